From an optimization exercise on the open Yosys and OpenROAD flow, aimed at small area; shortcuts taken in it are not production practice.
At most, simulation tests tie the RTL to the original design; equivalence was not proved.
Runs are listed by start time; runs that overlapped did not see each other's results, and the first one shown may already differ from the original design.
The series may have gaps, and a smaller design here may also do less where the tests do not look.
Only the layout flow was run in run 7; the RTL was not checked for function there.
Power figures rest on the tool's default switching activity, not on a simulated workload.

==> design/flow/config.mk <==
export PLATFORM = sky130hd
export DESIGN_NAME = Lab5
export DESIGN_NICKNAME = Lab5
export VERILOG_FILES = /design/flow/design.v
export SDC_FILE = /design/flow/constraint.sdc
export NUM_CORES = 4
export LEC_CHECK = 0
export CAP_MARGIN = 20
export CORE_MARGIN = 2
export CORE_UTILIZATION = 40
export SLEW_MARGIN = 20
==> design/flow/constraint.sdc <==
create_clock -name core_clock -period 6.0 [get_ports {sys_clk}]
set_input_delay 1.2000 -clock core_clock [delete_from_list [all_inputs] [get_ports {sys_clk}]]
set_output_delay 1.2000 -clock core_clock [all_outputs]
set_load 0.01 [all_outputs]
==> design/flow/design.v <==
module Lab5(input sys_clk, input [5:0] num, input [1:0] op, input do_op, input reset, output [6:0] HEX1, output [6:0] HEX0);
int top;
reg [5:0] stack[0:15];
reg [5:0] current;
reg stale;
reg [22:0] count;
parameter D = 1000;
assign HEX1[0] = ((current >= 6'd10 && current < 6'd20) || (current >= 6'd40 && current < 6'd50));
assign HEX1[1] = (current >= 6'd50);
assign HEX1[2] = (current >= 6'd20 && current < 6'd30);
assign HEX1[3] = ((current >= 6'd10 && current < 6'd20) || (current >= 6'd40 && current < 6'd50));
assign HEX1[4] = ((current >= 6'd10 && current < 6'd20) || (current >= 6'd30 && current < 6'd60));
assign HEX1[5] = (current >= 6'd10 && current < 6'd40);
assign HEX1[6] = (current >= 6'd0 && current < 6'd20);
assign HEX0[0] = (current % 6'd10 == 1 || current % 6'd10 == 4);
assign HEX0[1] = (current % 6'd10 == 5 || current % 6'd10 == 6);
assign HEX0[2] = (current % 6'd10 == 2);
assign HEX0[3] = (current % 6'd10 == 1 || current % 6'd10 == 4 || current % 6'd10 == 7);
assign HEX0[4] = ~(current % 6'd10 == 0 || current % 6'd10 == 2 || current % 6'd10 == 6 || current % 6'd10 == 8);
assign HEX0[5] = (current % 6'd10 == 1 || current % 6'd10 == 2 || current % 6'd10 == 3 || current % 6'd10 == 7);
assign HEX0[6] = (current % 6'd10 == 0 || current % 6'd10 == 1 || current % 6'd10 == 7);
always @ (posedge sys_clk) begin
	if (!reset) begin
		for (int j = 0; j < 16; j++) begin
			stack[j] <= 6'b0;
		end
		current <= 0;
		top <= 0;
		stale <= 0;
		count <= 0;
	end
	else if (stale) begin
		if (count == D) begin
			stale <= 0;
			count <= 0;
		end
		else begin
			count <= count + 1;
		end
	end
	else if (!do_op && !stale) begin
		stale <= 1;
		if (op[1] == 1'b1 && op[0] == 1'b0 && top < 15) begin
			stack[top] <= num;
			current <= num;
			top <= top + 1;
		end
		else if (op[1] == 1'b0 && op[0] == 1'b1) begin
			if (top > 0) begin
				top <= top - 1;
				stack[top - 1] <= 6'b0;
				current <= stack[top - 1];
			end
			else begin
				stack[0] <= 6'b0;
				current <= stack[0];
			end
		end
	end
end
endmodule
==> design/flow/run.sh <==
#!/bin/bash
# synth_recipe.tcl (not shown) runs the flow's synth.tcl, then flattens the netlist and writes it again
# the make line also repeats each setting of config.mk as NAME=value (left out here)
make -C /OpenROAD-flow-scripts/flow DESIGN_CONFIG=/design/flow/config.mk WORK_HOME=/design/flow/orfs CLKGATE_MAP_FILE= SYNTH_SCRIPT=/design/flow/synth_recipe.tcl finish
==> impl_metrics.sql, run 1 <==
INSERT INTO impl_metrics (metric_group, metric, value, unit) VALUES
('synthesis', 'synth_enable_flop_cells', '96', ''),
('clocking', 'h-tree-depth', '4', ''),
('synthesis', 'yosys.area.top_type', 'sky130_fd_sc_hd__edfxtp_1', ''),
('timing', 'timing.max_slew.rel_slack', '27.7', '%'),
('synthesis', 'synth.yosys.seq_area_share', '46.1', '%'),
('global_routing', 'antenna_found_initial', '0', ''),
('synthesis', 'netlist_top_cells_area', 'sky130_fd_sc_hd__edfxtp_1, sky130_fd_sc_hd__dfxtp_1, sky130_fd_sc_hd__nor2_1', ''),
('timing', 'final-hold-violation-count', '0', ''),
('setup_path', 'start_kind', 'flop', ''),
('die', 'initial_utilization', '40.8', '%'),
('timing', 'finalSetupViolations', '0', ''),
('die', 'core.rowCount', '54', ''),
('die', 'floorplan.die.width', '153', 'microns'),
('timing', 'highest_clock_frequency_the_design_can_meet', '176', 'MHz'),
('finish', 'most-common-layout-cells', 'sky130_fd_sc_hd__nor2_1, sky130_fd_sc_hd__edfxtp_1, sky130_fd_sc_hd__nand2_1, sky130_fd_sc_hd__dfxtp_1, sky130_fd_sc_hd__a21oi_1', ''),
('run_status', 'run_status', 'timing/DRC/antenna clean', ''),
('timing', 'period_share', '94.5', '%'),
('clocking', 'cts_tree', 'done', ''),
('synthesis', 'synthArstFlopShare', '0', '%'),
('clocking', 'number_of_sinks_handled_by_clock_tree_synthesis', '158', ''),
('power_and_ir_drop', 'power_density', '606', 'mW/mm^2'),
('route', 'ant_nets', '0', ''),
('route', 'drt_pre_antenna_iters', '5', ''),
('finish', 'post_route_cells_drive_above_1_share', '10.7', '%'),
('die', 'boundaryPins', '25', ''),
('synthesis', 'yosys_warnings', '1', ''),
('setup_path', 'r2r_start', 'top[15]', ''),
('setup_path', 'crit_type', 'flop to output pin', ''),
('clocking', 'clk-insertion-delay-late', '0.43', 'ns'),
('synthesis', 'synth_area', '0.00894', 'sq mm'),
('timing', 'setup-tns-final', '0', 'ns'),
('timing', 'worst_slew_pin_slew', '1.08', 'ns'),
('route', 'routed_wire_length_per_instance', '17.3', 'microns'),
('timing', 'worst_case_clock_skew', '0.0108', 'ns'),
('clocking', 'cts-buffers-inserted', '17', ''),
('timing', 'finalCriticalPeriod', '5.67', 'ns'),
('die', 'die-height', '153', 'microns'),
('place', 'numPortBuffers', '24', ''),
('place', 'routabilityCongestion', '0.859', ''),
('route', 'drt_iter0_markers', '405', ''),
('setup_path', 'critPathMaxFanout', '7', ''),
('global_routing', 'first_global_vias', '6545', ''),
('power_and_ir_drop', 'p_leak', '3.60', 'nW'),
('hold_path', 'timing.hold.worst.class', 'flop to flop', ''),
('clocking', 'clkTransAtPathRegs', '0.07', 'ns'),
('finish', 'final_common_cell', 'sky130_fd_sc_hd__nor2_1', ''),
('run', 'cap_viol_max_count', '0', ''),
('setup_path', 'setup.worst_path.start', 'current[4]', ''),
('clocking', 'cts_buffer_depth', '2', ''),
('finish', 'layout.nets', '954', ''),
('synthesis', 'postSynthAreaPerCell', '9.55', 'sq um'),
('finish', 'n_antenna_cell', '0', ''),
('finish', 'layout.filler_cells', '2057', ''),
('place', 'post-dp-hpwl', '14800', 'microns'),
('setup_path', 'r2r-end', 'stack[0][1]', ''),
('die', 'floorplan.die_area', '0.0236', 'sq mm'),
('power_and_ir_drop', 'vdd_ir_drop_max', '0.321', 'mV'),
('synthesis', 'synth_seq_cells', '158', ''),
('timing', 'drv_slew', '0', ''),
('setup_path', 'worst-r2r-cell-count', '8', ''),
('setup_path', 'worst-endpoint-arrival', '4.47', 'ns'),
('finish', 'area_growth_from_synthesis_to_layout', '12.1', '%'),
('route', 'wl', '21200', 'microns'),
('route', 'drc', '0', ''),
('synthesis', 'synthesis.nets', '957', ''),
('clocking', 'cts_root_buf', 'sky130_fd_sc_hd__clkbuf_16', ''),
('synthesis', 'synth.lib_cells_used.distinct', '79', ''),
('setup_path', 'setup.worst_path.end', 'HEX0[5]', ''),
('finish', 'multi_input_area', '0.00452', 'sq mm'),
('global_routing', 'grt_start_max_net_pins', '35', ''),
('global_routing', 'grt-ovfl-total', '0', '');
routing by layer:
layer / vias to the layer above / share of wire, % / GRT usage [%] / wire [microns]
met5: - / 0 / 0 / 0
met4: 0 / 1.6 / 4.94 / 336
met3: 27 / 4.3 / 3.35 / 924
met2: 176 / 48 / 30.2 / 10200
met1: 3385 / 46 / 24.5 / 9740
li1: 3428 / - / - / -
area by class of cell:
cell class | count | area share [%]
clock buffer | 17 | 4.25
clock inverter | 15 | 1.94
inverter | 16 | 0.600
multi-input combinational | 703 | 45.1
sequential | 158 | 41.2
tap | 280 | 3.50
timing repair buffer | 37 | 3.40
power by group:
group / switching (mW) / internal, mW
clock: 0.532 / 0.569
sequential: 0.200 / 1.29
combinational: 1.94 / 1.54
total: 2.67 / 3.40
worst max-delay path: stages, from the launching register on:
cell and delay, ns:
sky130_fd_sc_hd__dfxtp_1 0.33, sky130_fd_sc_hd__inv_1 0.09, sky130_fd_sc_hd__ha_1 0.22, sky130_fd_sc_hd__or2_2 0.30, sky130_fd_sc_hd__ha_1 0.31, sky130_fd_sc_hd__nand2b_1 0.17, sky130_fd_sc_hd__o21ai_1 0.13, sky130_fd_sc_hd__buf_4 0.16
sky130_fd_sc_hd__and3_4 0.23, sky130_fd_sc_hd__xnor2_1 0.19, sky130_fd_sc_hd__ha_2 0.38, sky130_fd_sc_hd__nor2b_1 0.12, sky130_fd_sc_hd__a21oi_1 0.04, sky130_fd_sc_hd__o41a_1 0.40, sky130_fd_sc_hd__a21boi_2 0.19, sky130_fd_sc_hd__o21ai_0 0.09
sky130_fd_sc_hd__a21oi_1 0.15, sky130_fd_sc_hd__clkdlybuf4s50_1 0.54
per-stage QoR:
stage,area [sq um],instances,total power [mW],worst slack (ns),util [%]
after floorplan,8940,936,4.04,0.591,-
after global placement,9350,1190,4.87,0.608,42.7
after detailed placement,9350,1190,4.90,0.502,42.7
after CTS,9970,1222,6.01,0.0369,45.5
after global routing,10000,1226,6.49,-0.0126,45.8
final,10000,1226,6.07,0.332,45.8
synthesized netlist by cell type (all sizes together) (3+ instances only):
library cell / number
o21ai: 48
nand2b: 6
nor3: 17
mux2i: 11
buf: 13
nor2: 184
clkbuf: 46
and3: 21
inv: 14
nand3b: 4
edfxtp: 96
nor4: 15
or4: 10
a41o: 3
or3: 20
nand4: 16
ha: 10
o211ai: 6
o22ai: 4
and2: 11
nor4b: 3
xnor2: 22
nor2b: 3
nand2: 84
a311oi: 4
nand3: 25
a211o: 7
dfxtp: 62
xor2: 17
or2: 7
a31oi: 9
a32oi: 3
nor3b: 12
mux4: 30
a21oi: 54
worst min-delay path by stage:
stage / to / cells past startpoint
5_1_grt: top[27] / 2
3_3_place_gp: top[27] / 2
6_report: top[10] / 2
4_1_cts: top[27] / 2
3_5_place_dp: top[10] / 2
2_1_floorplan: top[27] / 2
state kept, by name, indices dropped and copies added (netlist names):
register  cells
stale         1
count        23
current       6
top          32
stack        96
repair_timing:
action	4_1_cts	5_1_grt
setup endpoints to repair	0	7
gates resized for setup	0	8
setup buffers	0	4
hold buffers	0	0
cell families after synthesis:
group / share of synthesized area [%]
AOI/OAI and AO/OA: 11.6
buffers and inverters: 3.50
DFF: 46.1
and+or+nand+nor: 24.6
adders and majority gates: 1.51
xor gates and xnor gates: 3.82
muxes: 8.79
==> run 2, diff against run 1 <==
==> design/flow/design.v (replaced) <==
module Lab5(input sys_clk, input [5:0] num, input [1:0] op, input do_op, input reset, output [6:0] HEX1, output [6:0] HEX0);
reg [5:0] ring [0:14];
reg [5:0] current;
reg [5:0] tos;
reg       tos_ok;
reg [3:0] top;
reg [3:0] ph;
reg [9:0] cnt;           
wire [3:0] tm1   = top - 4'd1;
wire       match = (ph == tm1);           
wire       fetch = match & ~tos_ok;
wire       acc   = (cnt == 10'd0) & ~do_op;
wire       push  = op[1] & ~op[0];
wire       pop   = ~op[1] & op[0];
wire       full  = (top == 4'd15);
wire       empty = (top == 4'd0);
integer i;
always @(posedge sys_clk) begin
	for (i = 0; i < 14; i = i + 1)
		ring[i] <= ring[i+1];
	ring[14] <= match ? tos : ring[0];
end
always @(posedge sys_clk) begin
	ph <= (!reset || ph == 4'd14) ? 4'd0 : ph + 4'd1;
	if (fetch) begin
		tos    <= ring[0];
		tos_ok <= 1'b1;
	end
	if (!reset) begin
		current <= 6'd0;
		top     <= 4'd0;
		cnt     <= 10'd0;
	end else if (cnt != 10'd0) begin
		cnt <= cnt - 10'd1;
	end else if (!do_op) begin
		cnt <= 10'd1001;
		if (push && !full) begin
			current <= num;
			tos     <= num;
			tos_ok  <= 1'b1;
			top     <= top + 4'd1;
		end else if (pop) begin
			current <= empty ? 6'd0 : tos;
			tos_ok  <= 1'b0;
			if (!empty) top <= tm1;
		end
	end
end
wire [2:0] tens = current / 6'd10;
wire [3:0] ones = current % 6'd10;
function [6:0] seg(input [3:0] d);
	case (d)
		4'd0: seg = 7'b1000000;
		4'd1: seg = 7'b1111001;
		4'd2: seg = 7'b0100100;
		4'd3: seg = 7'b0110000;
		4'd4: seg = 7'b0011001;
		4'd5: seg = 7'b0010010;
		4'd6: seg = 7'b0000010;
		4'd7: seg = 7'b1111000;
		4'd8: seg = 7'b0000000;
		4'd9: seg = 7'b0010000;
		default: seg = 7'b1111111;
	endcase
endfunction
assign HEX1 = seg({1'b0, tens});
assign HEX0 = seg(ones);
endmodule
==> run 2 against run 1 <==
Compared with the run above:
- combinational power shrank 92%
- non-clock buffer count shrank 10
- core utilization grew 4.8 points
- wire length shrank 65%
- critical endpoint is now HEX0[4]
- count of clock-buffer cells in the layout is the same
- maximum frequency grew 1.7%
- sequential cell count shrank 37
- worst setup slack gained 0.096 ns
- clock skew shrank 0.0023 ns
- clock power shrank 14%
- final area shrank 48%
- sequential share of layout area grew 5.3 points
==> impl_metrics.sql, run 2 <==
INSERT INTO impl_metrics (metric_group, metric, value, unit) VALUES
('run_status', 'run_status', 'timing/DRC/antenna clean', ''),
('place', 'numPortBuffers', '24', ''),
('setup_path', 'worst-endpoint-required', '4.80', 'ns'),
('power_and_ir_drop', 'vdd_ir_drop_max', '0.202', 'mV'),
('setup_path', 'critPathMaxFanout', '9', ''),
('finish', 'reg_top3', 'ring: 90 flops, cnt: 10 flops', ''),
('clocking', 'cts-buffers-inserted', '17', ''),
('die', 'die-height', '107', 'microns'),
('route', 'wl', '7390', 'microns'),
('timing', 'worst_slew_pin_slew', '0.877', 'ns'),
('synthesis', 'synthesis.nets', '446', ''),
('setup_path', 'r2r-end', 'tos[4]', ''),
('finish', 'n_antenna_cell', '0', ''),
('power_and_ir_drop', 'pwr-share-seq', '42.4', '%'),
('timing', 'finalSetupViolations', '0', ''),
('power_and_ir_drop', 'internal_power', '1.53', 'mW'),
('synthesis', 'yosys.area.top_type', 'sky130_fd_sc_hd__dfxtp_1', ''),
('setup_path', 'worst-path-stages', '15', ''),
('global_routing', 'groute.usage.overall', '14.1', '%'),
('run', 'cap_viol_max_count', '0', ''),
('synthesis', 'synth_seq_cells', '121', ''),
('synthesis', 'synth.lib_cells_used.distinct', '50', ''),
('clocking', 'clk-insertion-delay-late', '0.51', 'ns'),
('global_routing', 'grt-ovfl-total', '0', ''),
('finish', 'area_growth_from_synthesis_to_layout', '22.7', '%'),
('timing', 'finalCriticalPeriod', '5.57', 'ns'),
('timing', 'worst_hold_slack', '0.325', 'ns'),
('clocking', 'number_of_sinks_handled_by_clock_tree_synthesis', '121', ''),
('timing', 'timing.max_slew.rel_slack', '41.1', '%'),
('setup_path', 'crit_buf_inv', '4', ''),
('setup_path', 'cp_top_family', 'compound AO/OA/AOI/OAI gates', ''),
('route', 'drc', '0', ''),
('timing', 'unrepaired_setup_endpoints_after_global_routing', 'false', ''),
('power_and_ir_drop', 'p_comb_share', '13.7', '%'),
('setup_path', 'crit_chain', 'inv_1 -> ha_1 -> o21ba_2 -> a21oi_1 -> a211oi_4 -> nor2_1 -> o21ai_1 -> inv_1 -> xnor2_1 -> ha_1 -> inv_1 -> or4_1 -> o211ai_1 -> a211oi_1 -> clkdlybuf4s50_1', ''),
('setup_path', 'r2r_start', 'top[0]', ''),
('synthesis', 'synth_top_area_share', '57.0', '%'),
('clocking', 'clkTransAtPathRegs', '0.06', 'ns'),
('setup_path', 'cell_repeated_most_along_the_worst_path', 'sky130_fd_sc_hd__inv_1', ''),
('synthesis', 'synth_enable_flop_cells', '0', ''),
('place', 'post-dp-hpwl', '4840', 'microns'),
('synthesis', 'postSynthCellCount', '419', ''),
('route', 'avgViaCountPerCell', '4.91', ''),
('finish', 'layout.nets', '476', ''),
('die', 'core.rowCount', '37', ''),
('synthesis', 'yosys_warnings', '2', ''),
('setup_path', 'setup.worst_path.end', 'HEX0[4]', ''),
('global_routing', 'antenna_found_initial', '0', ''),
('power_and_ir_drop', 'clock_group_share_of_total_power', '43.9', '%'),
('clocking', 'cts_tree', 'done', ''),
('clocking', 'holdBufCountCts', '0', ''),
('synthesis', 'synth.yosys.seq_area_share', '57.0', '%'),
('setup_path', 'worst-r2r-cell-count', '7', ''),
('timing', 'worst_case_clock_skew', '0.00850', 'ns'),
('die', 'floorplan.die_area', '0.0115', 'sq mm'),
('clocking', 'cts_root_buf', 'sky130_fd_sc_hd__clkbuf_8', ''),
('setup_path', 'crit_type', 'flop to output pin', ''),
('setup_path', 'critical_path.slowest_cell', 'sky130_fd_sc_hd__or4_1', ''),
('finish', 'regMostFlops', 'ring', ''),
('synthesis', 'netlist_top_cells_area', 'sky130_fd_sc_hd__dfxtp_1, sky130_fd_sc_hd__ha_1, sky130_fd_sc_hd__a21oi_1', ''),
('synthesis', 'top_cells_by_instance_count_after_synthesis', 'sky130_fd_sc_hd__dfxtp_1, sky130_fd_sc_hd__a21oi_1, sky130_fd_sc_hd__nand2_1', ''),
('finish', 'post_route_cells_drive_above_1_share', '11.9', '%'),
('route', 'vias', '2938', ''),
('setup_path', 'start_kind', 'flop', ''),
('clocking', 'cts_buffer_depth', '2', ''),
('die', 'initial_utilization', '41.2', '%'),
('route', 'drt_pre_antenna_iters', '4', ''),
('setup_path', 'reg2reg_setup_slack', '3.10', 'ns'),
('timing', 'drv_slew', '0', ''),
('route', 'routed_wire_length_per_instance', '12.4', 'microns'),
('die', 'boundaryPins', '25', ''),
('synthesis', 'post-synth-top-count-cell', 'sky130_fd_sc_hd__dfxtp_1', ''),
('timing', 'highest_clock_frequency_the_design_can_meet', '179', 'MHz'),
('setup_path', 'worst-endpoint-arrival', '4.37', 'ns'),
('power_and_ir_drop', 'power_density', '414', 'mW/mm^2'),
('die', 'floorplan.core_area', '0.0103', 'sq mm'),
('setup_path', 'cp-end-kind', 'output pin', ''),
('timing', 'final-hold-violation-count', '0', ''),
('die', 'floorplan.die.width', '107', 'microns'),
('synthesis', 'ys_dominant_reg_cell', 'sky130_fd_sc_hd__dfxtp_1', ''),
('place', 'routabilityCongestion', '0.855', ''),
('power_and_ir_drop', 'power.switching_fraction', '29.0', '%'),
('power_and_ir_drop', 'power.switching', '0.626', 'mW'),
('synthesis', 'synth_area', '0.00425', 'sq mm'),
('synthesis', 'postSynthAreaPerCell', '10.1', 'sq um'),
('finish', 'final_common_cell', 'sky130_fd_sc_hd__dfxtp_1', ''),
('setup_path', 'cpPeakStageDelay', '0.52', 'ns'),
('timing', 'setup-tns-final', '0', 'ns'),
('route', 'drt_iter0_markers', '137', ''),
('finish', 'most-common-layout-cells', 'sky130_fd_sc_hd__dfxtp_1, sky130_fd_sc_hd__nand2_1, sky130_fd_sc_hd__a21oi_1, sky130_fd_sc_hd__nor2_1, sky130_fd_sc_hd__clkdlybuf4s50_1', ''),
('global_routing', 'grt_start_max_net_pins', '22', ''),
('global_routing', 'grt_first_pass_wirelength', '12700', 'microns'),
('timing', 'period_share', '92.9', '%'),
('route', 'ant_nets', '0', ''),
('hold_path', 'timing.hold.worst.class', 'flop to flop', ''),
('finish', 'largest_register_ffs', '90', ''),
('synthesis', 'synthArstFlopShare', '0', '%'),
('clocking', 'h-tree-depth', '4', ''),
('power_and_ir_drop', 'p_leak', '1.97', 'nW'),
('setup_path', 'setup.worst_path.start', 'current[3]', ''),
('global_routing', 'first_global_vias', '2754', '');
## run 2: area by class of cell
type                    count  area (sq um)
clock buffers              17           414
clock inverters            15           158
fillers                   895          5110
inverters                  20          75.1
multi-input cells         262          1710
flip-flops and latches    121          2420
well taps                 136           170
repair buffers             27           263
## run 2: power by group through the flow
stage / sequential [mW] / clock (mW) / combinational (mW)
final: 0.916 / 0.948 / 0.295
after global routing: 0.924 / 1.00 / 0.335
after CTS: 0.915 / 0.968 / 0.295
after detailed placement: 0.932 / 0 / 0.294
after global placement: 0.931 / 0 / 0.283
after floorplan: 0.917 / 0 / 0.240
## run 2: cell families after synthesis
family | Yosys count | synth area share, %
AO/OA/AOI/OAI | 99 | 15.1
XOR/XNOR | 10 | 2.06
adder cells (fa/ha/maj) | 16 | 4.71
buffers and inverters | 36 | 3.24
flip-flops | 121 | 57.0
multiplexers | 17 | 4.21
AND/OR/NAND/NOR | 120 | 13.7
## run 2: how the worst min path moves through the flow
stage | end | from | depth (start not counted)
after detailed placement | ring[12][1] | ring[13][1] | 0
after CTS | ring[6][4] | ring[7][4] | 0
after floorplan | ring[0][0] | ring[1][0] | 0
after global routing | ring[0][4] | ring[1][4] | 0
final | ring[10][4] | ring[11][4] | 0
after global placement | ring[9][0] | ring[10][0] | 0
## run 2: what timing repair did
action / in CTS / in global routing
buffers inserted: 0 / 2
hold endpoints to repair: 0 / 0
setup endpoints to repair: 0 / 6
resized for setup: 0 / 4
## run 2: metal layers
layer | vias up | GRT usage [%] | wire (microns)
met5 | - | 0 | 0
met4 | 0 | 7.33 | 159
met3 | 15 | 4.62 | 250
met2 | 52 | 21.0 | 3240
met1 | 1346 | 18.1 | 3730
li1 | 1525 | - | -
## run 2: through the flow
stage / total power [mW] / utilization (%) / cell area, sq um / instances / worst slack (ns)
after floorplan: 1.16 / - / 4250 / 419 / 1.46
after global placement: 1.21 / 44.6 / 4610 / 564 / 0.770
after global routing: 2.26 / 50.5 / 5220 / 598 / 0.0117
after CTS: 2.18 / 50.2 / 5180 / 596 / 0.0588
after detailed placement: 1.23 / 44.7 / 4610 / 564 / 0.621
final: 2.16 / 50.5 / 5220 / 598 / 0.428
==> run 3, diff against run 2 <==
==> design/flow/design.v (replaced) <==
module Lab5(input sys_clk, input [5:0] num, input [1:0] op, input do_op, input reset, output [6:0] HEX1, output [6:0] HEX0);
localparam [9:0] LK_S    = 10'd4;
localparam [9:0] LK_E    = 10'd520;    
localparam [9:0] LK_EMSK = 10'd503;    
localparam [9:0] LK_NZ   = 10'd447;    
reg [5:0] ring [0:14];
reg [5:0] current;
reg [5:0] tos;
reg       tos_ok;
reg [3:0] top;
reg [3:0] rix;
reg [9:0] lk;
function [3:0] f4(input [3:0] s);
	f4 = {s[2:0], s[3] ^ s[2]};
endfunction
wire       stale = |(lk & LK_NZ);
wire       lk_end = (lk & LK_EMSK) == (LK_E & LK_EMSK);
wire       acc   = ~stale & ~do_op;
wire       push  = op[1] & ~op[0];
wire       pop   = ~op[1] & op[0];
wire       full  = (top == 4'd15);
wire       empty = (top == 4'd0);
wire       pushok = acc & push & ~full;
wire       popok  = acc & pop & ~empty;
wire       match = (rix == 4'b0001);
wire       fetch = match & ~tos_ok;
integer i;
always @(posedge sys_clk) begin
	for (i = 0; i < 14; i = i + 1)
		ring[i] <= ring[i+1];
	ring[14] <= match ? tos : ring[0];
end
always @(posedge sys_clk) begin
	if (!reset)
		rix <= 4'b0001;
	else if (pushok)
		rix <= rix;
	else if (popok)
		rix <= f4(f4(rix));
	else
		rix <= f4(rix);
	if (!reset)
		lk <= 10'd0;
	else
		lk <= (lk_end ? 10'd0 : {lk[8:0], lk[9] ^ lk[2]}) | (acc ? LK_S : 10'd0);
	if (fetch) begin
		tos    <= ring[0];
		tos_ok <= 1'b1;
	end
	if (!reset) begin
		current <= 6'd0;
		top     <= 4'd0;
	end else if (acc) begin
		if (push && !full) begin
			current <= num;
			tos     <= num;
			tos_ok  <= 1'b1;
			top     <= top + 4'd1;
		end else if (pop) begin
			current <= empty ? 6'd0 : tos;
			tos_ok  <= 1'b0;
			if (!empty) top <= top - 4'd1;
		end
	end
end
wire [2:0] tens = current / 6'd10;
wire [3:0] ones = current % 6'd10;
function [6:0] seg(input [3:0] d);
	case (d)
		4'd0: seg = 7'b1000000;
		4'd1: seg = 7'b1111001;
		4'd2: seg = 7'b0100100;
		4'd3: seg = 7'b0110000;
		4'd4: seg = 7'b0011001;
		4'd5: seg = 7'b0010010;
		4'd6: seg = 7'b0000010;
		4'd7: seg = 7'b1111000;
		4'd8: seg = 7'b0000000;
		4'd9: seg = 7'b0010000;
		default: seg = 7'b1111111;
	endcase
endfunction
assign HEX1 = seg({1'b0, tens});
assign HEX0 = seg(ones);
endmodule
--- a/design/flow/config.mk
+++ b/design/flow/config.mk
@@ -5,7 +5,11 @@
 export SDC_FILE = /design/flow/constraint.sdc
 export NUM_CORES = 4
 export LEC_CHECK = 0
+export ABC_AREA = 1
 export CAP_MARGIN = 20
 export CORE_MARGIN = 2
-export CORE_UTILIZATION = 40
+export CORE_UTILIZATION = 60
+export CTS_BUF_LIST = sky130_fd_sc_hd__clkbuf_4 sky130_fd_sc_hd__clkbuf_8
+export CTS_CLUSTER_DIAMETER = 100
+export CTS_CLUSTER_SIZE = 30
 export SLEW_MARGIN = 20
==> run 3 against run 2 <==
Compared with the run above:
- combinational power shrank 14%
- die area shrank 40%
- final area shrank 14%
- maximum frequency grew 37%
- via count shrank 15%
- worst setup slack gained 1.5 ns
- sequential share of layout area grew 7.8 points
- sequential power grew 35%
- sequential cell count is the same
- wire length shrank 19%
- register-to-register slack gained 0.66 ns
- count of clock-buffer cells in the layout grew 3
- critical path type unchanged
- largest cell class unchanged
- highest routed layer unchanged
==> impl_metrics.sql, run 3 <==
INSERT INTO impl_metrics (metric_group, metric, value, unit) VALUES
('run_status', 'run_status', 'timing/DRC/antenna clean', ''),
('die', 'floorplan.die_area', '0.00692', 'sq mm'),
('finish', 'reg_top3', 'ring: 90 flops, lk: 10 flops', ''),
('global_routing', 'grt_first_pass_wirelength', '11000', 'microns'),
('synthesis', 'synthesis.nets', '408', ''),
('synthesis', 'synth.lib_cells_used.distinct', '30', ''),
('synthesis', 'yosys.area.top_type', 'sky130_fd_sc_hd__dfxtp_1', ''),
('power_and_ir_drop', 'power_density', '489', 'mW/mm^2'),
('clocking', 'postCtsSetupRepairBufs', '0', ''),
('hold_path', 'timing.hold.worst.class', 'flop to flop', ''),
('setup_path', 'cp-end-kind', 'output pin', ''),
('route', 'ant_nets', '0', ''),
('die', 'initial_utilization', '62.8', '%'),
('timing', 'finalCriticalPeriod', '4.07', 'ns'),
('route', 'drc', '0', ''),
('place', 'routabilityCongestion', '0.799', ''),
('route', 'wl', '5970', 'microns'),
('finish', 'largest_register_ffs', '90', ''),
('synthesis', 'synthArstFlopShare', '0', '%'),
('route', 'avgViaCountPerCell', '4.95', ''),
('setup_path', 'worst-endpoint-arrival', '2.87', 'ns'),
('global_routing', 'grt_start_max_net_pins', '18', ''),
('timing', 'period_share', '67.8', '%'),
('timing', 'final-hold-violation-count', '0', ''),
('synthesis', 'postSynthAreaPerCell', '9.82', 'sq um'),
('power_and_ir_drop', 'power', '2.19', 'mW'),
('clocking', 'holdBufCountCts', '0', ''),
('global_routing', 'grt-ovfl-total', '0', ''),
('synthesis', 'synth_top_area_share', '64.4', '%'),
('timing', 'highest_clock_frequency_the_design_can_meet', '246', 'MHz'),
('die', 'boundaryPins', '25', ''),
('setup_path', 'worst-endpoint-required', '4.80', 'ns'),
('synthesis', 'top_cells_by_instance_count_after_synthesis', 'sky130_fd_sc_hd__dfxtp_1, sky130_fd_sc_hd__nand2_1, sky130_fd_sc_hd__inv_1', ''),
('setup_path', 'critPathMaxFanout', '6', ''),
('synthesis', 'ys_dominant_reg_cell', 'sky130_fd_sc_hd__dfxtp_1', ''),
('timing', 'drv_slew', '0', ''),
('place', 'placement.cell_area', '0.00407', 'sq mm'),
('clocking', 'clk-insertion-delay-late', '0.41', 'ns'),
('clocking', 'post_cts.resized_instances', '0', ''),
('route', 'drt_pre_antenna_iters', '4', ''),
('finish', 'final_core_utilization', '74.6', '%'),
('place', 'dp_slack', '2.37', 'ns'),
('synthesis', 'synth_enable_flop_cells', '0', ''),
('run', 'cap_viol_max_count', '0', ''),
('global_routing', 'groute.usage.overall', '20.0', '%'),
('clocking', 'cts-buffers-inserted', '17', ''),
('finish', 'final_common_cell', 'sky130_fd_sc_hd__dfxtp_1', ''),
('timing', 'worst_case_clock_skew', '0.00865', 'ns'),
('clocking', 'clkTransAtPathRegs', '0.07', 'ns'),
('synthesis', 'postSynthCellCount', '383', ''),
('power_and_ir_drop', 'p_leak', '2.07', 'nW'),
('finish', 'final_area', '0.00447', 'sq mm'),
('global_routing', 'first_global_vias', '2465', ''),
('die', 'floorplan.die.width', '83.2', 'microns'),
('clocking', 'h-tree-depth', '4', ''),
('clocking', 'number_of_sinks_handled_by_clock_tree_synthesis', '121', ''),
('timing', 'timing.max_slew.rel_slack', '55.7', '%'),
('setup_path', 'crit_type', 'flop to output pin', ''),
('route', 'drt_iter0_markers', '130', ''),
('finish', 'post_route_cells_drive_above_1_share', '10.7', '%'),
('synthesis', 'post-synth-top-count-cell', 'sky130_fd_sc_hd__dfxtp_1', ''),
('synthesis', 'synth_area', '0.00376', 'sq mm'),
('die', 'die-height', '83.2', 'microns'),
('place', 'numPortBuffers', '24', ''),
('synthesis', 'netlist_top_cells_area', 'sky130_fd_sc_hd__dfxtp_1, sky130_fd_sc_hd__nand2_1, sky130_fd_sc_hd__ha_1', ''),
('global_routing', 'antenna_found_initial', '0', ''),
('place', 'post-dp-hpwl', '3850', 'microns'),
('route', 'routed_wire_length_per_instance', '11.8', 'microns'),
('synthesis', 'synth_seq_cells', '121', ''),
('timing', 'setup_ws_post_layout', '1.93', 'ns'),
('die', 'core.rowCount', '28', ''),
('timing', 'setup-tns-final', '0', 'ns'),
('finish', 'regMostFlops', 'ring', ''),
('power_and_ir_drop', 'vdd_ir_drop_max', '0.354', 'mV'),
('finish', 'layout.nets', '445', ''),
('timing', 'worst_slew_pin_slew', '0.660', 'ns'),
('finish', 'n_antenna_cell', '0', ''),
('timing', 'unrepaired_setup_endpoints_after_global_routing', 'false', ''),
('synthesis', 'yosys_warnings', '2', ''),
('finish', 'area_growth_from_synthesis_to_layout', '18.7', '%'),
('die', 'floorplan.core_area', '0.00599', 'sq mm'),
('timing', 'finalSetupViolations', '0', ''),
('synthesis', 'synth.yosys.seq_area_share', '64.4', '%'),
('finish', 'most-common-layout-cells', 'sky130_fd_sc_hd__dfxtp_1, sky130_fd_sc_hd__nand2_1, sky130_fd_sc_hd__inv_1, sky130_fd_sc_hd__nor2_1, sky130_fd_sc_hd__o21ai_0', ''),
('clocking', 'cts_tree', 'done', ''),
('setup_path', 'start_kind', 'flop', ''),
('clocking', 'cts_root_buf', 'sky130_fd_sc_hd__clkbuf_8', ''),
('route', 'vias', '2504', ''),
('clocking', 'cts_buffer_depth', '2', '');
## run 3: cell types whose count changed in the layout (fill, tap and decap cells not counted), sizes merged, moves of 9 or more
cell,delta
a211oi,-9
a21oi,-22
inv,+20
mux2i,-10
nand2,+37
nand2b,-11
o21ai,+18
## run 3: worst paths after layout
check	startpoint	end	slack, ns	cells past startpoint
setup / recovery	current[3]	HEX0[0]	1.93	17
hold / removal	ring[14][2]	ring[13][2]	0.32	0
setup reg to reg	top[0]	current[4]	3.76	6
hold reg to reg	ring[14][2]	ring[13][2]	0.32	0
## run 3: report_power, final
group	total, mW	internal (mW)	switching (mW)	leakage (nW)
Clock	0.697	0.398	0.299	0.185
Combinational	0.254	0.112	0.142	0.867
Sequential	1.24	1.14	0.0964	1.01
## run 3: per-layer routing
layer | track usage, % | wire [microns] | vias to the layer above
met3 | 6.66 | 203 | 12
met2 | 30.9 | 2800 | 41
met5 | 0 | 0 | -
met1 | 24.9 | 2850 | 1150
met4 | 10.7 | 121 | 0
li1 | - | - | 1301
## run 3: cells by family after synthesis
logic type,Yosys count,synth area share (%)
simple gates,126,14.8
flops,121,64.4
compound gates,64,9.41
buf+inv,53,5.35
fa+ha+maj,14,4.86
xor+xnor,4,0.931
mux,1,0.299
## run 3: stage by stage
stage               hold WS (ns)  std cells
finish                     0.322        506
global route               0.328        506
CTS                        0.322        506
detailed placement         0.313        476
global placement           0.310        476
floorplan                  0.310        383
## run 3: worst max-delay path: stages, from the launching register on
cell and delay [ns]:
sky130_fd_sc_hd__dfxtp_1 0.36, sky130_fd_sc_hd__nor2_1 0.23, sky130_fd_sc_hd__nand3_1 0.13, sky130_fd_sc_hd__nand2_1 0.13
sky130_fd_sc_hd__inv_2 0.05, sky130_fd_sc_hd__nand3_1 0.11, sky130_fd_sc_hd__nand2_2 0.09, sky130_fd_sc_hd__nand2_4 0.10
sky130_fd_sc_hd__inv_2 0.06, sky130_fd_sc_hd__nand2_1 0.05, sky130_fd_sc_hd__nand2_1 0.09, sky130_fd_sc_hd__inv_1 0.12
sky130_fd_sc_hd__ha_1 0.15, sky130_fd_sc_hd__inv_1 0.04, sky130_fd_sc_hd__nand2_1 0.05, sky130_fd_sc_hd__nand2_1 0.06
sky130_fd_sc_hd__nor2_1 0.10, sky130_fd_sc_hd__clkdlybuf4s50_1 0.54
## run 3: final cells by class
| type | instances | area (sq um) |
|---|---|---|
| multi-input combinational | 209 | 1140 |
| clock buffer | 20 | 275 |
| timing repair buffer | 24 | 240 |
| fill | 446 | 1520 |
| tap | 75 | 93.8 |
| sequential | 121 | 2420 |
| inverter | 47 | 176 |
| clock inverter | 10 | 120 |
==> run 4, diff against run 3 <==
--- a/design/flow/config.mk
+++ b/design/flow/config.mk
@@ -9,7 +9,4 @@
 export CAP_MARGIN = 20
 export CORE_MARGIN = 2
 export CORE_UTILIZATION = 60
-export CTS_BUF_LIST = sky130_fd_sc_hd__clkbuf_4 sky130_fd_sc_hd__clkbuf_8
-export CTS_CLUSTER_DIAMETER = 100
-export CTS_CLUSTER_SIZE = 30
 export SLEW_MARGIN = 20
==> run 4 against run 3 <==
Compared with the run above:
- still clean
- non-clock buffer count stayed put
- critical path depth stayed put
- maximum frequency is 1.4% lower
- critical endpoint unchanged
- largest power group unchanged
- highest routed layer unchanged
==> impl_metrics.sql, run 4 <==
INSERT INTO impl_metrics (metric_group, metric, value, unit) VALUES
('run_status', 'run_status', 'timing/DRC/antenna clean', ''),
('synthesis', 'top_cells_by_instance_count_after_synthesis', 'sky130_fd_sc_hd__dfxtp_1, sky130_fd_sc_hd__nand2_1, sky130_fd_sc_hd__inv_1', ''),
('timing', 'setup_ws_post_layout', '1.88', 'ns'),
('synthesis', 'synth_top_area_share', '64.4', '%'),
('timing', 'highest_clock_frequency_the_design_can_meet', '243', 'MHz'),
('place', 'dp_slack', '2.37', 'ns'),
('clocking', 'cts_tree', 'done', ''),
('timing', 'worst_case_clock_skew', '0.0135', 'ns'),
('die', 'floorplan.die_area', '0.00692', 'sq mm'),
('setup_path', 'cp_top_family', 'simple AND/OR/NAND/NOR gates', ''),
('finish', 'final_core_utilization', '77.6', '%'),
('setup_path', 'reg2reg_setup_slack', '3.74', 'ns'),
('finish', 'post_route_cells_drive_above_1_share', '10.7', '%'),
('synthesis', 'postSynthAreaPerCell', '9.82', 'sq um'),
('setup_path', 'r2r_start', 'top[0]', ''),
('synthesis', 'ys_dominant_reg_cell', 'sky130_fd_sc_hd__dfxtp_1', ''),
('route', 'drt_iter0_markers', '90', ''),
('place', 'placement.cell_area', '0.00407', 'sq mm'),
('synthesis', 'synth_enable_flop_cells', '0', ''),
('clocking', 'cts-buffers-inserted', '17', ''),
('run', 'cap_viol_max_count', '0', ''),
('route', 'routed_wire_length_per_instance', '12.4', 'microns'),
('setup_path', 'crit_buf_inv', '5', ''),
('synthesis', 'netlist_top_cells_area', 'sky130_fd_sc_hd__dfxtp_1, sky130_fd_sc_hd__nand2_1, sky130_fd_sc_hd__ha_1', ''),
('timing', 'period_share', '68.7', '%'),
('setup_path', 'setup.worst_path.end', 'HEX0[0]', ''),
('setup_path', 'worst-endpoint-arrival', '2.92', 'ns'),
('place', 'post-dp-hpwl', '3850', 'microns'),
('route', 'drt_pre_antenna_iters', '5', ''),
('timing', 'worst_slew_pin_slew', '0.651', 'ns'),
('die', 'boundaryPins', '25', ''),
('setup_path', 'worst-endpoint-required', '4.80', 'ns'),
('clocking', 'clk-insertion-delay-late', '0.49', 'ns'),
('synthesis', 'synth.lib_cells_used.distinct', '30', ''),
('die', 'initial_utilization', '62.8', '%'),
('global_routing', 'gr-max-usage-layer', 'met2', ''),
('power_and_ir_drop', 'power_density', '528', 'mW/mm^2'),
('route', 'drc', '0', ''),
('finish', 'multi_input_area', '0.00114', 'sq mm'),
('global_routing', 'grt_start_max_net_pins', '18', ''),
('synthesis', 'synth.yosys.seq_area_share', '64.4', '%'),
('global_routing', 'globalRouteMet2Util', '33.4', '%'),
('timing', 'drv_slew', '0', ''),
('synthesis', 'synth_seq_cells', '121', ''),
('finish', 'layout.filler_cells', '398', ''),
('synthesis', 'yosys_warnings', '2', ''),
('global_routing', 'grt-ovfl-total', '0', ''),
('clocking', 'h-tree-depth', '4', ''),
('timing', 'unrepaired_setup_endpoints_after_global_routing', 'false', ''),
('clocking', 'number_of_sinks_handled_by_clock_tree_synthesis', '121', ''),
('finish', 'reg_top3', 'ring: 90 flops, lk: 10 flops', ''),
('clocking', 'post_cts.resized_instances', '0', ''),
('finish', 'layout.nets', '445', ''),
('setup_path', 'crit_chain', 'nor2_1 -> nand3_1 -> nand2_1 -> inv_2 -> nand3_1 -> nand2_2 -> nand2_4 -> inv_2 -> nand2_1 -> nand2_1 -> inv_1 -> ha_1 -> inv_1 -> nand2_1 -> nand2_1 -> nor2_1 -> clkdlybuf4s50_1', ''),
('die', 'die-height', '83.2', 'microns'),
('setup_path', 'cp-end-kind', 'output pin', ''),
('power_and_ir_drop', 'vdd_ir_drop_max', '0.393', 'mV'),
('timing', 'timing.max_slew.rel_slack', '56.3', '%'),
('setup_path', 'worst-path-stages', '17', ''),
('synthesis', 'yosys.area.top_type', 'sky130_fd_sc_hd__dfxtp_1', ''),
('setup_path', 'cpPeakStageDelay', '0.54', 'ns'),
('global_routing', 'antenna_found_initial', '0', ''),
('setup_path', 'r2r-end', 'current[5]', ''),
('timing', 'finalCriticalPeriod', '4.12', 'ns'),
('setup_path', 'worst-r2r-cell-count', '6', ''),
('setup_path', 'crit_type', 'flop to output pin', ''),
('finish', 'most-common-layout-cells', 'sky130_fd_sc_hd__dfxtp_1, sky130_fd_sc_hd__nand2_1, sky130_fd_sc_hd__inv_1, sky130_fd_sc_hd__nor2_1, sky130_fd_sc_hd__o21ai_0', ''),
('global_routing', 'first_global_vias', '2530', ''),
('route', 'wl', '6300', 'microns'),
('finish', 'area_growth_from_synthesis_to_layout', '23.5', '%'),
('timing', 'final-hold-violation-count', '0', ''),
('power_and_ir_drop', 'p_leak', '2.15', 'nW'),
('synthesis', 'synthArstFlopShare', '0', '%'),
('finish', 'largest_register_ffs', '90', ''),
('place', 'routabilityCongestion', '0.799', ''),
('global_routing', 'grt_first_pass_wirelength', '11400', 'microns'),
('clocking', 'cts_buffer_depth', '2', ''),
('finish', 'final_common_cell', 'sky130_fd_sc_hd__dfxtp_1', ''),
('timing', 'setup-tns-final', '0', 'ns'),
('setup_path', 'setup.worst_path.start', 'current[3]', ''),
('die', 'floorplan.die.width', '83.2', 'microns'),
('setup_path', 'cell_repeated_most_along_the_worst_path', 'sky130_fd_sc_hd__nand2_1', ''),
('setup_path', 'critical_path.slowest_cell', 'sky130_fd_sc_hd__clkdlybuf4s50_1', ''),
('finish', 'regMostFlops', 'ring', ''),
('finish', 'final_area', '0.00465', 'sq mm'),
('synthesis', 'post-synth-top-count-cell', 'sky130_fd_sc_hd__dfxtp_1', ''),
('route', 'ant_nets', '0', ''),
('synthesis', 'synth_area', '0.00376', 'sq mm'),
('setup_path', 'critPathMaxFanout', '6', ''),
('power_and_ir_drop', 'power', '2.45', 'mW'),
('global_routing', 'groute.layer.met1.usage', '25.2', '%'),
('setup_path', 'start_kind', 'flop', ''),
('global_routing', 'global_route.usage.met3', '7.95', '%'),
('clocking', 'holdBufCountCts', '0', ''),
('clocking', 'cts_root_buf', 'sky130_fd_sc_hd__clkbuf_8', ''),
('finish', 'register_area', '0.00242', 'sq mm'),
('clocking', 'postCtsSetupRepairBufs', '0', ''),
('clocking', 'clkTransAtPathRegs', '0.06', 'ns'),
('die', 'floorplan.core_area', '0.00599', 'sq mm'),
('global_routing', 'groute.usage.overall', '20.5', '%'),
('timing', 'finalSetupViolations', '0', ''),
('finish', 'n_antenna_cell', '0', ''),
('die', 'core.rowCount', '28', ''),
('synthesis', 'postSynthCellCount', '383', ''),
('place', 'numPortBuffers', '24', ''),
('synthesis', 'synthesis.nets', '408', ''),
('route', 'vias', '2489', ''),
('hold_path', 'timing.hold.worst.class', 'flop to flop', ''),
('route', 'avgViaCountPerCell', '4.92', '');
-- run 4: cells by family after synthesis --
logic type                 synth area share (%)
muxes                                     0.299
adders and majority gates                  4.86
and+or+nand+nor                            14.8
DFF                                        64.4
xor gates and xnor gates                  0.931
buffers and inverters                      5.35
AOI/OAI and AO/OA                          9.41
-- run 4: per-layer routing --
metal	up-vias	routed length (microns)
met5	-	0
li1	1298	-
met3	8	249
met4	0	70
met2	58	3100
met1	1125	2880
-- run 4: final cells by class --
cell class | count | area share (%)
timing repair buffer | 24 | 5.17
multi-input combinational | 209 | 24.5
sequential | 121 | 52.1
tap | 75 | 2.02
clock inverter | 10 | 2.58
inverter | 47 | 3.80
clock buffer | 20 | 9.80
-- run 4: how the worst min path moves through the flow --
stage / slack, ns / start / endpoint / depth (start not counted)
floorplan: 0.31 / ring[1][0] / ring[0][0] / 0
global placement: 0.31 / ring[9][5] / ring[8][5] / 0
detailed placement: 0.31 / ring[9][3] / ring[8][3] / 0
CTS: 0.32 / ring[10][2] / ring[9][2] / 0
global route: 0.32 / ring[10][2] / ring[9][2] / 0
finish: 0.32 / ring[10][2] / ring[9][2] / 0
-- run 4: through the flow --
stage | std cells | hold WS, ns
2_1_floorplan | 383 | 0.310
3_3_place_gp | 476 | 0.310
3_5_place_dp | 476 | 0.313
4_1_cts | 506 | 0.320
5_1_grt | 506 | 0.324
6_report | 506 | 0.319
-- run 4: power breakdown --
part	internal [mW]	leakage, nW	switching [mW]	total (mW)
combinational	0.112	0.867	0.144	0.256
clock	0.619	0.267	0.336	0.955
sequential	1.14	1.01	0.102	1.24
total	1.87	2.15	0.581	2.45
-- run 4: worst reg2reg max path: cells and delay by family (launching register included) --
family	cells	cell delay [ns]
flops	1	0.44
compound gates	3	0.94
buf+inv	1	0.23
simple gates	2	0.57
==> run 5, diff against run 4 <==
==> design/flow/flow/run.sh (new file) <==
#!/bin/bash
# Own layout flow: the standard ORFS flow (standard.sh, unchanged synthesis)
# with lighter clock-tree and port-buffer choices:
#  - CTS without dummy loads, with small clock buffers;
#  - input/output ports buffered with buf_1.
set -euo pipefail
cd "$(dirname "$0")/.."
CTS="-sink_clustering_enable -repair_clock_nets -dont_use_dummy_load -buf_list {sky130_fd_sc_hd__clkbuf_4 sky130_fd_sc_hd__clkbuf_8} -sink_clustering_size 30 -sink_clustering_max_diameter 100"
bash standard.sh "CTS_ARGS=$CTS" "BUFFER_PORTS_ARGS=-buffer_cell sky130_fd_sc_hd__buf_1" finish > flow_make.log 2>&1
==> design/flow/standard.sh (new file) <==
#!/bin/bash
# synth_recipe.tcl (not shown) runs the flow's synth.tcl, then flattens the netlist and writes it again
# the make line also repeats each setting of config.mk as NAME=value (left out here)
make -C /OpenROAD-flow-scripts/flow DESIGN_CONFIG=/design/flow/config.mk WORK_HOME=/design/flow/orfs CLKGATE_MAP_FILE= SYNTH_SCRIPT=/design/flow/synth_recipe.tcl "${@:-finish}"
removed: design/flow/run.sh
==> run 5 against run 4 <==
Compared with the run above:
- still clean on timing, DRC and antenna
- clock power fell by 49%
- critical path type unchanged
- non-clock buffer count did not move
- wire length fell by 11%
- count of clock-buffer cells in the layout fell by 3
- largest power group unchanged
- critical endpoint unchanged
- core utilization fell by 8.2 points
- sequential cell count did not move
- synthesized cell count did not move
- combinational power fell by 13%
- critical path depth did not move
==> impl_metrics.sql, run 5 <==
INSERT INTO impl_metrics (metric_group, metric, value, unit) VALUES
('timing', 'highest_clock_frequency_the_design_can_meet', '278', 'MHz'),
('clocking', 'holdBufCountCts', '0', ''),
('route', 'drc', '0', ''),
('setup_path', 'cpPeakStageDelay', '0.35', 'ns'),
('finish', 'n_antenna_cell', '0', ''),
('timing', 'final-hold-violation-count', '0', ''),
('finish', 'layout.nets', '445', ''),
('power_and_ir_drop', 'power_density', '467', 'mW/mm^2'),
('hold_path', 'min-delay-start', 'ring[12][2]', ''),
('setup_path', 'critPathMaxFanout', '6', ''),
('timing', 'worst_case_clock_skew', '0.0211', 'ns'),
('synthesis', 'synthArstFlopShare', '0', '%'),
('die', 'initial_utilization', '62.8', '%'),
('global_routing', 'first_global_vias', '2325', ''),
('setup_path', 'cp-end-kind', 'output pin', ''),
('power_and_ir_drop', 'power.switching', '0.472', 'mW'),
('clocking', 'cts_root_buf', 'sky130_fd_sc_hd__clkbuf_8', ''),
('timing', 'finalCriticalPeriod', '3.59', 'ns'),
('clocking', 'cts-buffers-inserted', '17', ''),
('synthesis', 'synth.lib_cells_used.distinct', '30', ''),
('global_routing', 'grt_first_pass_wirelength', '10000', 'microns'),
('timing', 'timing.max_slew.rel_slack', '53.4', '%'),
('finish', 'final_area', '0.00416', 'sq mm'),
('setup_path', 'cell_repeated_most_along_the_worst_path', 'sky130_fd_sc_hd__nand2_1', ''),
('setup_path', 'crit_type', 'flop to output pin', ''),
('power_and_ir_drop', 'p_leak', '1.94', 'nW'),
('finish', 'reg_top3', 'ring: 90 flops, lk: 10 flops', ''),
('die', 'boundaryPins', '25', ''),
('synthesis', 'postSynthAreaPerCell', '9.82', 'sq um'),
('synthesis', 'synth.yosys.seq_area_share', '64.4', '%'),
('finish', 'final_core_utilization', '69.4', '%'),
('route', 'drt_pre_antenna_iters', '4', ''),
('place', 'routabilityCongestion', '0.774', ''),
('setup_path', 'start_kind', 'flop', ''),
('die', 'floorplan.die.width', '83.2', 'microns'),
('timing', 'period_share', '59.9', '%'),
('route', 'ant_nets', '0', ''),
('clocking', 'h-tree-depth', '4', ''),
('setup_path', 'crit_chain', 'nor2_1 -> nand3_1 -> nand2_1 -> inv_2 -> nand3_1 -> nand2_2 -> nand2_4 -> inv_2 -> nand2_1 -> nand2_1 -> inv_1 -> ha_1 -> inv_1 -> nand2_1 -> nand2_1 -> nor2_1 -> buf_1', ''),
('finish', 'most-common-layout-cells', 'sky130_fd_sc_hd__dfxtp_1, sky130_fd_sc_hd__nand2_1, sky130_fd_sc_hd__inv_1, sky130_fd_sc_hd__nor2_1, sky130_fd_sc_hd__o21ai_0', ''),
('power_and_ir_drop', 'power.switching_fraction', '24.3', '%'),
('synthesis', 'postSynthCellCount', '383', ''),
('die', 'core.rowCount', '28', ''),
('route', 'routed_wire_length_per_instance', '11.4', 'microns'),
('synthesis', 'synth_top_area_share', '64.4', '%'),
('die', 'floorplan.core_area', '0.00599', 'sq mm'),
('timing', 'setup-tns-final', '0', 'ns'),
('power_and_ir_drop', 'clock_group_share_of_total_power', '25.0', '%'),
('setup_path', 'reg2reg_setup_slack', '3.78', 'ns'),
('clocking', 'postCtsSetupRepairBufs', '0', ''),
('synthesis', 'synth_seq_cells', '121', ''),
('finish', 'area_growth_from_synthesis_to_layout', '10.4', '%'),
('setup_path', 'worst-endpoint-arrival', '2.39', 'ns'),
('route', 'wl', '5630', 'microns'),
('finish', 'final_common_cell', 'sky130_fd_sc_hd__dfxtp_1', ''),
('setup_path', 'r2r_start', 'top[0]', ''),
('synthesis', 'synth_enable_flop_cells', '0', ''),
('setup_path', 'critical_path.slowest_cell', 'sky130_fd_sc_hd__dfxtp_1', ''),
('clocking', 'cts_tree', 'done', ''),
('timing', 'finalSetupViolations', '0', ''),
('synthesis', 'yosys_warnings', '2', ''),
('global_routing', 'grt_start_max_net_pins', '18', ''),
('clocking', 'number_of_sinks_handled_by_clock_tree_synthesis', '121', ''),
('global_routing', 'grt-ovfl-total', '0', ''),
('clocking', 'clk-insertion-delay-late', '0.41', 'ns'),
('clocking', 'clkTransAtPathRegs', '0.07', 'ns'),
('power_and_ir_drop', 'pwr-share-seq', '63.6', '%'),
('global_routing', 'groute.usage.overall', '18.4', '%'),
('run_status', 'run_status', 'timing/DRC/antenna clean', ''),
('synthesis', 'synth_area', '0.00376', 'sq mm'),
('finish', 'largest_register_ffs', '90', ''),
('die', 'die-height', '83.2', 'microns'),
('clocking', 'cts_buffer_depth', '2', ''),
('timing', 'worst_slew_pin_slew', '0.694', 'ns'),
('setup_path', 'setup.worst_path.start', 'current[3]', ''),
('synthesis', 'netlist_top_cells_area', 'sky130_fd_sc_hd__dfxtp_1, sky130_fd_sc_hd__nand2_1, sky130_fd_sc_hd__ha_1', ''),
('global_routing', 'antenna_found_initial', '0', ''),
('route', 'vias', '2403', ''),
('place', 'placement.cell_area', '0.00392', 'sq mm'),
('synthesis', 'top_cells_by_instance_count_after_synthesis', 'sky130_fd_sc_hd__dfxtp_1, sky130_fd_sc_hd__nand2_1, sky130_fd_sc_hd__inv_1', ''),
('clocking', 'post_cts.resized_instances', '0', ''),
('finish', 'post_route_cells_drive_above_1_share', '7.89', '%'),
('run', 'cap_viol_max_count', '0', ''),
('synthesis', 'post-synth-top-count-cell', 'sky130_fd_sc_hd__dfxtp_1', ''),
('power_and_ir_drop', 'internal_power', '1.47', 'mW'),
('route', 'avgViaCountPerCell', '4.87', ''),
('place', 'post-dp-hpwl', '3790', 'microns'),
('power_and_ir_drop', 'p_comb_share', '11.4', '%'),
('synthesis', 'yosys.area.top_type', 'sky130_fd_sc_hd__dfxtp_1', ''),
('die', 'floorplan.die_area', '0.00692', 'sq mm'),
('timing', 'unrepaired_setup_endpoints_after_global_routing', 'false', ''),
('finish', 'layout.filler_cells', '478', ''),
('place', 'numPortBuffers', '24', ''),
('timing', 'drv_slew', '0', ''),
('power_and_ir_drop', 'vdd_ir_drop_max', '0.383', 'mV'),
('route', 'drt_iter0_markers', '74', ''),
('setup_path', 'worst-endpoint-required', '4.80', 'ns'),
('hold_path', 'timing.hold.worst.class', 'flop to flop', ''),
('synthesis', 'ys_dominant_reg_cell', 'sky130_fd_sc_hd__dfxtp_1', ''),
('synthesis', 'synthesis.nets', '408', ''),
('finish', 'regMostFlops', 'ring', '');
[run 5: cells by family after synthesis]
kind of cell               Yosys count  share of synthesized area [%]
and+or+nand+nor                    126                           14.8
DFF                                121                           64.4
AOI/OAI and AO/OA                   64                           9.41
buffers and inverters               53                           5.35
adders and majority gates           14                           4.86
xor gates and xnor gates             4                          0.931
muxes                                1                          0.299
[run 5: area by class of cell]
class / instances / area (sq um) / share of cell area (%)
tap: 75 / 93.8 / 2.26
clock buffer: 17 / 234 / 5.63
multi-input combinational: 209 / 1140 / 27.4
sequential: 121 / 2420 / 58.3
inverter: 47 / 176 / 4.25
timing repair buffer: 24 / 90.1 / 2.17
[run 5: layer usage]
layer	up-vias	routed length (microns)	track usage [%]
li1	1286	-	-
met1	1076	2810	23.0
met2	29	2490	27.6
met3	12	226	6.66
met4	0	99	10.1
met5	-	0	0
[run 5: stage by stage]
step | instances | hold WS [ns] | total power, mW | worst slack, ns
final | 493 | 0.304 | 1.94 | 2.41
after global routing | 493 | 0.308 | 2.06 | 2.09
after CTS | 493 | 0.307 | 1.97 | 2.37
after detailed placement | 476 | 0.312 | 1.47 | 2.81
after global placement | 476 | 0.310 | 1.46 | 2.91
after floorplan | 383 | 0.310 | 1.38 | 3.00
[run 5: final timing paths]
check / to / depth (start not counted)
worst min register to register: ring[11][2] / 0
worst max-delay path: HEX0[0] / 17
worst max register to register: current[3] / 6
worst min-delay path: ring[11][2] / 0
[run 5: power groups by stage]
| stage | logic (mW) | registers [mW] | clock network [mW] |
|---|---|---|---|
| 2_1_floorplan | 0.171 | 1.21 | 0 |
| 3_3_place_gp | 0.216 | 1.24 | 0 |
| 3_5_place_dp | 0.222 | 1.25 | 0 |
| 4_1_cts | 0.224 | 1.24 | 0.503 |
| 5_1_grt | 0.260 | 1.27 | 0.532 |
| 6_report | 0.222 | 1.23 | 0.485 |
[run 5: worst max-delay path, delay by kind of cell, from the launching register on]
kind | cells | cell delay [ns]
adder cells (fa/ha/maj) | 1 | 0.14
buffers and inverters | 5 | 0.42
AND/OR/NAND/NOR | 11 | 1.09
flip-flops | 1 | 0.35
==> run 6, diff against run 5 <==
==> design/flow/flow/run.sh (replaced) <==
#!/bin/bash
# Own layout flow: the standard ORFS flow (standard.sh, unchanged synthesis)
# with lighter clock-tree and port-buffer choices:
#  - CTS without dummy loads, with clkbuf_4 clock buffers;
#  - input/output ports buffered with buf_1.
set -euo pipefail
cd "$(dirname "$0")/.."
CTS="-sink_clustering_enable -repair_clock_nets -dont_use_dummy_load -buf_list {sky130_fd_sc_hd__clkbuf_4}"
bash standard.sh "CTS_ARGS=$CTS" "BUFFER_PORTS_ARGS=-buffer_cell sky130_fd_sc_hd__buf_1" finish > flow_make.log 2>&1
==> run 6 against run 5 <==
Compared with the run above:
- cell count stayed put
- via count is 0.54% lower
- sequential share of layout area is 1.5 points higher
- combinational power hardly changed
- still clean
- wire length is 0.30% lower
- sequential cell count stayed put
- maximum frequency is 1.9% lower
- worst setup slack worse by 0.069 ns
- non-clock buffer count stayed put
- critical path depth stayed put
- total power is 7.1% lower
==> impl_metrics.sql, run 6 <==
INSERT INTO impl_metrics (metric_group, metric, value, unit) VALUES
('setup_path', 'cpPeakStageDelay', '0.36', 'ns'),
('global_routing', 'grt_first_pass_wirelength', '9960', 'microns'),
('synthesis', 'netlist_top_cells_area', 'sky130_fd_sc_hd__dfxtp_1, sky130_fd_sc_hd__nand2_1, sky130_fd_sc_hd__ha_1', ''),
('place', 'numPortBuffers', '24', ''),
('power_and_ir_drop', 'p_leak', '1.90', 'nW'),
('clocking', 'cts-buffers-inserted', '17', ''),
('place', 'post-dp-hpwl', '3790', 'microns'),
('die', 'floorplan.die.width', '83.2', 'microns'),
('route', 'routed_wire_length_per_instance', '11.4', 'microns'),
('timing', 'worst_case_clock_skew', '0.0328', 'ns'),
('die', 'floorplan.die_area', '0.00692', 'sq mm'),
('clocking', 'clkTransAtPathRegs', '0.10', 'ns'),
('setup_path', 'crit_type', 'flop to output pin', ''),
('setup_path', 'crit_buf_inv', '5', ''),
('hold_path', 'timing.hold.worst.class', 'flop to flop', ''),
('route', 'drc', '0', ''),
('run_status', 'run_status', 'timing/DRC/antenna clean', ''),
('setup_path', 'start_kind', 'flop', ''),
('finish', 'area_growth_from_synthesis_to_layout', '7.62', '%'),
('synthesis', 'synth_area', '0.00376', 'sq mm'),
('place', 'dp_slack', '2.81', 'ns'),
('synthesis', 'top_cells_by_instance_count_after_synthesis', 'sky130_fd_sc_hd__dfxtp_1, sky130_fd_sc_hd__nand2_1, sky130_fd_sc_hd__inv_1', ''),
('synthesis', 'synthAdderAreaFrac', '4.86', '%'),
('finish', 'layout.nets', '445', ''),
('setup_path', 'worst-endpoint-arrival', '2.46', 'ns'),
('setup_path', 'worst-endpoint-required', '4.80', 'ns'),
('synthesis', 'synth.yosys.seq_area_share', '64.4', '%'),
('timing', 'drv_slew', '0', ''),
('die', 'floorplan.core_area', '0.00599', 'sq mm'),
('finish', 'n_antenna_cell', '0', ''),
('synthesis', 'postSynthCellCount', '383', ''),
('route', 'avgViaCountPerCell', '4.85', ''),
('synthesis', 'synthMuxAreaShare', '0.299', '%'),
('clocking', 'cts_tree', 'done', ''),
('synthesis', 'yosys_warnings', '2', ''),
('route', 'wl', '5610', 'microns'),
('route', 'vias', '2390', ''),
('synthesis', 'synthesis.nets', '408', ''),
('global_routing', 'antenna_found_initial', '0', ''),
('clocking', 'cts_buffer_depth', '2', ''),
('clocking', 'clk-insertion-delay-late', '0.47', 'ns'),
('synthesis', 'synth_compound_area_share', '9.41', '%'),
('die', 'die-height', '83.2', 'microns'),
('global_routing', 'groute.usage.overall', '18.2', '%'),
('die', 'boundaryPins', '25', ''),
('timing', 'worst_hold_slack', '0.304', 'ns'),
('synthesis', 'synth_xor_xnor_area_share', '0.931', '%'),
('route', 'drt_pre_antenna_iters', '4', ''),
('synthesis', 'ys_dominant_reg_cell', 'sky130_fd_sc_hd__dfxtp_1', ''),
('synthesis', 'synth_enable_flop_cells', '0', ''),
('global_routing', 'first_global_vias', '2299', ''),
('timing', 'finalSetupViolations', '0', ''),
('synthesis', 'synth_top_area_share', '64.4', '%'),
('finish', 'regMostFlops', 'ring', ''),
('timing', 'final-hold-violation-count', '0', ''),
('setup_path', 'crit_chain', 'nor2_1 -> nand3_1 -> nand2_1 -> inv_2 -> nand3_1 -> nand2_2 -> nand2_4 -> inv_2 -> nand2_1 -> nand2_1 -> inv_1 -> ha_1 -> inv_1 -> nand2_1 -> nand2_1 -> nor2_1 -> buf_1', ''),
('timing', 'setup-tns-final', '0', 'ns'),
('finish', 'final_common_cell', 'sky130_fd_sc_hd__dfxtp_1', ''),
('synthesis', 'post-synth-top-count-cell', 'sky130_fd_sc_hd__dfxtp_1', ''),
('timing', 'worst_slew_pin_slew', '0.702', 'ns'),
('setup_path', 'cp-end-kind', 'output pin', ''),
('synthesis', 'postSynthAreaPerCell', '9.82', 'sq um'),
('finish', 'largest_register_ffs', '90', ''),
('setup_path', 'cell_repeated_most_along_the_worst_path', 'sky130_fd_sc_hd__nand2_1', ''),
('setup_path', 'cp_top_family', 'simple AND/OR/NAND/NOR gates', ''),
('timing', 'highest_clock_frequency_the_design_can_meet', '273', 'MHz'),
('place', 'placed_cells_incl_taps', '476', ''),
('finish', 'reg_top3', 'ring: 90 flops, lk: 10 flops', ''),
('die', 'initial_utilization', '62.8', '%'),
('setup_path', 'critical_path.slowest_cell', 'sky130_fd_sc_hd__dfxtp_1', ''),
('synthesis', 'dominant_combinational_cell_family_by_area_after_synthesis', 'simple AND/OR/NAND/NOR gates', ''),
('synthesis', 'yosys.area.top_type', 'sky130_fd_sc_hd__dfxtp_1', ''),
('place', 'placement.cell_area', '0.00392', 'sq mm'),
('run', 'cap_viol_max_count', '0', ''),
('synthesis', 'synthArstFlopShare', '0', '%'),
('finish', 'post_route_cells_drive_above_1_share', '7.89', '%'),
('finish', 'most-common-layout-cells', 'sky130_fd_sc_hd__dfxtp_1, sky130_fd_sc_hd__nand2_1, sky130_fd_sc_hd__inv_1, sky130_fd_sc_hd__nor2_1, sky130_fd_sc_hd__o21ai_0', ''),
('finish', 'final_core_utilization', '67.6', '%'),
('synthesis', 'synth_seq_cells', '121', ''),
('global_routing', 'grt-ovfl-total', '0', ''),
('timing', 'setup_ws_post_layout', '2.34', 'ns'),
('synthesis', 'synth_simple_gate_area_share', '14.8', '%'),
('timing', 'period_share', '61.1', '%'),
('clocking', 'post_cts.resized_instances', '0', ''),
('power_and_ir_drop', 'power_density', '445', 'mW/mm^2'),
('timing', 'unrepaired_setup_endpoints_after_global_routing', 'false', ''),
('finish', 'final_area', '0.00405', 'sq mm'),
('setup_path', 'reg2reg_setup_slack', '3.77', 'ns'),
('setup_path', 'critPathMaxFanout', '6', ''),
('global_routing', 'grt_start_max_net_pins', '18', ''),
('clocking', 'cts_root_buf', 'sky130_fd_sc_hd__clkbuf_4', ''),
('power_and_ir_drop', 'power', '1.80', 'mW'),
('clocking', 'holdBufCountCts', '0', ''),
('finish', 'stdcell_count', '493', ''),
('timing', 'timing.max_slew.rel_slack', '52.9', '%'),
('power_and_ir_drop', 'vdd_ir_drop_max', '0.338', 'mV'),
('timing', 'finalCriticalPeriod', '3.66', 'ns'),
('finish', 'layout.filler_cells', '495', ''),
('clocking', 'number_of_sinks_handled_by_clock_tree_synthesis', '121', ''),
('route', 'ant_nets', '0', ''),
('place', 'routabilityCongestion', '0.774', ''),
('clocking', 'h-tree-depth', '4', ''),
('die', 'core.rowCount', '28', ''),
('clocking', 'postCtsSetupRepairBufs', '0', ''),
('route', 'drt_iter0_markers', '53', ''),
('synthesis', 'synth.lib_cells_used.distinct', '30', '');
## run 6: cell counts after synthesis
Identical to the previous run, type by type.
## run 6: cells by family after synthesis
kind of cell    Yosys count
flops                   121
compound gates           64
xor+xnor                  4
fa+ha+maj                14
mux                       1
buf+inv                  53
simple gates            126
## run 6: worst paths after layout
kind,start,cells after the start,end
worst min register to register,ring[9][2],0,ring[8][2]
worst max register to register,top[0],6,current[3]
worst min-delay path,ring[9][2],0,ring[8][2]
worst max-delay path,current[3],17,HEX0[0]
## run 6: where the power goes
part	total [mW]	internal, mW	switching [mW]
registers	1.23	1.14	0.0937
logic	0.221	0.0815	0.140
clock network	0.351	0.129	0.222
total	1.80	1.35	0.456
## run 6: area by class of cell
| class | count | area (sq um) | share of cell area (%) |
|---|---|---|---|
| clock buffer | 17 | 128 | 3.15 |
| inverter | 47 | 176 | 4.36 |
| multi-input combinational | 209 | 1140 | 28.1 |
| sequential | 121 | 2420 | 59.8 |
| tap | 75 | 93.8 | 2.32 |
| timing repair buffer | 24 | 90.1 | 2.22 |
## run 6: metal layers
metal  track usage (%)  part of all wire (%)
met1              22.8                    49
met4              8.64                   1.5
met2              27.5                    44
met3              7.26                   4.7
met5                 0                     0
==> run 7, diff against run 6 <==
==> design/flow/design.v (replaced) <==
module Lab5(input sys_clk, input [5:0] num, input [1:0] op, input do_op, input reset, output [6:0] HEX1, output [6:0] HEX0);
localparam [9:0] LK_S    = 10'd4;
localparam [9:0] LK_E    = 10'd520;    
localparam [9:0] LK_EMSK = 10'd503;    
localparam [9:0] LK_NZ   = 10'd447;    
localparam [9:0] LK_INV  = 10'b1010101010;
reg [5:0] ring [0:14];
reg [5:0] cur_n;
reg [5:0] tos_n;
reg       tos_ok;
reg [3:0] top;
reg [3:0] rix;
reg [9:0] lks;
wire [5:0] cur = ~cur_n;
wire [5:0] tos = ~tos_n;
wire [9:0] lk  = lks ^ LK_INV;
wire stale  = |(lk & LK_NZ);
wire lk_end = (lk & LK_EMSK) == (LK_E & LK_EMSK);
wire acc    = ~stale & ~do_op;
wire push   = op[1] & ~op[0];
wire pop    = ~op[1] & op[0];
wire full   = &top;
wire empty  = ~|top;
wire pushok = acc & push & ~full;
wire popok  = acc & pop & ~empty;
wire popacc = acc & pop;
wire match  = (rix == 4'b0001);
wire fetch  = match & ~tos_ok & ~pushok;
integer i;
always @(posedge sys_clk) begin
	for (i = 0; i < 14; i = i + 1)
		ring[i] <= ring[i+1];
	ring[14] <= match ? tos : ring[0];
end
wire       c_num  = reset & pushok;
wire       c_tos  = reset & popok;
wire       c_hold = reset & ~pushok & ~popacc;
wire [5:0] cur_d  = ({6{c_num}} & num) | ({6{c_tos}} & tos) | ({6{c_hold}} & cur);
wire       t_hold = ~pushok & ~fetch;
wire [5:0] tos_d  = ({6{pushok}} & num) | ({6{fetch}} & ring[0]) | ({6{t_hold}} & tos);
wire [3:0] rf1 = {rix[2:0], rix[3] ^ rix[2]};
wire [3:0] rf2 = {rix[1:0], rix[3] ^ rix[2], rix[2] ^ rix[1]};
wire       r_s1 = reset & ~pushok & ~popok;
wire       r_s2 = reset & popok;
wire       r_h  = reset & pushok;
wire [3:0] rix_d = ({4{r_h}} & rix) | ({4{r_s1}} & rf1) | ({4{r_s2}} & rf2) | {3'b000, ~reset};
wire       tch = pushok | popok;
wire [3:0] top_d;
assign top_d[0] = reset & (top[0] ^ tch);
assign top_d[1] = reset & (top[1] ^ (tch & (pushok ? top[0] : ~top[0])));
assign top_d[2] = reset & (top[2] ^ (tch & (pushok ? &top[1:0] : ~|top[1:0])));
assign top_d[3] = reset & (top[3] ^ (tch & (pushok ? &top[2:0] : ~|top[2:0])));
wire       lk_kill = ~reset | lk_end;
wire [9:0] lk_d = ({10{~lk_kill}} & {lk[8:0], lk[9] ^ lk[2]}) | ({10{reset & acc}} & LK_S);
always @(posedge sys_clk) begin
	cur_n  <= ~cur_d;
	tos_n  <= ~tos_d;
	tos_ok <= pushok | (~popacc & (tos_ok | fetch));
	rix    <= rix_d;
	top    <= top_d;
	lks    <= lk_d ^ LK_INV;
end
wire [2:0] tens = cur / 6'd10;
wire [3:0] ones = cur % 6'd10;
function [6:0] seg(input [3:0] d);
	case (d)
		4'd0: seg = 7'b1000000;
		4'd1: seg = 7'b1111001;
		4'd2: seg = 7'b0100100;
		4'd3: seg = 7'b0110000;
		4'd4: seg = 7'b0011001;
		4'd5: seg = 7'b0010010;
		4'd6: seg = 7'b0000010;
		4'd7: seg = 7'b1111000;
		4'd8: seg = 7'b0000000;
		4'd9: seg = 7'b0010000;
		default: seg = 7'b1111111;
	endcase
endfunction
assign HEX1 = seg({1'b0, tens});
assign HEX0 = seg(ones);
endmodule
==> design/flow/flow/run.sh (replaced) <==
#!/bin/bash
# Own layout flow: the standard ORFS flow (standard.sh) with
#  - synthesis as standard.sh runs it, except that ABC maps the logic with
#    the area-oriented script in flow/abc_area.script (a copy of ORFS's
#    scripts folder with that one file replaced) and adders are left to ABC
#    (ADDER_MAP_FILE empty) instead of being mapped to ha/fa cells;
#  - CTS without dummy loads, with clkbuf_4 clock buffers;
#  - input/output ports buffered with buf_1.
# Each step's full output goes to its own log file in the work folder.
set -euo pipefail
cd "$(dirname "$0")/.."
W=$PWD
rm -rf "$W/scripts_own"
cp -r "$FLOW_HOME/scripts" "$W/scripts_own"
cp "$W/flow/abc_area.script" "$W/scripts_own/abc_area.script"
CTS="-sink_clustering_enable -repair_clock_nets -dont_use_dummy_load -buf_list {sky130_fd_sc_hd__clkbuf_4}"
bash standard.sh "SCRIPTS_DIR=$W/scripts_own" "ADDER_MAP_FILE=" synth > flow_synth.log 2>&1
bash standard.sh "SCRIPTS_DIR=$W/scripts_own" "ADDER_MAP_FILE=" "CTS_ARGS=$CTS" "BUFFER_PORTS_ARGS=-buffer_cell sky130_fd_sc_hd__buf_1" finish > flow_layout.log 2>&1
==> design/flow/flow/abc_area.script (new file) <==
strash
&get -n
&fraig -x
&put
scorr
dc2
strash
dch -f
amap
strash
&get -n
&dch -f
&nf -R 1000
&put
==> run 7 against run 6 <==
Compared with the run above:
- still clean on timing, DRC and antenna
- worst setup slack worse by 1.5 ns
- synthesized cell count is 29% lower
- total power is 13% lower
- worst hold slack better by 0.0066 ns
- wire length is 12% lower
- clock power hardly changed
- count of clock-buffer cells in the layout stayed put
- critical path depth is 2 lower
- non-clock buffer count stayed put
- sequential share of layout area is 8.2 points higher
- register-to-register slack worse by 0.04 ns
- critical path type unchanged
- largest cell class unchanged
- largest power group unchanged
==> impl_metrics.sql, run 7 <==
INSERT INTO impl_metrics (metric_group, metric, value, unit) VALUES
('timing', 'worst_case_clock_skew', '0.0361', 'ns'),
('synthesis', 'synth.yosys.seq_area_share', '74.8', '%'),
('power_and_ir_drop', 'power_density', '441', 'mW/mm^2'),
('synthesis', 'yosys_warnings', '2', ''),
('clocking', 'number_of_sinks_handled_by_clock_tree_synthesis', '121', ''),
('timing', 'finalSetupViolations', '0', ''),
('power_and_ir_drop', 'p_leak', '1.41', 'nW'),
('clocking', 'cts-buffers-inserted', '17', ''),
('route', 'drc', '0', ''),
('timing', 'worst_slew_pin_slew', '0.867', 'ns'),
('power_and_ir_drop', 'vdd_ir_drop_max', '0.278', 'mV'),
('clocking', 'clk-insertion-delay-late', '0.49', 'ns'),
('timing', 'setup-tns-final', '0', 'ns'),
('route', 'drt_pre_antenna_iters', '7', ''),
('route', 'ant_nets', '0', ''),
('finish', 'stdcell_count', '384', ''),
('global_routing', 'grt-ovfl-total', '0', ''),
('synthesis', 'yosys.area.top_type', 'sky130_fd_sc_hd__dfxtp_1', ''),
('synthesis', 'synthesis.nets', '284', ''),
('route', 'routed_wire_length_per_instance', '12.8', 'microns'),
('finish', 'layout.nets', '327', ''),
('run_status', 'run_status', 'timing/DRC/antenna clean', ''),
('run', 'cap_viol_max_count', '0', ''),
('place', 'routabilityCongestion', '0.825', ''),
('die', 'floorplan.die_area', '0.00600', 'sq mm'),
('setup_path', 'start_kind', 'flop', ''),
('route', 'drt_iter0_markers', '80', ''),
('die', 'floorplan.die.width', '77.5', 'microns'),
('synthesis', 'postSynthAreaPerCell', '11.9', 'sq um'),
('clocking', 'cts_tree', 'done', ''),
('setup_path', 'crit_type', 'flop to output pin', ''),
('synthesis', 'synth.lib_cells_used.distinct', '28', ''),
('global_routing', 'grt_first_pass_wirelength', '8270', 'microns'),
('synthesis', 'postSynthCellCount', '273', ''),
('place', 'numPortBuffers', '24', ''),
('timing', 'finalCriticalPeriod', '5.21', 'ns'),
('setup_path', 'crit_chain', 'a21o_1 -> nand2_1 -> o21ai_0 -> a21boi_0 -> a21oi_1 -> clkinv_1 -> a21oi_1 -> a31oi_1 -> o21ai_0 -> xor2_1 -> and2_0 -> nor2_1 -> o22a_1 -> nor2_1 -> buf_1', ''),
('finish', 'final_core_utilization', '68.8', '%'),
('route', 'wl', '4910', 'microns'),
('timing', 'period_share', '86.8', '%'),
('global_routing', 'first_global_vias', '1829', ''),
('die', 'boundaryPins', '25', ''),
('finish', 'regMostFlops', 'ring', ''),
('route', 'vias', '2001', ''),
('finish', 'reg_top3', 'ring: 90 flops, lks: 10 flops', ''),
('hold_path', 'timing.hold.worst.class', 'flop to flop', ''),
('synthesis', 'synthArstFlopShare', '0', '%'),
('clocking', 'cts_buffer_depth', '2', ''),
('synthesis', 'top_cells_by_instance_count_after_synthesis', 'sky130_fd_sc_hd__dfxtp_1, sky130_fd_sc_hd__nor2_1, sky130_fd_sc_hd__a21oi_1', ''),
('setup_path', 'cp-end-kind', 'output pin', ''),
('finish', 'largest_register_ffs', '90', ''),
('setup_path', 'critPathMaxFanout', '7', ''),
('die', 'initial_utilization', '62.6', '%'),
('die', 'die-height', '77.5', 'microns'),
('die', 'core.rowCount', '26', ''),
('clocking', 'clkTransAtPathRegs', '0.08', 'ns'),
('synthesis', 'synth_seq_cells', '121', ''),
('setup_path', 'critical_path.slowest_cell', 'sky130_fd_sc_hd__o21ai_0', ''),
('synthesis', 'synth_top_area_share', '74.8', '%'),
('global_routing', 'grt_start_max_net_pins', '22', ''),
('place', 'placed_cells_incl_taps', '367', ''),
('setup_path', 'worst-endpoint-arrival', '4.01', 'ns'),
('power_and_ir_drop', 'power', '1.57', 'mW'),
('synthesis', 'synth_enable_flop_cells', '0', ''),
('finish', 'post_route_cells_drive_above_1_share', '5.73', '%'),
('finish', 'most-common-layout-cells', 'sky130_fd_sc_hd__dfxtp_1, sky130_fd_sc_hd__nor2_1, sky130_fd_sc_hd__buf_1, sky130_fd_sc_hd__a21oi_1, sky130_fd_sc_hd__nand2_1', ''),
('clocking', 'h-tree-depth', '4', ''),
('route', 'avgViaCountPerCell', '5.21', ''),
('timing', 'timing.max_slew.rel_slack', '41.6', '%'),
('timing', 'drv_slew', '0', ''),
('timing', 'final-hold-violation-count', '0', ''),
('clocking', 'cts_root_buf', 'sky130_fd_sc_hd__clkbuf_4', ''),
('timing', 'unrepaired_setup_endpoints_after_global_routing', 'false', ''),
('setup_path', 'cpPeakStageDelay', '0.71', 'ns'),
('synthesis', 'synth_area', '0.00324', 'sq mm'),
('timing', 'highest_clock_frequency_the_design_can_meet', '192', 'MHz'),
('global_routing', 'antenna_found_initial', '0', ''),
('clocking', 'holdBufCountCts', '0', ''),
('setup_path', 'worst-endpoint-required', '4.80', 'ns'),
('synthesis', 'ys_dominant_reg_cell', 'sky130_fd_sc_hd__dfxtp_1', ''),
('finish', 'n_antenna_cell', '0', ''),
('clocking', 'post_cts.resized_instances', '0', ''),
('clocking', 'postCtsSetupRepairBufs', '0', ''),
('place', 'post-dp-hpwl', '3150', 'microns'),
('synthesis', 'post-synth-top-count-cell', 'sky130_fd_sc_hd__dfxtp_1', ''),
('synthesis', 'netlist_top_cells_area', 'sky130_fd_sc_hd__dfxtp_1, sky130_fd_sc_hd__nor2_1, sky130_fd_sc_hd__a21oi_1', ''),
('die', 'floorplan.core_area', '0.00517', 'sq mm'),
('finish', 'area_growth_from_synthesis_to_layout', '9.89', '%'),
('finish', 'final_common_cell', 'sky130_fd_sc_hd__dfxtp_1', ''),
('global_routing', 'groute.usage.overall', '18.3', '%');
==> run 7: cell count changes in the layout (fill, tap and decap cells not counted), sizes merged, moves of 13 or more <==
cell,delta
nand2,-57
inv,-47
o21ai,-27
nand3,-14
ha,-13
==> run 7: metrics by stage <==
step	setup slack [ns]	instance area, sq um	hold slack (ns)
2_1_floorplan	1.80	3240	0.310
3_3_place_gp	1.53	3420	0.310
3_5_place_dp	1.29	3420	0.312
4_1_cts	0.774	3550	0.306
5_1_grt	0.266	3560	0.307
6_report	0.790	3560	0.311
==> run 7: cell type report <==
cell class	instances	area, sq um
clock buffer	17	128
fill	397	1610
inverter	6	22.5
multi-input combinational	146	810
sequential	121	2420
tap	70	87.6
timing repair buffer	24	90.1
==> run 7: layer usage <==
| layer | up-vias | wire length, microns | global-route usage [%] |
|---|---|---|---|
| met1 | 915 | 2520 | 24.6 |
| met3 | 8 | 263 | 7.56 |
| met4 | 0 | 77 | 10.2 |
| met2 | 53 | 2050 | 24.8 |
| li1 | 1025 | - | - |
| met5 | - | 0 | 0 |
==> run 7: path summary, 6_finish.rpt <==
| kind | depth (start not counted) | from | slack [ns] | endpoint |
|---|---|---|---|---|
| setup / recovery | 15 | cur_n[4] | 0.79 | HEX0[3] |
| hold reg to reg | 0 | ring[1][5] | 0.31 | ring[0][5] |
| hold / removal | 0 | ring[1][5] | 0.31 | ring[0][5] |
| setup reg to reg | 7 | lks[2] | 3.73 | rix[2] |
==> run 7: worst max-delay path, delay by kind of cell, from the launching register on <==
kind / cells / cell delay [ns]
DFF: 1 / 0.44
xor gates and xnor gates: 1 / 0.30
and+or+nand+nor: 4 / 0.45
AOI/OAI and AO/OA: 8 / 2.01
buffers and inverters: 2 / 0.36
==> run 7: kinds of logic (layout without fill, tap and decap cells) <==
logic type / Yosys count / count (layout) / share of synthesized area [%]
compound gates: 61 / 61 / 11.7
buf+inv: 6 / 47 / 0.695
simple gates: 77 / 77 / 10.6
xor+xnor: 8 / 8 / 2.16
flops: 121 / 121 / 74.8
==> run 7: power by group <==
group | total, mW | switching [mW] | internal [mW]
clock network | 0.348 | 0.218 | 0.129
logic | 0.102 | 0.0582 | 0.0441
registers | 1.12 | 0.0774 | 1.04
total | 1.57 | 0.354 | 1.22
==> run 8, diff against run 7 <==
--- a/design/flow/design.v
+++ b/design/flow/design.v
@@ -4,10 +4,13 @@
 localparam [9:0] LK_EMSK = 10'd503;    
 localparam [9:0] LK_NZ   = 10'd447;    
 localparam [9:0] LK_INV  = 10'b1010101010;
-reg [5:0] ring [0:14];
+localparam [3:0] R_TOP   = 4'b0001;
+localparam [3:0] R_BELOW = 4'b1100;
+reg [5:0] ring [0:13];
 reg [5:0] cur_n;
 reg [5:0] tos_n;
-reg       tos_ok;
+reg       pw;              
+reg       pf;              
 reg [3:0] top;
 reg [3:0] rix;
 reg [9:0] lks;
@@ -24,26 +27,26 @@
 wire pushok = acc & push & ~full;
 wire popok  = acc & pop & ~empty;
 wire popacc = acc & pop;
-wire match  = (rix == 4'b0001);
-wire fetch  = match & ~tos_ok & ~pushok;
+wire wr     = pw & (rix == R_BELOW);
+wire fetch  = pf & (rix == R_TOP) & ~wr;
 integer i;
 always @(posedge sys_clk) begin
-	for (i = 0; i < 14; i = i + 1)
+	for (i = 0; i < 13; i = i + 1)
 		ring[i] <= ring[i+1];
-	ring[14] <= match ? tos : ring[0];
+	ring[13] <= wr ? tos : ring[0];
 end
 wire       c_num  = reset & pushok;
 wire       c_tos  = reset & popok;
 wire       c_hold = reset & ~pushok & ~popacc;
 wire [5:0] cur_d  = ({6{c_num}} & num) | ({6{c_tos}} & tos) | ({6{c_hold}} & cur);
-wire       t_hold = ~pushok & ~fetch;
-wire [5:0] tos_d  = ({6{pushok}} & num) | ({6{fetch}} & ring[0]) | ({6{t_hold}} & tos);
-wire [3:0] rf1 = {rix[2:0], rix[3] ^ rix[2]};
-wire [3:0] rf2 = {rix[1:0], rix[3] ^ rix[2], rix[2] ^ rix[1]};
+wire       t_hold = ~wr & ~fetch;
+wire [5:0] tos_d  = ({6{wr}} & cur) | ({6{fetch}} & ring[0]) | ({6{t_hold}} & tos);
+wire [3:0] rf1 = {~rix[3], rix[1:0], rix[2] ^ rix[1]};
+wire [3:0] rf2 = {rix[3], rix[0], rix[2] ^ rix[1], rix[1] ^ rix[0]};
 wire       r_s1 = reset & ~pushok & ~popok;
 wire       r_s2 = reset & popok;
 wire       r_h  = reset & pushok;
-wire [3:0] rix_d = ({4{r_h}} & rix) | ({4{r_s1}} & rf1) | ({4{r_s2}} & rf2) | {3'b000, ~reset};
+wire [3:0] rix_d = ({4{r_h}} & rix) | ({4{r_s1}} & rf1) | ({4{r_s2}} & rf2) | ({4{~reset}} & R_TOP);
 wire       tch = pushok | popok;
 wire [3:0] top_d;
 assign top_d[0] = reset & (top[0] ^ tch);
@@ -55,7 +58,8 @@
 always @(posedge sys_clk) begin
 	cur_n  <= ~cur_d;
 	tos_n  <= ~tos_d;
-	tos_ok <= pushok | (~popacc & (tos_ok | fetch));
+	pw     <= pushok | (pw & ~wr);
+	pf     <= popok | (pf & ~fetch & ~pushok);
 	rix    <= rix_d;
 	top    <= top_d;
 	lks    <= lk_d ^ LK_INV;
==> run 8 against run 7 <==
Compared with the run above:
- still clean
- final area fell by 2.7%
- sequential cell count is 5 lower
- critical path type unchanged
- area after synthesis fell by 3.0%
- first-iteration DRC count is 39% higher
- global-route usage hardly changed
==> impl_metrics.sql, run 8 <==
INSERT INTO impl_metrics (metric_group, metric, value, unit) VALUES
('synthesis', 'yosys.area.top_type', 'sky130_fd_sc_hd__dfxtp_1', ''),
('synthesis', 'synthMuxAreaShare', '0', '%'),
('finish', 'n_antenna_cell', '0', ''),
('route', 'routed_wire_length_per_instance', '12.5', 'microns'),
('setup_path', 'r2r_start', 'lks[8]', ''),
('timing', 'unrepaired_setup_endpoints_after_global_routing', 'false', ''),
('timing', 'period_share', '73.4', '%'),
('die', 'floorplan.die.width', '76.4', 'microns'),
('global_routing', 'antenna_found_initial', '0', ''),
('global_routing', 'grt-ovfl-total', '0', ''),
('timing', 'finalSetupViolations', '0', ''),
('run', 'cap_viol_max_count', '0', ''),
('finish', 'layout.nets', '325', ''),
('setup_path', 'setup.worst_path.start', 'cur_n[4]', ''),
('clocking', 'clk-insertion-delay-late', '0.46', 'ns'),
('clocking', 'cts_root_buf', 'sky130_fd_sc_hd__clkbuf_4', ''),
('setup_path', 'critPathMaxFanout', '7', ''),
('synthesis', 'ys_dominant_reg_cell', 'sky130_fd_sc_hd__dfxtp_1', ''),
('power_and_ir_drop', 'power_density', '368', 'mW/mm^2'),
('clocking', 'h-tree-depth', '4', ''),
('clocking', 'clkTransAtPathRegs', '0.10', 'ns'),
('setup_path', 'crit_chain', 'a21o_1 -> nand2_1 -> o21ai_0 -> nand2_1 -> a21oi_1 -> xnor2_1 -> nand2_1 -> nand2_1 -> nand2_1 -> xor2_1 -> nor2_1 -> clkinv_1 -> o22ai_1 -> buf_1', ''),
('die', 'floorplan.core_area', '0.00507', 'sq mm'),
('hold_path', 'timing.hold.worst.class', 'flop to flop', ''),
('setup_path', 'cp-end-kind', 'output pin', ''),
('synthesis', 'synth_enable_flop_cells', '0', ''),
('synthesis', 'top_cells_by_instance_count_after_synthesis', 'sky130_fd_sc_hd__dfxtp_1, sky130_fd_sc_hd__nand2_1, sky130_fd_sc_hd__nor2_1', ''),
('clocking', 'cts_buffer_depth', '2', ''),
('synthesis', 'yosys_warnings', '2', ''),
('timing', 'timing.max_slew.rel_slack', '31.0', '%'),
('setup_path', 'cp_top_family', 'compound AO/OA/AOI/OAI gates', ''),
('clocking', 'postCtsSetupRepairBufs', '0', ''),
('clocking', 'cts-buffers-inserted', '17', ''),
('synthesis', 'postSynthAreaPerCell', '11.7', 'sq um'),
('finish', 'post_route_cells_drive_above_1_share', '6.09', '%'),
('setup_path', 'crit_type', 'flop to output pin', ''),
('finish', 'final_common_cell', 'sky130_fd_sc_hd__dfxtp_1', ''),
('finish', 'reg_top3', 'ring: 84 flops, lks: 10 flops', ''),
('die', 'core.rowCount', '26', ''),
('place', 'routabilityCongestion', '0.757', ''),
('route', 'ant_nets', '0', ''),
('timing', 'drv_slew', '0', ''),
('finish', 'largest_register_ffs', '84', ''),
('finish', 'most-common-layout-cells', 'sky130_fd_sc_hd__dfxtp_1, sky130_fd_sc_hd__nand2_1, sky130_fd_sc_hd__buf_1, sky130_fd_sc_hd__nor2_1, sky130_fd_sc_hd__clkbuf_4', ''),
('route', 'vias', '1972', ''),
('synthesis', 'post-synth-top-count-cell', 'sky130_fd_sc_hd__dfxtp_1', ''),
('setup_path', 'start_kind', 'flop', ''),
('run_status', 'run_status', 'timing/DRC/antenna clean', ''),
('place', 'numPortBuffers', '24', ''),
('power_and_ir_drop', 'vdd_ir_drop_max', '0.252', 'mV'),
('timing', 'setup-tns-final', '0', 'ns'),
('finish', 'regMostFlops', 'ring', ''),
('setup_path', 'worst-endpoint-required', '4.80', 'ns'),
('synthesis', 'synth_compound_area_share', '11.5', '%'),
('global_routing', 'groute.usage.overall', '18.2', '%'),
('timing', 'worst_case_clock_skew', '0.0426', 'ns'),
('finish', 'area_growth_from_synthesis_to_layout', '10.2', '%'),
('synthesis', 'synthesis.nets', '280', ''),
('power_and_ir_drop', 'p_leak', '1.36', 'nW'),
('hold_path', 'min-delay-start', 'ring[6][4]', ''),
('synthesis', 'synth_top_area_share', '73.9', '%'),
('route', 'avgViaCountPerCell', '5.16', ''),
('synthesis', 'dominant_combinational_cell_family_by_area_after_synthesis', 'simple AND/OR/NAND/NOR gates', ''),
('synthesis', 'synth_simple_gate_area_share', '11.7', '%'),
('timing', 'worst_slew_pin_slew', '1.03', 'ns'),
('power_and_ir_drop', 'power', '1.27', 'mW'),
('route', 'drt_iter0_markers', '111', ''),
('global_routing', 'grt_start_max_net_pins', '27', ''),
('synthesis', 'synth.yosys.seq_area_share', '73.9', '%'),
('setup_path', 'worst-endpoint-arrival', '3.20', 'ns'),
('route', 'wl', '4770', 'microns'),
('die', 'initial_utilization', '61.9', '%'),
('setup_path', 'crit_buf_inv', '2', ''),
('timing', 'highest_clock_frequency_the_design_can_meet', '227', 'MHz'),
('finish', 'final_area', '0.00346', 'sq mm'),
('timing', 'finalCriticalPeriod', '4.40', 'ns'),
('die', 'boundaryPins', '25', ''),
('setup_path', 'cpPeakStageDelay', '0.44', 'ns'),
('global_routing', 'first_global_vias', '1785', ''),
('synthesis', 'synth_seq_cells', '116', ''),
('timing', 'final-hold-violation-count', '0', ''),
('clocking', 'number_of_sinks_handled_by_clock_tree_synthesis', '116', ''),
('die', 'floorplan.die_area', '0.00583', 'sq mm'),
('place', 'placed_cells_incl_taps', '365', ''),
('clocking', 'post_cts.resized_instances', '0', ''),
('clocking', 'holdBufCountCts', '0', ''),
('setup_path', 'cell_repeated_most_along_the_worst_path', 'sky130_fd_sc_hd__nand2_1', ''),
('setup_path', 'critical_path.slowest_cell', 'sky130_fd_sc_hd__dfxtp_1', ''),
('place', 'post-dp-hpwl', '3180', 'microns'),
('clocking', 'cts_tree', 'done', ''),
('global_routing', 'grt_first_pass_wirelength', '8150', 'microns'),
('finish', 'stdcell_count', '382', ''),
('die', 'die-height', '76.4', 'microns'),
('synthesis', 'netlist_top_cells_area', 'sky130_fd_sc_hd__dfxtp_1, sky130_fd_sc_hd__nand2_1, sky130_fd_sc_hd__nor2_1', ''),
('synthesis', 'synthAdderAreaFrac', '0', '%'),
('place', 'placement.cell_area', '0.00333', 'sq mm'),
('finish', 'layout.filler_cells', '393', ''),
('synthesis', 'synth_xor_xnor_area_share', '2.51', '%'),
('route', 'drt_pre_antenna_iters', '4', ''),
('synthesis', 'synth.lib_cells_used.distinct', '27', ''),
('synthesis', 'synthArstFlopShare', '0', '%'),
('synthesis', 'synth_area', '0.00314', 'sq mm'),
('synthesis', 'postSynthCellCount', '269', ''),
('route', 'drc', '0', '');
[run 8: cell count changes in the layout (fill, tap and decap cells not counted), sizes merged, moves of 6 or more]
| cell | before | now |
|---|---|---|
| nor2 | 34 | 23 |
| nand3 | 3 | 10 |
| nand2 | 18 | 30 |
| a21oi | 22 | 15 |
| a221oi | 6 | 0 |
[run 8: metal layers]
| metal | vias up | track usage [%] | part of all wire, % |
|---|---|---|---|
| met5 | - | 0 | 0 |
| met4 | 0 | 7.82 | 0.69 |
| met3 | 4 | 8.89 | 7.1 |
| met2 | 64 | 23.6 | 42 |
| met1 | 882 | 25.7 | 50 |
| li1 | 1022 | - | - |
[run 8: where the power goes]
group	internal [mW]	total, mW	leakage, nW	switching (mW)
Sequential	0.816	0.848	0.940	0.0313
Combinational	0.0416	0.0918	0.340	0.0502
Clock	0.129	0.335	0.0782	0.206
[run 8: cell families (layout without fill, tap and decap cells)]
logic type / after synthesis / in the layout
xor gates and xnor gates: 9 / 9
and+or+nand+nor: 82 / 82
buffers and inverters: 3 / 46
DFF: 116 / 116
AOI/OAI and AO/OA: 59 / 59
[run 8: worst paths after layout]
| check | endpoint | slack (ns) | cells past startpoint |
|---|---|---|---|
| worst min register to register | ring[5][4] | 0.29 | 0 |
| worst max-delay path | HEX0[3] | 1.60 | 14 |
| worst max register to register | cur_n[0] | 3.39 | 8 |
| worst min-delay path | ring[5][4] | 0.29 | 0 |
[run 8: layout make-up]
cell class	count	area [sq um]	share of cell area (%)
multi-input combinational	150	808	23.3
timing repair buffer	26	105	3.04
inverter	3	11.3	0.325
clock buffer	17	128	3.69
sequential	116	2320	67.1
tap	70	87.6	2.53
[run 8: through the flow]
stage          hold WS (ns)  utilization, %  worst slack (ns)
6_report              0.291            68.2              1.60
4_1_cts               0.294            68.2              1.62
3_5_place_dp          0.312            65.7              2.15
2_1_floorplan         0.310               -              2.51
3_3_place_gp          0.310            65.7              2.28
5_1_grt               0.297            68.2              1.23
==> run 9, diff against run 8 <==
--- a/design/flow/config.mk
+++ b/design/flow/config.mk
@@ -8,5 +8,6 @@
 export ABC_AREA = 1
 export CAP_MARGIN = 20
 export CORE_MARGIN = 2
-export CORE_UTILIZATION = 60
+export CORE_UTILIZATION = 80
+export PLACE_DENSITY = 0.85
 export SLEW_MARGIN = 20
==> run 9 against run 8 <==
Compared with the run above:
- global-route usage up 26 points
- sequential power rose by 2%
- still clean on timing, DRC and antenna
- core utilization grew 24 points
- largest power group unchanged
- total power rose by 4.8%
==> impl_metrics.sql, run 9 <==
INSERT INTO impl_metrics (metric_group, metric, value, unit) VALUES
('power_and_ir_drop', 'power.switching', '0.349', 'mW'),
('route', 'drc', '0', ''),
('route', 'drt_iter0_markers', '241', ''),
('clocking', 'number_of_sinks_handled_by_clock_tree_synthesis', '116', ''),
('timing', 'worst_hold_slack', '0.309', 'ns'),
('die', 'floorplan.die.width', '66.7', 'microns'),
('synthesis', 'synth.yosys.seq_area_share', '73.9', '%'),
('finish', 'largest_register_ffs', '84', ''),
('clocking', 'holdBufCountCts', '0', ''),
('place', 'numPortBuffers', '24', ''),
('synthesis', 'yosys_warnings', '2', ''),
('setup_path', 'cp-end-kind', 'output pin', ''),
('route', 'ant_nets', '0', ''),
('synthesis', 'synth_top_area_share', '73.9', '%'),
('die', 'die-height', '66.7', 'microns'),
('die', 'floorplan.core_area', '0.00372', 'sq mm'),
('setup_path', 'worst-endpoint-arrival', '3.83', 'ns'),
('clocking', 'clk-insertion-delay-late', '0.50', 'ns'),
('synthesis', 'synth_seq_cells', '116', ''),
('timing', 'timing.max_slew.rel_slack', '25.8', '%'),
('synthesis', 'postSynthAreaPerCell', '11.7', 'sq um'),
('power_and_ir_drop', 'power_density', '390', 'mW/mm^2'),
('power_and_ir_drop', 'p_comb_share', '8.2', '%'),
('finish', 'most-common-layout-cells', 'sky130_fd_sc_hd__dfxtp_1, sky130_fd_sc_hd__nand2_1, sky130_fd_sc_hd__buf_1, sky130_fd_sc_hd__nor2_1, sky130_fd_sc_hd__clkbuf_4', ''),
('hold_path', 'timing.hold.worst.class', 'flop to flop', ''),
('finish', 'n_antenna_cell', '0', ''),
('finish', 'layout.nets', '324', ''),
('route', 'avgViaCountPerCell', '6.92', ''),
('power_and_ir_drop', 'internal_power', '0.987', 'mW'),
('synthesis', 'top_cells_by_instance_count_after_synthesis', 'sky130_fd_sc_hd__dfxtp_1, sky130_fd_sc_hd__nand2_1, sky130_fd_sc_hd__nor2_1', ''),
('clocking', 'cts_buffer_depth', '2', ''),
('clocking', 'cts_root_buf', 'sky130_fd_sc_hd__clkbuf_4', ''),
('clocking', 'h-tree-depth', '4', ''),
('route', 'wl', '8570', 'microns'),
('setup_path', 'critPathMaxFanout', '7', ''),
('finish', 'register_area', '0.00232', 'sq mm'),
('run_status', 'run_status', 'timing/DRC/antenna clean', ''),
('timing', 'unrepaired_setup_endpoints_after_global_routing', 'false', ''),
('setup_path', 'crit_type', 'flop to output pin', ''),
('clocking', 'clkTransAtPathRegs', '0.09', 'ns'),
('timing', 'worst_case_clock_skew', '0.0375', 'ns'),
('global_routing', 'first_global_vias', '2534', ''),
('synthesis', 'synth.lib_cells_used.distinct', '27', ''),
('die', 'floorplan.die_area', '0.00444', 'sq mm'),
('timing', 'period_share', '83.9', '%'),
('synthesis', 'synth_area', '0.00314', 'sq mm'),
('synthesis', 'netlist_top_cells_area', 'sky130_fd_sc_hd__dfxtp_1, sky130_fd_sc_hd__nand2_1, sky130_fd_sc_hd__nor2_1', ''),
('timing', 'highest_clock_frequency_the_design_can_meet', '199', 'MHz'),
('synthesis', 'yosys.area.top_type', 'sky130_fd_sc_hd__dfxtp_1', ''),
('setup_path', 'start_kind', 'flop', ''),
('die', 'initial_utilization', '84.5', '%'),
('synthesis', 'synthesis.nets', '280', ''),
('power_and_ir_drop', 'p_leak', '1.35', 'nW'),
('power_and_ir_drop', 'pwr-share-seq', '64.4', '%'),
('route', 'routedLengthMet1', '2860', 'microns'),
('die', 'core.rowCount', '22', ''),
('timing', 'worst_slew_pin_slew', '1.11', 'ns'),
('finish', 'final_common_cell', 'sky130_fd_sc_hd__dfxtp_1', ''),
('run', 'cap_viol_max_count', '0', ''),
('finish', 'regMostFlops', 'ring', ''),
('clocking', 'post_cts.resized_instances', '0', ''),
('power_and_ir_drop', 'power.switching_fraction', '26.1', '%'),
('timing', 'drv_slew', '0', ''),
('finish', 'area_growth_from_synthesis_to_layout', '9.16', '%'),
('finish', 'final_core_utilization', '92.3', '%'),
('clocking', 'cts-buffers-inserted', '17', ''),
('clocking', 'cts_tree', 'done', ''),
('route', 'routed_wire_length_per_instance', '23.9', 'microns'),
('global_routing', 'grt-ovfl-total', '0', ''),
('power_and_ir_drop', 'vdd_ir_drop_max', '0.235', 'mV'),
('global_routing', 'grt_first_pass_wirelength', '13300', 'microns'),
('synthesis', 'postSynthCellCount', '269', ''),
('timing', 'finalSetupViolations', '0', ''),
('route', 'routed_met3_length', '799', 'microns'),
('synthesis', 'ys_dominant_reg_cell', 'sky130_fd_sc_hd__dfxtp_1', ''),
('synthesis', 'synthArstFlopShare', '0', '%'),
('global_routing', 'grt_start_max_net_pins', '27', ''),
('power_and_ir_drop', 'clock_group_share_of_total_power', '27.4', '%'),
('finish', 'reg_top3', 'ring: 84 flops, lks: 10 flops', ''),
('place', 'routabilityCongestion', '0.886', ''),
('finish', 'post_route_cells_drive_above_1_share', '6.11', '%'),
('clocking', 'postCtsSetupRepairBufs', '0', ''),
('route', 'vias', '2486', ''),
('finish', 'multi_input_area', '811', 'sq um'),
('global_routing', 'antenna_found_initial', '0', ''),
('timing', 'final-hold-violation-count', '0', ''),
('timing', 'setup-tns-final', '0', 'ns'),
('route', 'route.met2.wl', '4150', 'microns'),
('place', 'post-dp-hpwl', '5080', 'microns'),
('synthesis', 'synth_enable_flop_cells', '0', ''),
('timing', 'finalCriticalPeriod', '5.03', 'ns'),
('die', 'boundaryPins', '25', ''),
('setup_path', 'worst-endpoint-required', '4.80', 'ns'),
('synthesis', 'post-synth-top-count-cell', 'sky130_fd_sc_hd__dfxtp_1', ''),
('global_routing', 'groute.usage.overall', '44.0', '%'),
('finish', 'layout.filler_cells', '110', ''),
('route', 'drt_pre_antenna_iters', '5', ''),
('route', 'top_signal_layer_used', 'met4', '');
==> run 9: metal layers <==
metal / vias to the layer above / GRT usage (%)
li1: 1018 / -
met3: 83 / 15.4
met5: - / 0
met2: 225 / 73.0
met4: 0 / 34.2
met1: 1160 / 45.0
==> run 9: stage by stage <==
stage	power [mW]	cell area [sq um]	instances	setup slack (ns)
2_1_floorplan	0.923	3140	269	2.51
3_3_place_gp	0.951	3300	342	2.30
3_5_place_dp	0.970	3300	342	1.87
4_1_cts	1.32	3430	359	1.07
5_1_grt	1.37	3430	359	0.669
6_report	1.34	3430	359	0.965
==> run 9: worst paths after layout <==
| kind | cells past startpoint | to | slack, ns | start |
|---|---|---|---|---|
| worst max-delay path | 14 | HEX0[5] | 0.97 | cur_n[4] |
| worst min-delay path | 0 | ring[4][0] | 0.31 | ring[5][0] |
| worst max register to register | 8 | cur_n[3] | 2.98 | lks[2] |
| worst min register to register | 0 | ring[4][0] | 0.31 | ring[5][0] |
==> run 9: power by group through the flow <==
stage / Combinational (mW) / Clock, mW / Sequential (mW)
2_1_floorplan: 0.0675 / 0 / 0.855
3_3_place_gp: 0.0870 / 0 / 0.864
3_5_place_dp: 0.100 / 0 / 0.870
4_1_cts: 0.106 / 0.360 / 0.856
5_1_grt: 0.117 / 0.387 / 0.862
6_report: 0.109 / 0.366 / 0.861
==> run 9: final cells by class <==
cell class	instances	area share, %
clock buffer	17	3.72
inverter	3	0.328
multi-input combinational	150	23.6
sequential	116	67.7
tap	48	1.75
timing repair buffer	25	2.85
==> run 9: kinds of logic after synthesis <==
kind of cell / after synthesis / share of synthesized area [%]
XOR/XNOR: 9 / 2.51
flip-flops: 116 / 73.9
AO/OA/AOI/OAI: 59 / 11.5
AND/OR/NAND/NOR: 82 / 11.7
buffers and inverters: 3 / 0.358
==> run 9: worst max-delay path, cell delays in order, from the launching register on <==
cell                      delay, ns
sky130_fd_sc_hd__dfxtp_1       0.50
sky130_fd_sc_hd__a21o_1        0.22
sky130_fd_sc_hd__nand2_1       0.07
sky130_fd_sc_hd__o21ai_0       0.18
sky130_fd_sc_hd__nand2_1       0.16
sky130_fd_sc_hd__a21oi_1       0.44
sky130_fd_sc_hd__xnor2_1       0.30
sky130_fd_sc_hd__nand2_1       0.15
sky130_fd_sc_hd__nand2_1       0.13
sky130_fd_sc_hd__nand2_1       0.19
sky130_fd_sc_hd__xor2_1        0.39
sky130_fd_sc_hd__nor2_1        0.13
sky130_fd_sc_hd__o21ai_0       0.26
sky130_fd_sc_hd__nor2_1        0.09
sky130_fd_sc_hd__buf_1         0.14
==> run 10, diff against run 9 <==
--- a/design/flow/flow/run.sh
+++ b/design/flow/flow/run.sh
@@ -1,7 +1,7 @@
 #!/bin/bash
 # Own layout flow: the standard ORFS flow (standard.sh) with
 #  - synthesis as standard.sh runs it, except that ABC maps the logic with
-#    the area-oriented script in flow/abc_area.script (a copy of ORFS's
+#    the area-oriented script in flow/abc_area.script (with &deepsyn) (a copy of ORFS's
 #    scripts folder with that one file replaced) and adders are left to ABC
 #    (ADDER_MAP_FILE empty) instead of being mapped to ha/fa cells;
 #  - CTS without dummy loads, with clkbuf_4 clock buffers;
==> design/flow/flow/abc_area.script (replaced) <==
strash
&get -n
&fraig -x
&put
scorr
dc2
strash
&get -n
&deepsyn -T 60
&put
strash
dch -f
amap
strash
&get -n
&dch -f
&nf -R 1000
&put
==> run 10 against run 9 <==
Compared with the run above:
- synthesized cell count shrank 3.7%
- sequential cell count is the same
- cell count shrank 3.1%
- die area shrank 1.5%
- largest cell class unchanged
==> impl_metrics.sql, run 10 <==
INSERT INTO impl_metrics (metric_group, metric, value, unit) VALUES
('timing', 'timing.max_slew.rel_slack', '38.8', '%'),
('setup_path', 'start_kind', 'flop', ''),
('synthesis', 'synth_top_area_share', '75.1', '%'),
('timing', 'worst_slew_pin_slew', '0.914', 'ns'),
('setup_path', 'critPathMaxFanout', '10', ''),
('power_and_ir_drop', 'clock_group_share_of_total_power', '26.6', '%'),
('global_routing', 'grt_start_max_net_pins', '20', ''),
('synthesis', 'netlist_top_cells_area', 'sky130_fd_sc_hd__dfxtp_1, sky130_fd_sc_hd__nand2_1, sky130_fd_sc_hd__nor2_1', ''),
('synthesis', 'dominant_combinational_cell_family_by_area_after_synthesis', 'simple AND/OR/NAND/NOR gates', ''),
('clocking', 'number_of_sinks_handled_by_clock_tree_synthesis', '116', ''),
('die', 'floorplan.core_area', '0.00369', 'sq mm'),
('finish', 'regMostFlops', 'ring', ''),
('synthesis', 'postSynthAreaPerCell', '11.9', 'sq um'),
('synthesis', 'synth_enable_flop_cells', '0', ''),
('die', 'boundaryPins', '25', ''),
('power_and_ir_drop', 'power.switching_fraction', '27.0', '%'),
('timing', 'drv_slew', '0', ''),
('timing', 'unrepaired_setup_endpoints_after_global_routing', 'false', ''),
('global_routing', 'first_global_vias', '2445', ''),
('global_routing', 'grt_first_pass_wirelength', '13400', 'microns'),
('global_routing', 'antenna_found_initial', '0', ''),
('route', 'ant_nets', '0', ''),
('finish', 'reg_top3', 'ring: 84 flops, lks: 10 flops', ''),
('route', 'avgViaCountPerCell', '6.92', ''),
('synthesis', 'synth.yosys.seq_area_share', '75.1', '%'),
('route', 'vias', '2408', ''),
('power_and_ir_drop', 'internal_power', '1.01', 'mW'),
('synthesis', 'synthesis.nets', '270', ''),
('power_and_ir_drop', 'p_leak', '1.28', 'nW'),
('route', 'wl', '8710', 'microns'),
('finish', 'final_common_cell', 'sky130_fd_sc_hd__dfxtp_1', ''),
('synthesis', 'synth_simple_gate_area_share', '11.8', '%'),
('finish', 'layout.nets', '313', ''),
('finish', 'most-common-layout-cells', 'sky130_fd_sc_hd__dfxtp_1, sky130_fd_sc_hd__nand2_1, sky130_fd_sc_hd__nor2_1, sky130_fd_sc_hd__buf_1, sky130_fd_sc_hd__clkbuf_4', ''),
('power_and_ir_drop', 'vdd_ir_drop_max', '0.362', 'mV'),
('die', 'floorplan.die_area', '0.00438', 'sq mm'),
('setup_path', 'crit_type', 'flop to output pin', ''),
('place', 'numPortBuffers', '24', ''),
('timing', 'finalCriticalPeriod', '4.51', 'ns'),
('timing', 'highest_clock_frequency_the_design_can_meet', '222', 'MHz'),
('global_routing', 'groute.usage.overall', '45.0', '%'),
('finish', 'n_antenna_cell', '0', ''),
('power_and_ir_drop', 'pwr-share-seq', '64.8', '%'),
('synthesis', 'synth_area', '0.00309', 'sq mm'),
('synthesis', 'ys_dominant_reg_cell', 'sky130_fd_sc_hd__dfxtp_1', ''),
('place', 'routabilityCongestion', '0.729', ''),
('finish', 'post_route_cells_drive_above_1_share', '6.00', '%'),
('setup_path', 'worst-endpoint-required', '4.80', 'ns'),
('die', 'die-height', '66.2', 'microns'),
('clocking', 'postCtsSetupRepairBufs', '0', ''),
('synthesis', 'synth_xor_xnor_area_share', '1.70', '%'),
('clocking', 'h-tree-depth', '4', ''),
('timing', 'finalSetupViolations', '0', ''),
('route', 'drt_iter0_markers', '523', ''),
('synthesis', 'post-synth-top-count-cell', 'sky130_fd_sc_hd__dfxtp_1', ''),
('timing', 'final-hold-violation-count', '0', ''),
('synthesis', 'synth_compound_area_share', '10.2', '%'),
('die', 'core.rowCount', '22', ''),
('synthesis', 'synth_seq_cells', '116', ''),
('run_status', 'run_status', 'timing/DRC/antenna clean', ''),
('die', 'floorplan.die.width', '66.2', 'microns'),
('synthesis', 'top_cells_by_instance_count_after_synthesis', 'sky130_fd_sc_hd__dfxtp_1, sky130_fd_sc_hd__nand2_1, sky130_fd_sc_hd__nor2_1', ''),
('timing', 'worst_case_clock_skew', '0.0329', 'ns'),
('synthesis', 'synthArstFlopShare', '0', '%'),
('setup_path', 'worst-endpoint-arrival', '3.31', 'ns'),
('clocking', 'clkTransAtPathRegs', '0.11', 'ns'),
('route', 'routed_wire_length_per_instance', '25.0', 'microns'),
('power_and_ir_drop', 'p_comb_share', '8.6', '%'),
('synthesis', 'yosys_warnings', '2', ''),
('clocking', 'post_cts.resized_instances', '0', ''),
('place', 'dp_slack', '2.37', 'ns'),
('timing', 'setup-tns-final', '0', 'ns'),
('hold_path', 'timing.hold.worst.class', 'flop to flop', ''),
('finish', 'largest_register_ffs', '84', ''),
('synthesis', 'postSynthCellCount', '259', ''),
('finish', 'area_growth_from_synthesis_to_layout', '9.19', '%'),
('clocking', 'cts-buffers-inserted', '17', ''),
('synthesis', 'yosys.area.top_type', 'sky130_fd_sc_hd__dfxtp_1', ''),
('route', 'drt_pre_antenna_iters', '6', ''),
('place', 'post-dp-hpwl', '4590', 'microns'),
('clocking', 'cts_tree', 'done', ''),
('clocking', 'cts_buffer_depth', '2', ''),
('run', 'cap_viol_max_count', '0', ''),
('global_routing', 'grt-ovfl-total', '0', ''),
('timing', 'period_share', '75.2', '%'),
('clocking', 'clk-insertion-delay-late', '0.50', 'ns'),
('finish', 'layout.filler_cells', '113', ''),
('synthesis', 'synthAdderAreaFrac', '0', '%'),
('route', 'drc', '0', ''),
('synthesis', 'synthMuxAreaShare', '0.364', '%'),
('die', 'initial_utilization', '83.8', '%'),
('clocking', 'cts_root_buf', 'sky130_fd_sc_hd__clkbuf_4', ''),
('setup_path', 'cp-end-kind', 'output pin', ''),
('clocking', 'holdBufCountCts', '0', ''),
('synthesis', 'synth.lib_cells_used.distinct', '30', ''),
('timing', 'setup_ws_post_layout', '1.49', 'ns'),
('power_and_ir_drop', 'power.switching', '0.374', 'mW'),
('power_and_ir_drop', 'power_density', '411', 'mW/mm^2');
run 10: worst paths after layout:
check | from | endpoint | slack (ns) | depth (start not counted)
worst max-delay path | cur_n[5] | HEX0[1] | 1.49 | 11
worst min-delay path | ring[2][1] | ring[1][1] | 0.31 | 0
worst max register to register | lks[0] | top[0] | 2.68 | 7
worst min register to register | ring[2][1] | ring[1][1] | 0.31 | 0
run 10: cells by family (layout without fill, tap and decap cells):
kind of cell	after synthesis	after routing
flops	116	116
simple gates	81	81
compound gates	48	48
buf+inv	7	48
xor+xnor	6	6
mux	1	1
run 10: worst max-delay path: stages (launching register included):
cell                       delay [ns]
sky130_fd_sc_hd__dfxtp_1         0.57
sky130_fd_sc_hd__nand2_1         0.17
sky130_fd_sc_hd__a21oi_1         0.36
sky130_fd_sc_hd__mux2_1          0.25
sky130_fd_sc_hd__a21oi_1         0.06
sky130_fd_sc_hd__a21oi_1         0.28
sky130_fd_sc_hd__nand2_1         0.18
sky130_fd_sc_hd__o21a_1          0.16
sky130_fd_sc_hd__nor2_1          0.23
sky130_fd_sc_hd__clkinv_1        0.16
sky130_fd_sc_hd__a21oi_1         0.20
sky130_fd_sc_hd__buf_1           0.21
run 10: cell type report:
class,instances,area (sq um),share of cell area [%]
clock buffers,17,128,3.78
well taps,48,60.1,1.78
repair buffers,24,90.1,2.67
multi-input cells,136,748,22.2
flip-flops and latches,116,2320,68.8
inverters,7,26.3,0.779
run 10: metrics by stage:
step / util, % / hold WS, ns / std cells / total power [mW] / instance area [sq um]
after floorplan: - / 0.310 / 259 / 0.953 / 3090
after CTS: 91.3 / 0.310 / 348 / 1.37 / 3370
after detailed placement: 87.9 / 0.312 / 331 / 1.00 / 3240
final: 91.5 / 0.310 / 348 / 1.39 / 3370
after global routing: 91.5 / 0.309 / 348 / 1.42 / 3370
after global placement: 87.9 / 0.311 / 331 / 0.982 / 3240
run 10: power by group through the flow:
stage / Combinational, mW / Sequential, mW / Clock [mW]
after global routing: 0.125 / 0.901 / 0.390
final: 0.119 / 0.898 / 0.368
after detailed placement: 0.102 / 0.902 / 0
after CTS: 0.111 / 0.891 / 0.365
after floorplan: 0.0689 / 0.884 / 0
after global placement: 0.0889 / 0.893 / 0
run 10: per-layer routing:
metal	vias up	global-route usage, %	part of all wire (%)
met1	1108	50.1	34
met3	79	20.8	12
met4	0	26.0	6.1
met2	254	70.5	48
met5	-	0	0
li1	967	-	-
==> run 11, diff against run 10 <==
--- a/design/flow/design.v
+++ b/design/flow/design.v
@@ -11,7 +11,8 @@
 reg [5:0] tos_n;
 reg       pw;              
 reg       pf;              
-reg [3:0] top;
+reg [3:0] top_s;
+wire [3:0] top = top_s ^ 4'b1010;
 reg [3:0] rix;
 reg [9:0] lks;
 wire [5:0] cur = ~cur_n;
@@ -61,7 +62,7 @@
 	pw     <= pushok | (pw & ~wr);
 	pf     <= popok | (pf & ~fetch & ~pushok);
 	rix    <= rix_d;
-	top    <= top_d;
+	top_s  <= top_d ^ 4'b1010;
 	lks    <= lk_d ^ LK_INV;
 end
 wire [2:0] tens = cur / 6'd10;
==> run 11 against run 10 <==
Compared with the run above:
- still clean
- worst hold slack better by 0.012 ns
- combinational power is 4% higher
- first-iteration DRC count is 0.76% lower
- maximum frequency is 12% higher
- core utilization hardly changed
- critical path type unchanged
==> impl_metrics.sql, run 11 <==
INSERT INTO impl_metrics (metric_group, metric, value, unit) VALUES
('synthesis', 'synthesis.nets', '273', ''),
('global_routing', 'first_global_vias', '2592', ''),
('synthesis', 'postSynthAreaPerCell', '11.9', 'sq um'),
('synthesis', 'synth_area', '0.00312', 'sq mm'),
('synthesis', 'yosys.area.top_type', 'sky130_fd_sc_hd__dfxtp_1', ''),
('clocking', 'clkTransAtPathRegs', '0.08', 'ns'),
('die', 'core.rowCount', '22', ''),
('timing', 'worst_slew_pin_slew', '0.983', 'ns'),
('clocking', 'cts_root_buf', 'sky130_fd_sc_hd__clkbuf_4', ''),
('finish', 'layout.nets', '316', ''),
('route', 'routedLengthMet1', '3100', 'microns'),
('setup_path', 'worst-endpoint-arrival', '2.84', 'ns'),
('setup_path', 'crit_type', 'flop to output pin', ''),
('synthesis', 'netlist_top_cells_area', 'sky130_fd_sc_hd__dfxtp_1, sky130_fd_sc_hd__nand2_1, sky130_fd_sc_hd__nor2_1', ''),
('place', 'numPortBuffers', '24', ''),
('timing', 'period_share', '67.4', '%'),
('place', 'routabilityCongestion', '0.851', ''),
('global_routing', 'grt_first_pass_wirelength', '14000', 'microns'),
('clocking', 'holdBufCountCts', '0', ''),
('timing', 'worst_case_clock_skew', '0.0325', 'ns'),
('synthesis', 'synth_top_area_share', '74.5', '%'),
('synthesis', 'post-synth-top-count-cell', 'sky130_fd_sc_hd__dfxtp_1', ''),
('global_routing', 'groute.usage.overall', '47.8', '%'),
('die', 'floorplan.core_area', '0.00372', 'sq mm'),
('place', 'post-dp-hpwl', '4880', 'microns'),
('timing', 'finalSetupViolations', '0', ''),
('run_status', 'run_status', 'timing/DRC/antenna clean', ''),
('clocking', 'number_of_sinks_handled_by_clock_tree_synthesis', '116', ''),
('finish', 'regMostFlops', 'ring', ''),
('route', 'drt_iter0_markers', '519', ''),
('synthesis', 'postSynthCellCount', '262', ''),
('global_routing', 'grt_start_max_net_pins', '20', ''),
('timing', 'final-hold-violation-count', '0', ''),
('finish', 'n_antenna_cell', '0', ''),
('clocking', 'cts-buffers-inserted', '17', ''),
('setup_path', 'r2r_start', 'lks[2]', ''),
('clocking', 'cts_buffer_depth', '2', ''),
('power_and_ir_drop', 'p_leak', '1.29', 'nW'),
('die', 'floorplan.die_area', '0.00441', 'sq mm'),
('setup_path', 'start_kind', 'flop', ''),
('setup_path', 'reg2reg_setup_slack', '2.14', 'ns'),
('route', 'drt_pre_antenna_iters', '6', ''),
('route', 'avgViaCountPerCell', '7.12', ''),
('synthesis', 'ys_dominant_reg_cell', 'sky130_fd_sc_hd__dfxtp_1', ''),
('timing', 'unrepaired_setup_endpoints_after_global_routing', 'false', ''),
('timing', 'drv_slew', '0', ''),
('synthesis', 'top_cells_by_instance_count_after_synthesis', 'sky130_fd_sc_hd__dfxtp_1, sky130_fd_sc_hd__nand2_1, sky130_fd_sc_hd__nor2_1', ''),
('die', 'boundaryPins', '25', ''),
('power_and_ir_drop', 'power_density', '409', 'mW/mm^2'),
('hold_path', 'min_delay_worst_endpoint', 'ring[6][0]', ''),
('run', 'cap_viol_max_count', '0', ''),
('timing', 'timing.max_slew.rel_slack', '33.8', '%'),
('synthesis', 'synth_seq_cells', '116', ''),
('route', 'top_signal_layer_used', 'met4', ''),
('finish', 'most-common-layout-cells', 'sky130_fd_sc_hd__dfxtp_1, sky130_fd_sc_hd__nand2_1, sky130_fd_sc_hd__nor2_1, sky130_fd_sc_hd__buf_1', ''),
('finish', 'final_common_cell', 'sky130_fd_sc_hd__dfxtp_1', ''),
('global_routing', 'grt-ovfl-total', '0', ''),
('synthesis', 'synth.yosys.seq_area_share', '74.5', '%'),
('clocking', 'post_cts.resized_instances', '0', ''),
('setup_path', 'cp-end-kind', 'output pin', ''),
('global_routing', 'antenna_found_initial', '0', ''),
('route', 'drc', '0', ''),
('setup_path', 'critPathMaxFanout', '9', ''),
('clocking', 'cts_tree', 'done', ''),
('clocking', 'h-tree-depth', '4', ''),
('synthesis', 'yosys_warnings', '2', ''),
('power_and_ir_drop', 'power', '1.39', 'mW'),
('clocking', 'clk-insertion-delay-late', '0.49', 'ns'),
('synthesis', 'synthArstFlopShare', '0', '%'),
('route', 'routed_wire_length_per_instance', '26.4', 'microns'),
('hold_path', 'min-delay-start', 'ring[7][0]', ''),
('route', 'wl', '9270', 'microns'),
('route', 'ant_nets', '0', ''),
('route', 'routed_met3_length', '1100', 'microns'),
('hold_path', 'holdPathStages', '0', ''),
('route', 'vias', '2500', ''),
('route', 'route.met2.wl', '4170', 'microns'),
('finish', 'reg_top3', 'ring: 84 flops, lks: 10 flops', ''),
('synthesis', 'synth.lib_cells_used.distinct', '31', ''),
('finish', 'largest_register_ffs', '84', ''),
('timing', 'finalCriticalPeriod', '4.04', 'ns'),
('clocking', 'postCtsSetupRepairBufs', '0', ''),
('setup_path', 'worst-endpoint-required', '4.80', 'ns'),
('power_and_ir_drop', 'vdd_ir_drop_max', '0.263', 'mV'),
('synthesis', 'synth_enable_flop_cells', '0', ''),
('setup_path', 'r2r-end', 'top_s[0]', ''),
('hold_path', 'timing.hold.worst.class', 'flop to flop', ''),
('finish', 'post_route_cells_drive_above_1_share', '5.94', '%'),
('timing', 'highest_clock_frequency_the_design_can_meet', '247', 'MHz'),
('setup_path', 'worst-r2r-cell-count', '9', ''),
('die', 'die-height', '66.4', 'microns'),
('die', 'initial_utilization', '83.9', '%'),
('timing', 'setup-tns-final', '0', 'ns'),
('die', 'floorplan.die.width', '66.4', 'microns'),
('finish', 'area_growth_from_synthesis_to_layout', '9.11', '%');
run 11: cell types whose count changed in the layout (fill, tap and decap cells not counted), moves of 2 or more:
cell                       delta
sky130_fd_sc_hd__nor2b_1      +3
sky130_fd_sc_hd__xor2_1       -2
sky130_fd_sc_hd__a211oi_1     +3
sky130_fd_sc_hd__clkinv_1     -3
sky130_fd_sc_hd__nand2b_1     +2
sky130_fd_sc_hd__a222oi_1     -2
sky130_fd_sc_hd__o22a_1       +2
sky130_fd_sc_hd__o21bai_1     +2
sky130_fd_sc_hd__nor4_1       -2
sky130_fd_sc_hd__o21ai_0      +3
sky130_fd_sc_hd__o22ai_1      -2
sky130_fd_sc_hd__nor2_1       -3
run 11: final cells by class:
class	instances	area (sq um)
Sequential cell	116	2320
Clock buffer	17	128
Tap cell	48	60.1
Fill cell	102	315
Timing Repair Buffer	24	90.1
Inverter	4	15.0
Multi-Input combinational cell	142	786
run 11: logic make-up (layout without fill, tap and decap cells):
group                     count (synthesis)  count (layout)  synth area share [%]
DFF                                     116             116                  74.5
and+or+nand+nor                          79              79                  11.4
AOI/OAI and AO/OA                        59              59                  12.4
buffers and inverters                     4              45                 0.482
xor gates and xnor gates                  3               3                 0.843
muxes                                     1               1                 0.321
run 11: worst max-delay path by stage:
stage | startpoint | slack (ns) | to | cells after the start
CTS | cur_n[5] | 2.05 | HEX0[5] | 11
global route | cur_n[5] | 1.70 | HEX0[5] | 11
global placement | cur_n[5] | 2.87 | HEX0[5] | 11
detailed placement | do_op | 2.60 | top_s[0] | 8
finish | cur_n[5] | 1.96 | HEX0[5] | 11
floorplan | cur_n[5] | 2.79 | HEX0[5] | 10
run 11: critical path, stage by stage (launching register included):
cell	delay, ns
sky130_fd_sc_hd__dfxtp_1	0.55
sky130_fd_sc_hd__nor2_1	0.15
sky130_fd_sc_hd__o21a_1	0.27
sky130_fd_sc_hd__a21oi_1	0.21
sky130_fd_sc_hd__nor2_1	0.09
sky130_fd_sc_hd__o22a_1	0.26
sky130_fd_sc_hd__nand2_1	0.15
sky130_fd_sc_hd__o21a_1	0.15
sky130_fd_sc_hd__o21bai_1	0.14
sky130_fd_sc_hd__nor2_1	0.10
sky130_fd_sc_hd__nor2b_1	0.13
sky130_fd_sc_hd__buf_1	0.16
run 11: power breakdown:
group / leakage [nW] / switching, mW / internal, mW
Clock: 0.0782 / 0.241 / 0.130
Sequential: 0.940 / 0.0629 / 0.834
Combinational: 0.275 / 0.0787 / 0.0453
run 11: stage by stage:
| step | utilization (%) | hold slack [ns] | worst slack (ns) | instance area, sq um | std cells |
|---|---|---|---|---|---|
| finish | 91.5 | 0.322 | 1.96 | 3400 | 351 |
| global route | 91.5 | 0.314 | 1.70 | 3400 | 351 |
| CTS | 91.3 | 0.316 | 2.05 | 3390 | 351 |
| detailed placement | 87.9 | 0.312 | 2.60 | 3270 | 334 |
| global placement | 87.9 | 0.310 | 2.87 | 3270 | 334 |
| floorplan | - | 0.310 | 2.79 | 3120 | 262 |
run 11: layer usage:
layer  vias up  track usage [%]
met5         -             22.2
met4         0             39.8
met3       116             23.2
met2       294             70.8
met1      1104             49.0
li1        986                -

re-timing with driven ports:
The flow's constraints put no driver on any port. The routed layouts listed below were extracted and timed again, unchanged, in two steps.
Step 1 sets driving cells, clkbuf_16 on the clock port and buf_2 on the other inputs (assumed; they add their load-dependent delay and slew).
Step 2 adds t to the input delays and takes it off the output delays; t is the mean of the earliest and latest rising clock arrival at the registers after step 1. Input paths then give back, and output paths get back, about the clock's delay inside the block.
a / b / c = ideal / step 1 / step 2; a / b = the first two.
| run | t, ns | setup slack, ns | worst register clock-pin slew, ns | worst data-port slew with drivers (ns) |
|---|---|---|---|---|
| run 1 | 0.471 | 0.332 / 0.287 / 0.758 | 0.08 / 0.08 | 0.05 |
| run 2 | 0.532 | 0.428 / 0.397 / 0.929 | 0.07 / 0.07 | 0.03 |
| run 3 | 0.439 | 1.934 / 1.903 / 2.341 | 0.07 / 0.07 | 0.03 |
| run 4 | 0.520 | 1.877 / 1.845 / 2.365 | 0.06 / 0.06 | 0.03 |
| run 5 | 0.428 | 2.405 / 2.374 / 2.802 | 0.07 / 0.07 | 0.04 |
| run 6 | 0.489 | 2.336 / 2.308 / 2.797 | 0.10 / 0.10 | 0.03 |
| run 7 | 0.496 | 0.790 / 0.763 / 1.259 | 0.10 / 0.10 | 0.04 |
| run 8 | 0.467 | 1.596 / 1.572 / 2.039 | 0.10 / 0.10 | 0.04 |
| run 9 | 0.511 | 0.965 / 0.936 / 1.447 | 0.10 / 0.10 | 0.04 |
| run 10 | 0.502 | 1.489 / 1.469 / 1.971 | 0.11 / 0.11 | 0.04 |
| run 11 | 0.504 | 1.957 / 1.932 / 1.989 | 0.11 / 0.11 | 0.06 |
After both steps every run listed still meets setup and hold.
